Background: an optimization exercise with open tools, aiming at small area. Do not read the settings as production practice. Where RTL was checked, it was by simulation tests only, not by an equivalence proof against the original. Runs are listed by start time; runs that overlapped did not see each other's results, and the first one shown may already differ from the original design. Some runs may be left out. An edit can pass the tests and still lose a function that they never use. The RTL of run 6 was laid out without a check of its function. Power and IR drop assume default switching activity.

--- design/flow/run.sh ---
#!/bin/bash
# synth_recipe.tcl (not shown) runs the flow's synth.tcl, then flattens the netlist and writes it again
# the make line also repeats each setting of config.mk as NAME=value (left out here)
make -C /OpenROAD-flow-scripts/flow DESIGN_CONFIG=/design/flow/config.mk WORK_HOME=/design/flow/orfs CLKGATE_MAP_FILE= SYNTH_SCRIPT=/design/flow/synth_recipe.tcl finish
--- design/flow/config.mk ---
export PLATFORM = sky130hd
export DESIGN_NAME = Register_File
export DESIGN_NICKNAME = Register_File
export VERILOG_FILES = /design/flow/design.v
export SDC_FILE = /design/flow/constraint.sdc
export NUM_CORES = 4
export LEC_CHECK = 0
export CAP_MARGIN = 20
export CORE_MARGIN = 2
export CORE_UTILIZATION = 40
export SLEW_MARGIN = 20
--- design/flow/constraint.sdc ---
create_clock -name core_clock -period 10.0 [get_ports {clk}]
set_input_delay 2.0000 -clock core_clock [delete_from_list [all_inputs] [get_ports {clk}]]
set_output_delay 2.0000 -clock core_clock [all_outputs]
set_load 0.01 [all_outputs]
--- design/flow/design.v ---
module RegisterUnit
#(
    parameter W = 8
)(
    input                   clk, rst, en, 
    input       [W-1:0]     D,
    output reg  [W-1:0]     Q
);
always @(posedge clk or negedge rst)begin
    if (!rst) Q <= {W{1'b0}};
    else if (en) Q <= D;
    else Q <= Q;
end
endmodule
module MultiplexerUnit
#(
    parameter SEL = 2,
    parameter WORD = 8
)
(
    input   [(2**SEL)*WORD-1:0] DATAin,
    input   [SEL-1:0] Select,
    output  [WORD-1:0] DATAout
);
wire [WORD-1:0] Ddatas [2**SEL-1:0];
genvar i;
generate
    for(i = 0; i < 2**SEL; i = i + 1)begin : Dat
        assign Ddatas[i] = DATAin[(WORD-1+WORD*i):(0+WORD*i)];
    end
endgenerate
assign DATAout = Ddatas[Select];
endmodule
module DecoderUnit
#(
    parameter LEN = 2
)
(
    input   [LEN-1:0]   Dir,
    output  [2**LEN-1:0] Sal
);
localparam [2**LEN-1:0]ONE = 'b1;
assign Sal = ONE << Dir;
endmodule
module Register_File
#(
    parameter N = 32,
    parameter ADDR = 5
)
(
    input               clk,
    input               reset,
    input               Reg_Write_i,
    input   [ADDR-1:0]  Write_Register_i,
    input   [ADDR-1:0]  Read_Register_1_i,
    input   [ADDR-1:0]  Read_Register_2_i,
    input   [N-1:0]     Write_Data_i,
    output  [N-1:0]     Read_Data_1_o,
    output  [N-1:0]     Read_Data_2_o
);
wire [2**ADDR-1:0] DecEnables;
wire [(2**ADDR)*N-1:0] Words;
genvar i;
generate
    for(i = 0; i < 2**ADDR; i = i + 1) begin: REG
        if (i == 0)
            RegisterUnit #(.W(N)) R(.clk(clk), .rst(reset), .en(Reg_Write_i & DecEnables[i]), .D({N{1'b0}}), .Q(Words[(N-1+N*i):(0+N*i)]));
        else
            RegisterUnit #(.W(N)) R(.clk(clk), .rst(reset), .en(Reg_Write_i & DecEnables[i]), .D(Write_Data_i), .Q(Words[(N-1+N*i):(0+N*i)]));
    end
endgenerate
DecoderUnit #(.LEN(ADDR)) Decoder(.Dir(Write_Register_i), .Sal(DecEnables));
MultiplexerUnit #(.SEL(ADDR), .WORD(N)) Mux0(.DATAin(Words),.Select(Read_Register_1_i),.DATAout(Read_Data_1_o));
MultiplexerUnit #(.SEL(ADDR), .WORD(N)) Mux1(.DATAin(Words),.Select(Read_Register_2_i),.DATAout(Read_Data_2_o));
endmodule
==> impl_metrics.ini, run 1 <==
[setup_path]
critical_path.most_common_cell = clkdlybuf4s50_1
end_kind = output pin
rrSetupSlack_ns = 9.15
crit_arrival_ns = 6.75
cp_cell_sequence = clkdlybuf4s50_1 > and3b_2 > and2_2 > buf_4 > a22oi_1 > nand3_1 > or4_1 > clkdlybuf4s50_1
cp_max_fo = 20
r2r-end = REG[10].genblk1.R.Q[30]
cp-start-kind = primary input
rr_worst_depth = 1
path_depth = 8
r2r_start = REG[10].genblk1.R.Q[30]
crit_family = buffers and inverters
crit_slowest_cell = clkdlybuf4s50_1
crit_required_ns = 8.00
criticalPathCategory = in2out
critPathMaxStageDelay_ns = 1.22
cp_num_buf_inv = 3

[yosys]
synth.net_count = 4234
ys.flop_type = dfrtp_1
ys_top_cells_by_count = 997 x mux2_2, 992 x dfrtp_1, 616 x a22oi_1, 372 x and3_1, 310 x clkbuf_1
syn_inst = 4184
yosysWarnings = 2
synth_most_common_cell = mux2_2
avgSynthCellArea_um2 = 12.0
yosysTopAreaCell = dfrtp_1
ys_seq_area_share_pct = 49.4
synth_cell_type_count = 59
yosys-top-cells-area = dfrtp_1 49%, mux2_2 22%, a22oi_1 9.2%, and3_1 4.6%, clkbuf_1 2.3%
ys_seq_elements = 992
async_flop_share_pct = 100
synth_top_area_share_pct = 49.4
synth_edf_count = 0
synth_area_um2 = 50300

[sta]
rsz0062_at_grt = false
relSlewSlack_pct = 9.36
fmaxAchievable_mhz = 114
timing.hold.ws_ns = 0.521
fin_crit_sh_pct = 87.5
tns_ns = 0
fin_crit_ns = 8.75
tightest_slew_ns = 1.36
slew_violations = 0
setup_viol_count_final = 0
skew_ns = 0
hold_viol = 0

[layout]
drive_gt1_share_pct = 35.3
largest_reg_flops = 992
top_register = REG.genblk1.R.Q
largest_registers = REG.genblk1.R.Q (992)
syn2layout_area_growth_pct = 12.8
nFillCells = 11400
nets = 4153

[floorplan]
core_area_um2 = 125000
die_area_um2 = 129000
initial_utilization_pct = 40.2
die_h_um = 358
rows = 130
ios = 114
dieWidth_um = 358

[clock_tree]
cts_root_buffer = clkbuf_16
clk_latency_ns = 0.72
post_cts_buffers = 0
clk_pin_slew_worst_paths_ns = 0.06
postCtsResizedCells = 0
cts_buffers = 106
cts_tree = done
h-tree-depth = 3
clock_path_buffers = 3
clock_sinks = 992
hold_buffers = 0

[hold_path]
holdPathEnd = REG[4].genblk1.R.Q[15]
hold_class = reg2reg
hp-start = REG[4].genblk1.R.Q[15]
min_path_cells = 1

[detailed_routing]
vias = 42700
via_per_inst = 7.30
wl_met1_mm = 85.7
drtAntennaViolNets = 0
drtIter0Drc = 7631
drt_wl_total_mm = 234
met2_length_mm = 94.4
routedWlPerCell_um = 40.0
drc_errors = 0
highest_layer = met5
drtPass1Iterations = 10
route.met3.wl_mm = 35.3

[power_and_ir_drop]
power_frac_comb_pct = 14.5
power_density_nw_per_um2 = 199
p_switching_mw = 3.24
p_clk_share_pct = 36.7
leakage_nw = 25.8
vdd_drop_max_v = 0.000129
p_sw_share_pct = 28.7
seqPwrFrac_pct = 48.8
p_int_mw = 8.05

[global_routing]
gr-total-overflow = 0
grt_pass1_wl_mm = 323
grt_pass1_vias = 40900
grt_max_degree = 168
antenna_found_initial = 13
grt_util_all_layers_pct = 35.8

[place]
gp_congestion = 0.936
portBuffers = 113
dpl.hpwl_mm = 131

[flow_run]
cap_violations = 0

[run_status]
status = timing/DRC/antenna clean
-- through the flow --
| stage | instances | instance area (µm²) | power [mW] | worst slack, ns | utilization, % |
|---|---|---|---|---|---|
| after floorplan | 4184 | 50300 | 6.32 | 4.32 | - |
| after CTS | 5836 | 56700 | 11.2 | 1.65 | 45.3 |
| after global routing | 5839 | 56700 | 11.6 | 1.43 | 45.3 |
| final | 5845 | 56700 | 11.3 | 1.25 | 45.3 |
| after global placement | 5643 | 53100 | 7.10 | 1.68 | 42.5 |
| after detailed placement | 5644 | 53100 | 7.15 | 1.62 | 42.5 |
-- cell type report --
type                       instances  area (µm²)  area share, %
sequential                       992       24800           43.8
inverter                           1        3.75        0.00662
timing repair buffer             263        2310           4.08
clock inverter                    45         527          0.929
multi-input combinational       2739       23900           42.2
antenna                            8        20.0         0.0353
clock buffer                     147        3040           5.35
tap                             1650        2060           3.64
-- power groups by stage --
stage | registers (mW) | clock network [mW] | logic [mW]
after detailed placement | 5.54 | 0 | 1.61
after CTS | 5.48 | 4.14 | 1.61
after global routing | 5.59 | 4.31 | 1.73
final | 5.51 | 4.14 | 1.64
after global placement | 5.53 | 0 | 1.56
after floorplan | 5.27 | 0 | 1.04
-- cell usage in the layout, fill, tap and decap left out, drive strengths merged, types with 18 or more instances in the layout --
| cell | n |
|---|---|
| a2111oi | 123 |
| and3 | 375 |
| a222oi | 49 |
| nor2 | 52 |
| a22oi | 616 |
| dfrtp | 992 |
| clkdlybuf4s50 | 106 |
| clkbuf | 147 |
| or4 | 62 |
| and2 | 38 |
| nand4 | 74 |
| mux2 | 997 |
| nand3 | 176 |
| clkinv | 31 |
| mux2i | 18 |
| nand2 | 50 |
| buf | 157 |
-- worst max path at each step --
| stage | from | to | slack, ns |
|---|---|---|---|
| after floorplan | Read_Register_2_i[2] | Read_Data_2_o[19] | 4.32 |
| after global placement | Read_Register_1_i[0] | Read_Data_1_o[17] | 1.68 |
| after detailed placement | Read_Register_1_i[0] | Read_Data_1_o[17] | 1.62 |
| after CTS | Read_Register_1_i[0] | Read_Data_1_o[17] | 1.65 |
| after global routing | Read_Register_1_i[0] | Read_Data_1_o[17] | 1.43 |
| final | Read_Register_1_i[0] | Read_Data_1_o[17] | 1.25 |
-- per-layer routing --
layer  vias up  track usage [%]
met5         -            0.741
met4        10             21.9
met3      1126             13.5
met2      3822             49.8
met1     21700             46.9
li1      16100                -
-- cells by family (layout without fill, tap and decap cells) --
kind of cell    after synthesis  after routing  share of synthesized area [%]
flops                       992            992                           49.4
compound gates              839            839                           13.5
buf+inv                     453            456                           3.94
simple gates                883            883                           10.4
mux                        1017           1017                           22.8
other cells                   0              8                              0
==> inputs of run 2 (changes only) <==
==> design/flow/design.v (replaced) <==
module RegisterUnit
#(
    parameter W = 8
)(
    input                   clk, rst, en, 
    input       [W-1:0]     D,
    output reg  [W-1:0]     Q
);
always @(posedge clk or negedge rst)begin
    if (!rst) Q <= {W{1'b0}};
    else if (en) Q <= D;
    else Q <= Q;
end
endmodule
module MultiplexerUnit
(
    input   [30:0]  D,
    input   [30:0]  S,
    output          Y
);
wire [10:0] yn;
wire [2:0]  z;
genvar g;
generate
    for (g = 0; g < 10; g = g + 1) begin : AO
        ao222n U(.a(D[3*g]), .b(S[3*g]), .c(D[3*g+1]), .d(S[3*g+1]),
                 .e(D[3*g+2]), .f(S[3*g+2]), .y(yn[g]));
    end
endgenerate
nand2g N0(.a(D[30]), .b(S[30]), .y(yn[10]));
nand4g N1(.a(yn[0]), .b(yn[1]), .c(yn[2]), .d(yn[3]), .y(z[0]));
nand4g N2(.a(yn[4]), .b(yn[5]), .c(yn[6]), .d(yn[7]), .y(z[1]));
nand3g N3(.a(yn[8]), .b(yn[9]), .c(yn[10]), .y(z[2]));
or3g   O0(.a(z[0]), .b(z[1]), .c(z[2]), .y(Y));
endmodule
module ao222n(input a, b, c, d, e, f, output y);
assign y = ~((a & b) | (c & d) | (e & f));
endmodule
module nand2g(input a, b, output y);
assign y = ~(a & b);
endmodule
module nand3g(input a, b, c, output y);
assign y = ~(a & b & c);
endmodule
module nand4g(input a, b, c, d, output y);
assign y = ~(a & b & c & d);
endmodule
module or3g(input a, b, c, output y);
assign y = a | b | c;
endmodule
module DecoderUnit
#(
    parameter LEN = 2
)
(
    input   [LEN-1:0]   Dir,
    output  [2**LEN-1:0] Sal
);
localparam [2**LEN-1:0]ONE = 'b1;
assign Sal = ONE << Dir;
endmodule
module Register_File
#(
    parameter N = 32,
    parameter ADDR = 5
)
(
    input               clk,
    input               reset,
    input               Reg_Write_i,
    input   [ADDR-1:0]  Write_Register_i,
    input   [ADDR-1:0]  Read_Register_1_i,
    input   [ADDR-1:0]  Read_Register_2_i,
    input   [N-1:0]     Write_Data_i,
    output  [N-1:0]     Read_Data_1_o,
    output  [N-1:0]     Read_Data_2_o
);
localparam R = 2**ADDR;
reg  [N-1:0] data [1:R-1];
reg  [R-1:1] valid;
wire [R-1:1] we;
wire [R-1:1] sel1, sel2;
genvar i, b;
generate
    for (i = 1; i < R; i = i + 1) begin : REG
        assign we[i]   = Reg_Write_i & (Write_Register_i == i);
        assign sel1[i] = valid[i] & (Read_Register_1_i == i);
        assign sel2[i] = valid[i] & (Read_Register_2_i == i);
        always @(posedge clk)
            if (we[i]) data[i] <= Write_Data_i;
        always @(posedge clk or negedge reset)
            if (!reset) valid[i] <= 1'b0;
            else if (we[i]) valid[i] <= 1'b1;
    end
    for (b = 0; b < N; b = b + 1) begin : BIT
        wire [R-2:0] col;
        for (i = 1; i < R; i = i + 1) begin : C
            assign col[i-1] = data[i][b];
        end
        MultiplexerUnit M1(.D(col), .S(sel1), .Y(Read_Data_1_o[b]));
        MultiplexerUnit M2(.D(col), .S(sel2), .Y(Read_Data_2_o[b]));
    end
endgenerate
endmodule
--- a/design/flow/config.mk
+++ b/design/flow/config.mk
@@ -11 +11,2 @@
 export SLEW_MARGIN = 20
+export SYNTH_HIERARCHICAL = 1
==> impl_metrics.ini, run 2 <==
[yosys]
synth_fa_ha_area_share_pct = 0
yosysTopAreaCell = edfxtp_1
synth_edf_count = 992
ys_seq_area_share_pct = 76.7
avgSynthCellArea_um2 = 18.4
ys_seq_elements = 1023
yosys.area_share.xor_xnor_pct = 0
syn_inst = 2162
synth_compound_area_share_pct = 16.7
synth_top_family_by_area = compound AO/OA/AOI/OAI gates
yosys-top-cells-area = edfxtp_1 75%, a222oi_1 16%, nand4_1 2.0%, dfrtp_1 1.9%, and3_1 1.0%
synthMuxAreaShare_pct = 0
synth_area_um2 = 39800
synth_top_area_share_pct = 74.8
ys_top_cells_by_count = 992 x edfxtp_1, 640 x a222oi_1, 129 x nand4_1, 65 x nand2_1
ys.flop_type = edfxtp_1
yosys.area_share.simple_pct = 6.41
synth.net_count = 2212
synth_cell_type_count = 25
synth_most_common_cell = edfxtp_1
async_flop_share_pct = 3.03
yosysWarnings = 8

[clock_tree]
hold_buffers = 0
cts_root_buffer = clkbuf_16
clock_sinks = 1023
cts_tree = done
clk_latency_ns = 0.66
post_cts_buffers = 0
cts_buffers = 99
clock_path_buffers = 3
clk_pin_slew_worst_paths_ns = 0.06
postCtsResizedCells = 0
h-tree-depth = 3

[place]
dpl.hpwl_mm = 79.9
dp_slack_ns = 2.32
gp_congestion = 0.897
dpl_cell_area_um2 = 43500
portBuffers = 113

[detailed_routing]
drtAntennaViolNets = 0
vias = 28600
drc_errors = 0
via_per_inst = 7.46
drt_wl_total_mm = 142
drtIter0Drc = 7444
drtPass1Iterations = 14
routedWlPerCell_um = 37.0

[layout]
final_common_cell = edfxtp_1
nets = 2508
nFillCells = 8146
drive_gt1_share_pct = 11.4
final_cell_mix = 992 x edfxtp_1, 640 x a222oi_1, 129 x nand4_1
syn2layout_area_growth_pct = 17.2
final_cell_area_um2 = 46700
largest_reg_flops = 992
top_register = data
largest_registers = data (992), valid (31)

[setup_path]
cp_max_fo = 18
critical_path.most_common_cell = clkdlybuf4s50_1
cp_num_buf_inv = 3
cp_cell_sequence = clkdlybuf4s50_1 > nor3_1 > and3_1 > buf_4 > a222oi_1 > nand4_1 > or3_1 > clkdlybuf4s50_1
path_depth = 8
crit_family = simple AND/OR/NAND/NOR gates
crit_required_ns = 8.00
crit_slowest_cell = and3_1
cp-start-kind = primary input
rr_worst_depth = 1
critPathMaxStageDelay_ns = 1.05
crit_arrival_ns = 5.84
criticalPathCategory = in2out
end_kind = output pin

[sta]
rsz0062_at_grt = false
setup_viol_count_final = 0
setup_slack_ns = 2.16
fmaxAchievable_mhz = 128
tns_ns = 0
timing.hold.ws_ns = 0.495
skew_ns = 0
fin_crit_sh_pct = 78.4
relSlewSlack_pct = 18.9
hold_viol = 0
tightest_slew_ns = 1.22
fin_crit_ns = 7.84
slew_violations = 0

[floorplan]
initial_utilization_pct = 40.4
dieWidth_um = 320
rows = 115
core_area_um2 = 98600
ios = 114
die_h_um = 320
die_area_um2 = 102000

[hold_path]
min_path_cells = 1
hold_class = reg2reg

[power_and_ir_drop]
finalPower_mw = 9.20
vdd_drop_max_v = 0.000177
power_density_nw_per_um2 = 197
leakage_nw = 14.9

[global_routing]
antenna_found_initial = 1
grt_util_all_layers_pct = 26.9
grt_pass1_vias = 28300
grt_max_degree = 33
grt_pass1_wl_mm = 199
gr-total-overflow = 0

[run_status]
status = timing/DRC/antenna clean

[flow_run]
cap_violations = 0
==> run 2: worst paths after layout <==
path / slack, ns / to / start
max in group asynchronous: 7.95 / valid[21] / reset
hold reg to reg: 0.49 / valid[4] / valid[4]
hold / removal: 0.49 / valid[4] / valid[4]
setup / recovery: 2.16 / Read_Data_1_o[17] / Read_Register_1_i[1]
setup reg to reg: 9.27 / valid[2] / valid[2]
min in group asynchronous: 1.73 / valid[5] / reset
==> run 2: stage by stage <==
| step | instances | util (%) |
|---|---|---|
| detailed placement | 3644 | 44.1 |
| finish | 3831 | 47.4 |
| CTS | 3829 | 47.4 |
| global route | 3829 | 47.3 |
| floorplan | 2162 | - |
| global placement | 3644 | 44.1 |
==> run 2: report_power, final <==
group | internal [mW] | switching, mW | leakage (nW)
Combinational | 0.204 | 0.376 | 3.98
Sequential | 4.78 | 0.0436 | 9.29
Clock | 2.20 | 1.60 | 1.60
==> run 2: per-module statistics from Yosys (local to each module, per instance), excerpt <==
module | times used | area, µm²
nand3g | 64 | 5.00
nand2g | 64 | 3.75
ao222n | 640 | 10.0
or3g | 64 | 6.26
nand4g | 128 | 6.26
Register_File | 1 | 31700
==> run 2: cell families (layout without fill, tap and decap cells) <==
family	after synthesis	after routing
other cells	0	2
compound gates	671	671
simple gates	453	453
flops	1023	1023
buf+inv	15	395
==> run 2: final cells by class <==
cell class	count	area [µm²]	area share, %
Tap cell	1287	1610	3.45
Multi-Input combinational cell	1124	9440	20.2
Antenna cell	2	5.00	0.0107
Clock buffer	127	2650	5.67
Timing Repair Buffer	210	1780	3.81
Clock inverter	58	627	1.34
Sequential cell	1023	30600	65.5
==> run 2: per-layer routing <==
metal | global-route usage (%) | wire (µm) | part of all wire, % | vias to the layer above
li1 | - | - | - | 11300
met5 | 0 | 7 | 0.0049 | -
met3 | 7.05 | 22200 | 16 | 347
met4 | 12.7 | 7030 | 5.0 | 2
met1 | 37.1 | 50900 | 36 | 14300
met2 | 39.7 | 61800 | 44 | 2656
==> inputs of run 3 (changes only) <==
--- a/design/flow/config.mk
+++ b/design/flow/config.mk
@@ -7,6 +7,7 @@
 export LEC_CHECK = 0
-export CAP_MARGIN = 20
+export CAP_MARGIN = 0
 export CORE_MARGIN = 2
-export CORE_UTILIZATION = 40
-export SLEW_MARGIN = 20
+export CORE_UTILIZATION = 60
+export CTS_BUF_LIST = sky130_fd_sc_hd__clkbuf_4
+export SLEW_MARGIN = 0
 export SYNTH_HIERARCHICAL = 1
==> impl_metrics.ini, run 3 <==
[detailed_routing]
drtPass1Iterations = 14
routedWlPerCell_um = 38.0
drt_wl_total_mm = 138
drtAntennaViolNets = 0
drtIter0Drc = 7487
vias = 29600
via_per_inst = 8.13
drc_errors = 0

[yosys]
synth_edf_count = 992
ys_seq_elements = 1023
yosysTopAreaCell = edfxtp_1
ys_top_cells_by_count = 992 x edfxtp_1, 640 x a222oi_1, 129 x nand4_1, 65 x nand2_1
synth.net_count = 2212
synth_most_common_cell = edfxtp_1
synth_top_area_share_pct = 74.8
async_flop_share_pct = 3.03
synth_area_um2 = 39800
synth_cell_type_count = 25
syn_inst = 2162
yosys-top-cells-area = edfxtp_1 75%, a222oi_1 16%, nand4_1 2.0%, dfrtp_1 1.9%, and3_1 1.0%
ys.flop_type = edfxtp_1
avgSynthCellArea_um2 = 18.4
ys_seq_area_share_pct = 76.7
yosysWarnings = 8

[global_routing]
top_usage_layer = met2
grt_pass1_wl_mm = 193
grt_util_all_layers_pct = 40.0
grt_max_degree = 33
met3_usage_pct = 13.1
use_met1_pct = 52.3
globalRouteMet2Util_pct = 59.0
grt_pass1_vias = 29400
antenna_found_initial = 5
gr-total-overflow = 0

[floorplan]
core_area_um2 = 65700
dieWidth_um = 262
ios = 114
rows = 94
initial_utilization_pct = 60.6
die_h_um = 262
die_area_um2 = 68500

[layout]
final_cell_area_um2 = 46000
syn2layout_area_growth_pct = 15.4
nFillCells = 4327
nets = 2662
largest_registers = data (992), valid (31)
utilization_pct = 69.9
largest_reg_flops = 992
final_cell_mix = 992 x edfxtp_1, 640 x a222oi_1, 382 x clkbuf_4
drive_gt1_share_pct = 19.1
top_register = data
final_common_cell = edfxtp_1

[sta]
fin_crit_sh_pct = 77.3
fmaxAchievable_mhz = 129
rsz0062_at_grt = false
hold_viol = 0
skew_ns = 0
slew_violations = 0
setup_viol_count_final = 0
tightest_slew_ns = 1.38
fin_crit_ns = 7.73
relSlewSlack_pct = 7.44
timing.hold.ws_ns = 0.485
tns_ns = 0

[setup_path]
path_depth = 7
rr_worst_depth = 1
cp_num_buf_inv = 2
cp_cell_sequence = clkdlybuf4s50_1 > nor3b_1 > and3_2 > a222oi_1 > nand4_1 > or3_1 > clkdlybuf4s50_1
critPathMaxStageDelay_ns = 1.06
crit_slowest_cell = and3_2
cp_max_fo = 32
crit_arrival_ns = 5.73
crit_required_ns = 8.00
cp-start-kind = primary input
crit_family = simple AND/OR/NAND/NOR gates
end_kind = output pin
critical_path.most_common_cell = clkdlybuf4s50_1
criticalPathCategory = in2out

[clock_tree]
cts_root_buffer = clkbuf_4
post_cts_buffers = 0
clock_sinks = 1023
clk_pin_slew_worst_paths_ns = 0.07
postCtsResizedCells = 0
clock_path_buffers = 4
h-tree-depth = 5
cts_tree = done
hold_buffers = 0
clk_latency_ns = 1.07
cts_buffers = 275

[power_and_ir_drop]
power_density_nw_per_um2 = 193
vdd_drop_max_v = 0.000113
leakage_nw = 15.0
finalPower_mw = 8.86

[place]
gp_congestion = 0.974
dpl.hpwl_mm = 74.4
portBuffers = 113
dpl_cell_area_um2 = 42800

[hold_path]
min_path_cells = 1
hold_class = reg2reg

[run_status]
status = timing/DRC/antenna clean

[flow_run]
cap_violations = 0
## run 3: cell types whose count changed in the layout (fill, tap and decap cells not counted), moves of 3 or more
cell,change
clkbuf_16,-101
clkinv_1,+19
clkinv_2,-12
and3_2,+21
inv_2,+5
buf_4,-22
and3_1,-21
clkdlybuf4s50_1,+16
buf_2,-16
clkbuf_1,-24
clkbuf_4,+382
inv_6,-3
bufinv_16,-10
## run 3: logic make-up (layout without fill, tap and decap cells)
logic type	count (synthesis)	count (layout)	share of synthesized area, %
compound gates	671	671	16.7
buf+inv	15	624	0.176
flops	1023	1023	76.7
other cells	0	4	0
simple gates	453	453	6.41
## run 3: report_power, final
part | internal, mW | switching, mW | total [mW]
clock | 1.82 | 1.64 | 3.46
combinational | 0.206 | 0.370 | 0.576
sequential | 4.78 | 0.0414 | 4.83
total | 6.81 | 2.05 | 8.86
## run 3: layer usage
layer | up-vias | part of all wire, %
met4 | 4 | 6.1
met2 | 2950 | 45
met1 | 14500 | 33
li1 | 11700 | -
met5 | - | 0.043
met3 | 453 | 16
## run 3: stage by stage
step,std cells,setup WS [ns]
after detailed placement,3199,2.36
after global placement,3199,2.38
after CTS,3635,2.34
final,3639,2.27
after floorplan,2162,4.47
after global routing,3637,2.16
## run 3: cell type report
| type | count | area (µm²) | share of cell area (%) |
|---|---|---|---|
| flip-flops and latches | 1023 | 30600 | 66.5 |
| multi-input cells | 1124 | 9470 | 20.6 |
| clock buffers | 382 | 2870 | 6.24 |
| repair buffers | 188 | 1690 | 3.68 |
| well taps | 864 | 1080 | 2.35 |
| clock inverters | 54 | 292 | 0.634 |
| diodes | 4 | 10.0 | 0.0218 |
## run 3: per-module statistics from Yosys, one instance, submodules excluded, a selection
| module | cell area [µm²] | cells |
|---|---|---|
| Register_File | 31700 | 1202 |
| nand4g | 6.26 | 1 |
| ao222n | 10.0 | 1 |
| nand2g | 3.75 | 1 |
| or3g | 6.26 | 1 |
| nand3g | 5.00 | 1 |
## run 3: path summary, 6_finish.rpt
path                                     end            startpoint  slack, ns
max                        Read_Data_1_o[28]  Read_Register_1_i[1]       2.27
min                                valid[13]             valid[13]       0.48
max reg2reg                        valid[25]             valid[25]       9.28
min reg2reg                        valid[13]             valid[13]       0.48
max in group asynchronous          valid[31]                 reset       8.33
min in group asynchronous          valid[14]                 reset       1.33
==> inputs of run 4 (changes only) <==
==> design/flow/flow/run.sh (new file) <==
#!/bin/bash
# Standard layout (standard.sh) with two changes: the port buffers
# are buf_1 cells, and clock tree synthesis uses no dummy loads and the
# leaf cluster size below.
export BUFFER_PORTS_ARGS="-buffer_cell sky130_fd_sc_hd__buf_1"
export CTS_ARGS="-sink_clustering_enable -repair_clock_nets -dont_use_dummy_load -buf_list sky130_fd_sc_hd__clkbuf_16 -sink_clustering_size 24 -sink_clustering_max_diameter 80"
bash standard.sh > flow.log 2>&1
==> design/flow/standard.sh (new file) <==
#!/bin/bash
# synth_recipe.tcl (not shown) runs the flow's synth.tcl, then flattens the netlist and writes it again
# the make line also repeats each setting of config.mk as NAME=value (left out here)
make -C /OpenROAD-flow-scripts/flow DESIGN_CONFIG=/design/flow/config.mk WORK_HOME=/design/flow/orfs CLKGATE_MAP_FILE= SYNTH_SCRIPT=/design/flow/synth_recipe.tcl "${@:-finish}"
--- a/design/flow/config.mk
+++ b/design/flow/config.mk
@@ -10,3 +10,3 @@
 export CORE_UTILIZATION = 60
-export CTS_BUF_LIST = sky130_fd_sc_hd__clkbuf_4
+export CTS_BUF_LIST = sky130_fd_sc_hd__clkbuf_16
 export SLEW_MARGIN = 0
removed: design/flow/run.sh
==> impl_metrics.ini, run 4 <==
[detailed_routing]
routedWlPerCell_um = 42.4
vias = 28200
drtIter0Drc = 7578
drtPass1Iterations = 13
via_per_inst = 8.63
drt_wl_total_mm = 139
drc_errors = 0
drtAntennaViolNets = 0

[flow_run]
cap_violations = 0

[sta]
rsz0062_at_grt = false
tns_ns = 0
skew_ns = 0
fin_crit_sh_pct = 72.1
hold_viol = 0
setup_viol_count_final = 0
fin_crit_ns = 7.21
tightest_slew_ns = 1.47
fmaxAchievable_mhz = 139
slew_violations = 0
relSlewSlack_pct = 1.80

[yosys]
ys_top_cells_by_count = 992 x edfxtp_1, 640 x a222oi_1, 129 x nand4_1, 65 x nand2_1
yosys.area_share.xor_xnor_pct = 0
synth.net_count = 2212
synthMuxAreaShare_pct = 0
avgSynthCellArea_um2 = 18.4
yosysWarnings = 8
synth_compound_area_share_pct = 16.7
syn_inst = 2162
synth_fa_ha_area_share_pct = 0
synth_top_area_share_pct = 74.8
synth_cell_type_count = 25
ys.flop_type = edfxtp_1
yosysTopAreaCell = edfxtp_1
async_flop_share_pct = 3.03
ys_seq_elements = 1023
yosys.area_share.simple_pct = 6.41
yosys-top-cells-area = edfxtp_1 75%, a222oi_1 16%, nand4_1 2.0%, dfrtp_1 1.9%, and3_1 1.0%
synth_edf_count = 992
synth_most_common_cell = edfxtp_1
ys_seq_area_share_pct = 76.7
synth_area_um2 = 39800
synth_top_family_by_area = compound AO/OA/AOI/OAI gates

[layout]
top_register = data
final_cell_mix = 992 x edfxtp_1, 640 x a222oi_1, 129 x nand4_1
largest_reg_flops = 992
syn2layout_area_growth_pct = 9.06
nFillCells = 4523
utilization_pct = 66.1
nets = 2450
largest_registers = data (992), valid (31)
stdcell_count = 3265
drive_gt1_share_pct = 8.47
multiInputGateArea_um2 = 9470
final_common_cell = edfxtp_1
regArea_um2 = 30600

[place]
dp.cells = 3213
gp_congestion = 0.941
portBuffers = 113
dpl.hpwl_mm = 75.5

[hold_path]
hold_class = reg2reg

[floorplan]
die_area_um2 = 68500
rows = 94
initial_utilization_pct = 60.6
die_h_um = 262
ios = 114
dieWidth_um = 262
core_area_um2 = 65700

[setup_path]
cp_max_fo = 17
criticalPathCategory = in2out
crit_arrival_ns = 5.21
end_kind = output pin
crit_required_ns = 8.00
cp-start-kind = primary input

[power_and_ir_drop]
finalPower_mw = 7.47
vdd_drop_max_v = 0.000152
power_density_nw_per_um2 = 172
leakage_nw = 13.5

[clock_tree]
cts_buffers = 49
clk_latency_ns = 0.62
clock_sinks = 1023
clock_path_buffers = 3
postCtsResizedCells = 0
cts_root_buffer = clkbuf_16
clk_pin_slew_worst_paths_ns = 0.08
hold_buffers = 0
post_cts_buffers = 0
h-tree-depth = 2
cts_tree = done

[global_routing]
grt_util_all_layers_pct = 40.1
antenna_found_initial = 4
grt_pass1_vias = 27400
grt_pass1_wl_mm = 192
gr-total-overflow = 0
grt_max_degree = 33

[run_status]
status = timing/DRC/antenna clean
-- run 4: cell counts after synthesis --
No cell type changed its count.
-- run 4: per-module statistics from Yosys (local to each module, per instance), a selection --
module         flip-flops and latches  times used
ao222n                              0         640
nand4g                              0         128
nand3g                              0          64
Register_File                    1023           1
nand2g                              0          64
or3g                                0          64
-- run 4: area by class of cell --
| cell class | instances | area share (%) |
|---|---|---|
| Antenna cell | 3 | 0.0173 |
| Clock buffer | 49 | 2.82 |
| Sequential cell | 1023 | 70.4 |
| Timing Repair Buffer | 202 | 2.51 |
| Tap cell | 864 | 2.49 |
| Multi-Input combinational cell | 1124 | 21.8 |
-- run 4: power by group --
| group | switching (mW) | total [mW] | internal, mW |
|---|---|---|---|
| clock network | 1.27 | 2.14 | 0.876 |
| logic | 0.371 | 0.507 | 0.137 |
| registers | 0.0423 | 4.82 | 4.77 |
| total | 1.68 | 7.47 | 5.79 |
-- run 4: final timing paths --
check / startpoint / to / slack, ns / cells after the start
worst max-delay path: Read_Register_1_i[4] / Read_Data_1_o[20] / 2.79 / 8
worst min-delay path: valid[5] / valid[5] / 0.49 / 1
worst max register to register: valid[2] / valid[2] / 9.28 / 1
worst min register to register: valid[5] / valid[5] / 0.49 / 1
max in group asynchronous: reset / valid[20] / 8.31 / 2
min in group asynchronous: reset / valid[6] / 1.37 / 2
-- run 4: cells by family (layout without fill, tap and decap cells) --
logic type | after synthesis | count (layout)
flip-flops | 1023 | 1023
AO/OA/AOI/OAI | 671 | 671
AND/OR/NAND/NOR | 453 | 453
buffers and inverters | 15 | 251
other | 0 | 3
-- run 4: metrics by stage --
stage	setup slack (ns)	hold slack, ns	area, µm²
floorplan	4.47	0.448	39800
global placement	3.17	0.465	42200
detailed placement	3.09	0.470	42200
CTS	3.09	0.492	43400
global route	2.79	0.511	43400
finish	2.79	0.494	43400
-- run 4: layer usage --
metal  GRT usage [%]  part of all wire (%)  vias up
met5           0.347                 0.022        -
met4            23.7                   7.0        4
met3            11.1                    16      423
met2            59.0                    44     2717
met1            54.0                    34    14000
li1                -                     -    11000
-- run 4: worst max-delay path, stage by stage --
cell and delay [ns]:
buf_1 0.22, nor3b_1 0.39, and3_1 1.21, buf_4 0.50, a222oi_1 0.16, nand4_1 0.25, or3_1 0.26, buf_1 0.21
==> inputs of run 5 (changes only) <==
==> design/flow/flow/run.sh (replaced) <==
#!/bin/bash
# Standard layout (standard.sh) with two changes: the port buffers
# are buf_1 cells, and clock tree synthesis uses no dummy loads and the
# leaf cluster size below.
export BUFFER_PORTS_ARGS="-buffer_cell sky130_fd_sc_hd__buf_1"
export CTS_ARGS="-sink_clustering_enable -repair_clock_nets -dont_use_dummy_load -buf_list sky130_fd_sc_hd__clkbuf_8 -sink_clustering_size 16 -sink_clustering_max_diameter 60"
bash standard.sh > flow.log 2>&1
--- a/design/flow/config.mk
+++ b/design/flow/config.mk
@@ -10,3 +10,3 @@
 export CORE_UTILIZATION = 60
-export CTS_BUF_LIST = sky130_fd_sc_hd__clkbuf_16
+export CTS_BUF_LIST = sky130_fd_sc_hd__clkbuf_8
 export SLEW_MARGIN = 0
==> impl_metrics.ini, run 5 <==
[setup_path]
cp_cell_sequence = buf_1 > nor3b_1 > and3_1 > buf_4 > a222oi_1 > nand4_1 > or3_1 > buf_1
end_kind = output pin
rr_worst_depth = 1
cp_num_buf_inv = 3
crit_required_ns = 8.00
cp_max_fo = 17
r2r-end = valid[2]
rrSetupSlack_ns = 9.28
critPathMaxStageDelay_ns = 1.22
critical_path.most_common_cell = buf_1
crit_family = simple AND/OR/NAND/NOR gates
crit_slowest_cell = and3_1
crit_arrival_ns = 5.23
criticalPathCategory = in2out
r2r_start = valid[2]
cp-start-kind = primary input

[floorplan]
dieWidth_um = 262
die_area_um2 = 68500
rows = 94
ios = 114
initial_utilization_pct = 60.6
core_area_um2 = 65700
die_h_um = 262

[yosys]
synth.net_count = 2212
synth_top_area_share_pct = 74.8
ys_seq_area_share_pct = 76.7
yosysTopAreaCell = edfxtp_1
yosys-top-cells-area = edfxtp_1 75%, a222oi_1 16%, nand4_1 2.0%, dfrtp_1 1.9%, and3_1 1.0%
ys_top_cells_by_count = 992 x edfxtp_1, 640 x a222oi_1, 129 x nand4_1, 65 x nand2_1
yosysWarnings = 8
synth_edf_count = 992
synth_area_um2 = 39800
synth_cell_type_count = 25
ys.flop_type = edfxtp_1
synth_most_common_cell = edfxtp_1
avgSynthCellArea_um2 = 18.4
ys_seq_elements = 1023
async_flop_share_pct = 3.03
syn_inst = 2162

[global_routing]
use_met1_pct = 54.7
globalRouteMet2Util_pct = 59.7
grt_pass1_wl_mm = 194
grt_util_all_layers_pct = 40.4
met3_usage_pct = 11.0
grt_max_degree = 33
top_usage_layer = met2
antenna_found_initial = 3
gr-total-overflow = 0
grt_pass1_vias = 27600

[power_and_ir_drop]
power_density_nw_per_um2 = 169
vdd_drop_max_v = 0.000127
finalPower_mw = 7.29
leakage_nw = 13.5

[sta]
fin_crit_ns = 7.23
setup_viol_count_final = 0
slew_violations = 0
hold_viol = 0
skew_ns = 0
tns_ns = 0
timing.hold.ws_ns = 0.497
fmaxAchievable_mhz = 138
rsz0062_at_grt = false
relSlewSlack_pct = 1.37
fin_crit_sh_pct = 72.3
tightest_slew_ns = 1.48

[hold_path]
holdPathEnd = valid[5]
hold_class = reg2reg
min_path_cells = 1
hp-start = valid[5]

[place]
dpl.hpwl_mm = 75.5
portBuffers = 113
dpl_cell_area_um2 = 42200
gp_congestion = 0.941

[clock_tree]
postCtsResizedCells = 0
cts_root_buffer = clkbuf_8
cts_tree = done
hold_buffers = 0
clk_latency_ns = 0.70
clock_sinks = 1023
clock_path_buffers = 3
post_cts_buffers = 0
cts_buffers = 76
clk_pin_slew_worst_paths_ns = 0.09
h-tree-depth = 3

[detailed_routing]
drc_errors = 0
routedWlPerCell_um = 42.4
drt_wl_total_mm = 140
drtPass1Iterations = 14
drtAntennaViolNets = 0
vias = 28500
via_per_inst = 8.66
drtIter0Drc = 7359

[flow_run]
cap_violations = 0

[layout]
final_common_cell = edfxtp_1
nets = 2477
syn2layout_area_growth_pct = 8.61
drive_gt1_share_pct = 9.48
nFillCells = 4574
final_cell_mix = 992 x edfxtp_1, 640 x a222oi_1, 129 x nand4_1
largest_registers = data (992), valid (31)
top_register = data
largest_reg_flops = 992
final_cell_area_um2 = 43300

[run_status]
status = timing/DRC/antenna clean
==> run 5: changes by cell type in the layout (fill, tap and decap cells not counted) <==
cell	change
clkbuf_16	-49
clkbuf_8	+76
diode_2	+1
==> run 5: stage by stage <==
step                      worst slack (ns)  util, %  cells
after floorplan                       4.47        -   2162
after global placement                3.17     64.2   3213
after detailed placement              3.09     64.2   3213
after CTS                             3.09     65.8   3289
after global routing                  2.78     65.8   3290
final                                 2.77     65.8   3293
==> run 5: worst max-delay path by stage <==
stage | from | to | slack (ns) | cells after the start
after floorplan | Read_Register_2_i[2] | Read_Data_2_o[0] | 4.47 | 5
after global placement | Read_Register_1_i[0] | Read_Data_1_o[0] | 3.17 | 7
after detailed placement | Read_Register_1_i[0] | Read_Data_1_o[0] | 3.09 | 7
after CTS | Read_Register_1_i[0] | Read_Data_1_o[0] | 3.09 | 7
after global routing | Read_Register_1_i[4] | Read_Data_1_o[20] | 2.78 | 8
final | Read_Register_1_i[4] | Read_Data_1_o[20] | 2.77 | 8
==> run 5: final cells by class <==
type / instances / area (µm²) / share of cell area, %
Timing Repair Buffer: 202 / 1090 / 2.52
Antenna cell: 4 / 10.0 / 0.0231
Clock buffer: 76 / 1050 / 2.42
Multi-Input combinational cell: 1124 / 9470 / 21.9
Sequential cell: 1023 / 30600 / 70.6
Tap cell: 864 / 1080 / 2.50
==> run 5: per-module statistics from Yosys (local to each module, per instance), excerpt <==
| module | cells | flops+latches |
|---|---|---|
| nand2g | 1 | 0 |
| nand3g | 1 | 0 |
| nand4g | 1 | 0 |
| or3g | 1 | 0 |
| ao222n | 1 | 0 |
| Register_File | 1202 | 1023 |
==> run 5: metal layers <==
layer	up-vias	wire, µm
li1	11100	-
met1	14100	46900
met2	2848	61700
met3	424	21900
met4	2	9190
met5	-	16
==> run 5: report_power, final <==
group	total, mW	leakage, nW	internal [mW]	switching, mW
combinational	0.510	3.62	0.137	0.373
sequential	4.82	9.29	4.77	0.0422
clock	1.97	0.546	0.684	1.28
==> run 5: logic make-up (layout without fill, tap and decap cells) <==
group / Yosys count / in the layout / share of synthesized area [%]
compound gates: 671 / 671 / 16.7
buf+inv: 15 / 278 / 0.176
flops: 1023 / 1023 / 76.7
other cells: 0 / 4 / 0
simple gates: 453 / 453 / 6.41
==> inputs of run 6 (changes only) <==
--- a/design/flow/design.v
+++ b/design/flow/design.v
@@ -51,11 +51,8 @@
 module DecoderUnit
-#(
-    parameter LEN = 2
-)
 (
-    input   [LEN-1:0]   Dir,
-    output  [2**LEN-1:0] Sal
+    input   an,
+    input   bn,
+    output  y
 );
-localparam [2**LEN-1:0]ONE = 'b1;
-assign Sal = ONE << Dir;
+assign y = ~(an | bn);
 endmodule
@@ -78,10 +75,20 @@
 localparam R = 2**ADDR;
+localparam H = N / 2;
 reg  [N-1:0] data [1:R-1];
 reg  [R-1:1] valid;
-wire [R-1:1] we;
+wire [R-1:1] weL, weH;
 wire [R-1:1] sel1, sel2;
+wire [3:0] wln;
+wire [7:0] whn;
 genvar i, b;
 generate
+    for (i = 0; i < 4; i = i + 1) begin : WL
+        assign wln[i] = ~(Reg_Write_i & (Write_Register_i[1:0] == i));
+    end
+    for (i = 0; i < 8; i = i + 1) begin : WH
+        assign whn[i] = ~(Write_Register_i[ADDR-1:2] == i);
+    end
     for (i = 1; i < R; i = i + 1) begin : REG
-        assign we[i]   = Reg_Write_i & (Write_Register_i == i);
+        DecoderUnit DL(.an(wln[i % 4]), .bn(whn[i / 4]), .y(weL[i]));
+        DecoderUnit DH(.an(wln[i % 4]), .bn(whn[i / 4]), .y(weH[i]));
         assign sel1[i] = valid[i] & (Read_Register_1_i == i);
@@ -89,6 +96,8 @@
         always @(posedge clk)
-            if (we[i]) data[i] <= Write_Data_i;
+            if (weL[i]) data[i][H-1:0] <= Write_Data_i[H-1:0];
+        always @(posedge clk)
+            if (weH[i]) data[i][N-1:H] <= Write_Data_i[N-1:H];
         always @(posedge clk or negedge reset)
             if (!reset) valid[i] <= 1'b0;
-            else if (we[i]) valid[i] <= 1'b1;
+            else if (weL[i]) valid[i] <= 1'b1;
     end
==> impl_metrics.ini, run 6 <==
[setup_path]
end_kind = output pin
crit_slowest_cell = and3_1
crit_arrival_ns = 5.11
r2r-end = valid[8]
crit_family = simple AND/OR/NAND/NOR gates
criticalPathCategory = in2out
r2r_start = valid[8]
crit_end = Read_Data_2_o[21]
cp_cell_sequence = buf_1 > nor2b_1 > and3_1 > buf_4 > a222oi_1 > nand4_1 > or3_1 > buf_1
rr_worst_depth = 1
cp-start-kind = primary input
critical_path.most_common_cell = buf_1
cp-startpoint = Read_Register_2_i[0]
rrSetupSlack_ns = 9.18
cp_max_fo = 19
path_depth = 8
cp_num_buf_inv = 3
crit_required_ns = 8.00
critPathMaxStageDelay_ns = 1.10

[sta]
setup_viol_count_final = 0
tightest_slew_ns = 1.35
fin_crit_sh_pct = 71.1
hold_viol = 0
relSlewSlack_pct = 10.1
slew_violations = 0
skew_ns = 0
rsz0062_at_grt = false
fmaxAchievable_mhz = 141
fin_crit_ns = 7.11
tns_ns = 0

[layout]
top_register = data
final_common_cell = edfxtp_1
utilization_pct = 66.0
nets = 2535
largest_reg_flops = 992
final_cell_mix = 992 x edfxtp_1, 640 x a222oi_1, 128 x nand4_1
drive_gt1_share_pct = 11.4
syn2layout_area_growth_pct = 8.91
largest_registers = data (992), valid (31)

[global_routing]
globalRouteMet2Util_pct = 59.3
grt_pass1_vias = 27200
top_usage_layer = met2
gr-total-overflow = 0
met3_usage_pct = 9.14
grt_pass1_wl_mm = 190
grt_util_all_layers_pct = 39.4
antenna_found_initial = 8
use_met1_pct = 53.8
grt_max_degree = 33

[yosys]
ys_top_cells_by_count = 992 x edfxtp_1, 640 x a222oi_1, 128 x nand4_1, 66 x nand3_1, 66 x nor2_1
ys_seq_area_share_pct = 76.7
synth_cell_type_count = 21
avgSynthCellArea_um2 = 18.3
ys_seq_elements = 1023
syn_inst = 2179
yosysTopAreaCell = edfxtp_1
synth_top_area_share_pct = 74.7
async_flop_share_pct = 3.03
ys.flop_type = edfxtp_1
synth_edf_count = 992
synth.net_count = 2229
synth_most_common_cell = edfxtp_1
synth_area_um2 = 39900
yosys-top-cells-area = edfxtp_1 75%, a222oi_1 16%, nand4_1 2.0%, dfrtp_1 1.9%, or3_1 1.0%
yosysWarnings = 8

[clock_tree]
post_cts_buffers = 0
cts_tree = done
cts_buffers = 75
clk_pin_slew_worst_paths_ns = 0.08
hold_buffers = 0
clock_path_buffers = 3
clock_sinks = 1023
cts_root_buffer = clkbuf_8
h-tree-depth = 3
clk_latency_ns = 0.72
postCtsResizedCells = 0

[detailed_routing]
drt_wl_total_mm = 136
drtAntennaViolNets = 0
drc_errors = 0
drtIter0Drc = 7667
drtPass1Iterations = 15
routedWlPerCell_um = 40.7
via_per_inst = 8.49
vias = 28500

[hold_path]
hold_class = reg2reg

[floorplan]
ios = 114
die_area_um2 = 68500
dieWidth_um = 262
rows = 94
core_area_um2 = 65700
die_h_um = 262
initial_utilization_pct = 60.6

[power_and_ir_drop]
power_density_nw_per_um2 = 168
vdd_drop_max_v = 0.000131
leakage_nw = 13.7

[run_status]
status = timing/DRC/antenna clean

[flow_run]
cap_violations = 0

[place]
gp_congestion = 1.03
dpl.hpwl_mm = 77.9
portBuffers = 113
-- run 6: worst min path at each step --
stage                          from        end  cells after the start
after floorplan           valid[10]  valid[10]                      1
after global placement    valid[28]  valid[28]                      1
after detailed placement  valid[28]  valid[28]                      1
after CTS                  valid[4]   valid[4]                      1
after global routing      valid[28]  valid[28]                      1
final                      valid[4]   valid[4]                      1
-- run 6: routing by layer --
metal	vias up	part of all wire, %
li1	11200	-
met1	14000	33
met2	2810	45
met3	428	15
met4	8	6.2
met5	-	0.034
-- run 6: area by class of cell --
| class | count | area, µm² |
|---|---|---|
| Sequential cell | 1023 | 30600 |
| Fill cell | 4519 | 22300 |
| Multi-Input combinational cell | 1156 | 9420 |
| Timing Repair Buffer | 229 | 1300 |
| Tap cell | 864 | 1080 |
| Clock buffer | 75 | 1030 |
| Antenna cell | 6 | 15.0 |
-- run 6: cell families (layout without fill, tap and decap cells) --
group / after synthesis / count (layout) / synth area share [%]
DFF: 1023 / 1023 / 76.7
buffers and inverters: 0 / 304 / 0
and+or+nand+nor: 516 / 516 / 7.24
AOI/OAI and AO/OA: 640 / 640 / 16.1
other: 0 / 6 / 0
-- run 6: stage by stage --
stage / setup slack (ns) / cell area (µm²) / cells / hold slack (ns) / power [mW]
floorplan: 4.47 / 39900 / 2179 / 0.446 / 5.10
global placement: 3.13 / 42400 / 3272 / 0.463 / 5.38
detailed placement: 3.04 / 42400 / 3272 / 0.467 / 5.40
CTS: 3.05 / 43400 / 3347 / 0.483 / 7.25
global route: 2.92 / 43400 / 3348 / 0.494 / 7.43
finish: 2.89 / 43400 / 3353 / 0.489 / 7.27
-- run 6: modules after synthesis (local to each module, per instance), a selection --
| module | times used | cell area (µm²) | flip-flops and latches |
|---|---|---|---|
| nand4g | 128 | 6.26 | 0 |
| nand3g | 64 | 5.00 | 0 |
| nand2g | 64 | 3.75 | 0 |
| Register_File | 1 | 31500 | 1023 |
| ao222n | 640 | 10.0 | 0 |
| DecoderUnit | 62 | 3.75 | 0 |
| or3g | 64 | 6.26 | 0 |
-- run 6: power breakdown --
| group | total, mW | switching, mW | internal, mW |
|---|---|---|---|
| registers | 4.82 | 0.0419 | 4.77 |
| clock network | 1.95 | 1.28 | 0.675 |
| logic | 0.504 | 0.364 | 0.139 |
==> inputs of run 7 (changes only) <==
--- a/design/flow/design.v
+++ b/design/flow/design.v
@@ -51,8 +51,11 @@
 module DecoderUnit
+#(
+    parameter LEN = 2
+)
 (
-    input   an,
-    input   bn,
-    output  y
+    input   [LEN-1:0]   Dir,
+    output  [2**LEN-1:0] Sal
 );
-assign y = ~(an | bn);
+localparam [2**LEN-1:0]ONE = 'b1;
+assign Sal = ONE << Dir;
 endmodule
@@ -75,20 +78,10 @@
 localparam R = 2**ADDR;
-localparam H = N / 2;
 reg  [N-1:0] data [1:R-1];
 reg  [R-1:1] valid;
-wire [R-1:1] weL, weH;
+wire [R-1:1] we;
 wire [R-1:1] sel1, sel2;
-wire [3:0] wln;
-wire [7:0] whn;
 genvar i, b;
 generate
-    for (i = 0; i < 4; i = i + 1) begin : WL
-        assign wln[i] = ~(Reg_Write_i & (Write_Register_i[1:0] == i));
-    end
-    for (i = 0; i < 8; i = i + 1) begin : WH
-        assign whn[i] = ~(Write_Register_i[ADDR-1:2] == i);
-    end
     for (i = 1; i < R; i = i + 1) begin : REG
-        DecoderUnit DL(.an(wln[i % 4]), .bn(whn[i / 4]), .y(weL[i]));
-        DecoderUnit DH(.an(wln[i % 4]), .bn(whn[i / 4]), .y(weH[i]));
+        assign we[i]   = Reg_Write_i & (Write_Register_i == i);
         assign sel1[i] = valid[i] & (Read_Register_1_i == i);
@@ -96,8 +89,6 @@
         always @(posedge clk)
-            if (weL[i]) data[i][H-1:0] <= Write_Data_i[H-1:0];
-        always @(posedge clk)
-            if (weH[i]) data[i][N-1:H] <= Write_Data_i[N-1:H];
+            if (we[i]) data[i] <= Write_Data_i;
         always @(posedge clk or negedge reset)
             if (!reset) valid[i] <= 1'b0;
-            else if (weL[i]) valid[i] <= 1'b1;
+            else if (we[i]) valid[i] <= 1'b1;
     end
==> design/flow/flow/run.sh (replaced) <==
#!/bin/bash
# Standard layout (standard.sh) with two changes: the port buffers
# are buf_1 cells, and clock tree synthesis uses no dummy loads and the
# leaf cluster size below.
export BUFFER_PORTS_ARGS="-buffer_cell sky130_fd_sc_hd__buf_1"
export CTS_ARGS="-sink_clustering_enable -repair_clock_nets -dont_use_dummy_load -buf_list sky130_fd_sc_hd__clkbuf_8 -sink_clustering_size 18 -sink_clustering_max_diameter 70"
bash standard.sh > flow.log 2>&1
==> impl_metrics.ini, run 7 <==
[sta]
tns_ns = 0
hold_viol = 0
fin_crit_ns = 7.18
slew_violations = 0
relSlewSlack_pct = 3.45
tightest_slew_ns = 1.45
fmaxAchievable_mhz = 139
setup_viol_count_final = 0
fin_crit_sh_pct = 71.8
rsz0062_at_grt = false
skew_ns = 0
setup_slack_ns = 2.82

[clock_tree]
cts_root_buffer = clkbuf_8
cts_tree = done
clk_latency_ns = 0.71
postCtsResizedCells = 0
cts_buffers = 67
h-tree-depth = 3
clk_pin_slew_worst_paths_ns = 0.08
clock_path_buffers = 3
hold_buffers = 0
clock_sinks = 1023
post_cts_buffers = 0

[layout]
nFillCells = 4580
largest_reg_flops = 992
multiInputGateArea_um2 = 9470
final_common_cell = edfxtp_1
syn2layout_area_growth_pct = 8.30
final_cell_mix = 992 x edfxtp_1, 640 x a222oi_1, 129 x nand4_1
top_register = data
drive_gt1_share_pct = 9.15
largest_registers = data (992), valid (31)
regArea_um2 = 30600
nets = 2468

[detailed_routing]
drtIter0Drc = 7582
drtPass1Iterations = 13
vias = 28400
routedWlPerCell_um = 42.4
via_per_inst = 8.66
drt_wl_total_mm = 139
drtAntennaViolNets = 0
drc_errors = 0

[setup_path]
critical_path.most_common_cell = buf_1
cp-start-kind = primary input
crit_slowest_cell = and3_1
rr_worst_depth = 1
cp_max_fo = 17
r2r_start = valid[2]
crit_arrival_ns = 5.18
cp_cell_sequence = buf_1 > nor3b_1 > and3_1 > buf_4 > a222oi_1 > nand4_1 > or3_1 > buf_1
end_kind = output pin
r2r-end = valid[2]
criticalPathCategory = in2out
critPathMaxStageDelay_ns = 1.20
rrSetupSlack_ns = 9.27
crit_required_ns = 8.00

[place]
gp_congestion = 0.941
dp_slack_ns = 3.09
dpl.hpwl_mm = 75.5
portBuffers = 113

[hold_path]
min_path_cells = 1
hold_class = reg2reg
holdPathEnd = valid[8]
hp-start = valid[8]

[yosys]
ys_seq_elements = 1023
yosysWarnings = 8
yosysTopAreaCell = edfxtp_1
avgSynthCellArea_um2 = 18.4
synth_area_um2 = 39800
synth_top_area_share_pct = 74.8
synth_cell_type_count = 25
ys_top_cells_by_count = 992 x edfxtp_1, 640 x a222oi_1, 129 x nand4_1, 65 x nand2_1
async_flop_share_pct = 3.03
syn_inst = 2162
ys_seq_area_share_pct = 76.7
yosys-top-cells-area = edfxtp_1 75%, a222oi_1 16%, nand4_1 2.0%, dfrtp_1 1.9%, and3_1 1.0%
synth_edf_count = 992
ys.flop_type = edfxtp_1
synth.net_count = 2212
synth_most_common_cell = edfxtp_1

[flow_run]
cap_violations = 0

[power_and_ir_drop]
leakage_nw = 13.4
vdd_drop_max_v = 0.000123
power_density_nw_per_um2 = 167
finalPower_mw = 7.18

[global_routing]
grt_util_all_layers_pct = 40.3
grt_pass1_wl_mm = 193
grt_max_degree = 33
antenna_found_initial = 4
grt_pass1_vias = 27500
gr-total-overflow = 0

[floorplan]
rows = 94
core_area_um2 = 65700
die_area_um2 = 68500
dieWidth_um = 262
initial_utilization_pct = 60.6
ios = 114
die_h_um = 262

[run_status]
status = timing/DRC/antenna clean
-- run 7: changes by cell type after synthesis, sizes merged, moves of 2 or more --
cell	change
buf	+6
clkbuf	+9
nand2b	+2
nand3	-2
nand3b	-5
nand4b	+3
nand4bb	+3
nor2	-32
o21bai	+31
or2	-30
or3b	-3
-- run 7: layout make-up --
type | count | area share [%]
Sequential cell | 1023 | 70.8
Clock buffer | 67 | 2.14
Multi-Input combinational cell | 1124 | 22.0
Antenna cell | 4 | 0.0232
Tap cell | 864 | 2.51
Timing Repair Buffer | 202 | 2.53
-- run 7: where the power goes --
part           total [mW]  internal (mW)  switching [mW]
Sequential           4.82           4.77          0.0425
Clock                1.86          0.608            1.25
Combinational       0.509          0.137           0.372
Total                7.18           5.52            1.67
-- run 7: cells by family after synthesis --
kind of cell           share of synthesized area (%)
flip-flops                                      76.7
AO/OA/AOI/OAI                                   16.7
AND/OR/NAND/NOR                                 6.41
buffers and inverters                          0.176
-- run 7: worst max-delay path, delay by kind of cell --
family          cells  cell delay, ns
simple gates        4            2.09
buf+inv             3            0.91
compound gates      1            0.16
-- run 7: layer usage --
layer	global-route usage, %	wire (µm)	vias up	part of all wire, %
li1	-	-	11100	-
met1	54.4	46500	14100	33
met2	60.1	61800	2770	44
met3	11.3	22100	445	16
met4	22.1	8880	6	6.4
met5	0.347	45	-	0.032
-- run 7: worst max path at each step --
stage | start | to | slack (ns) | cells past startpoint
after floorplan | Read_Register_2_i[2] | Read_Data_2_o[0] | 4.47 | 5
after global placement | Read_Register_1_i[0] | Read_Data_1_o[0] | 3.17 | 7
after detailed placement | Read_Register_1_i[0] | Read_Data_1_o[0] | 3.09 | 7
after CTS | Read_Register_1_i[0] | Read_Data_1_o[0] | 3.09 | 7
after global routing | Read_Register_1_i[4] | Read_Data_1_o[20] | 2.80 | 8
final | Read_Register_1_i[4] | Read_Data_1_o[20] | 2.82 | 8
-- run 7: stage by stage --
stage / utilization, % / instances / hold slack, ns / cell area (µm²)
after floorplan: - / 2162 / 0.448 / 39800
after global placement: 64.2 / 3213 / 0.465 / 42200
after detailed placement: 64.2 / 3213 / 0.470 / 42200
after CTS: 65.6 / 3280 / 0.494 / 43100
after global routing: 65.6 / 3281 / 0.520 / 43100
final: 65.6 / 3284 / 0.496 / 43100
-- run 7: Yosys stat by module, one instance, submodules excluded, a selection --
module | copies in the design | flip-flops and latches
ao222n | 640 | 0
nand4g | 128 | 0
Register_File | 1 | 1023
nand3g | 64 | 0
or3g | 64 | 0
nand2g | 64 | 0
==> inputs of run 8 (changes only) <==
==> design/flow/flow/run.sh (replaced) <==
#!/bin/bash
# Standard layout (standard.sh) with two changes: the port buffers
# are buf_1 cells, and clock tree synthesis uses no dummy loads and the
# leaf cluster size below.
export BUFFER_PORTS_ARGS="-buffer_cell sky130_fd_sc_hd__buf_1"
export CTS_ARGS="-sink_clustering_enable -repair_clock_nets -dont_use_dummy_load -buf_list sky130_fd_sc_hd__clkbuf_4 -sink_clustering_size 10 -sink_clustering_max_diameter 50"
bash standard.sh > flow.log 2>&1
--- a/design/flow/config.mk
+++ b/design/flow/config.mk
@@ -10,3 +10,3 @@
 export CORE_UTILIZATION = 60
-export CTS_BUF_LIST = sky130_fd_sc_hd__clkbuf_8
+export CTS_BUF_LIST = sky130_fd_sc_hd__clkbuf_4
 export SLEW_MARGIN = 0
==> impl_metrics.ini, run 8 <==
[run_status]
status = timing/DRC/antenna clean

[place]
gp_congestion = 0.941
portBuffers = 113
dpl.hpwl_mm = 75.5

[sta]
timing.hold.ws_ns = 0.502
tightest_slew_ns = 1.49
fin_crit_ns = 7.18
relSlewSlack_pct = 0.778
slew_violations = 0
setup_viol_count_final = 0
fmaxAchievable_mhz = 139
skew_ns = 0
tns_ns = 0
hold_viol = 0
rsz0062_at_grt = false
fin_crit_sh_pct = 71.8

[global_routing]
gr-total-overflow = 0
grt_max_degree = 33
grt_pass1_wl_mm = 194
grt_pass1_vias = 28000
antenna_found_initial = 5
grt_util_all_layers_pct = 40.6

[layout]
nets = 2517
syn2layout_area_growth_pct = 8.18
largest_reg_flops = 992
largest_registers = data (992), valid (31)
final_cell_mix = 992 x edfxtp_1, 640 x a222oi_1, 129 x nand4_1
drive_gt1_share_pct = 11.0
top_register = data
regArea_um2 = 30600
nFillCells = 4601
final_common_cell = edfxtp_1
multiInputGateArea_um2 = 9470

[detailed_routing]
routedWlPerCell_um = 42.1
drc_errors = 0
drtPass1Iterations = 15
drtAntennaViolNets = 0
vias = 28800
drt_wl_total_mm = 140
drtIter0Drc = 7546
via_per_inst = 8.62

[setup_path]
crit_family = simple AND/OR/NAND/NOR gates
crit_required_ns = 8.00
criticalPathCategory = in2out
cp_max_fo = 17
cp_cell_sequence = buf_1 > nor3b_1 > and3_1 > buf_4 > a222oi_1 > nand4_1 > or3_1 > buf_1
critPathMaxStageDelay_ns = 1.22
critical_path.most_common_cell = buf_1
crit_arrival_ns = 5.18
cp-start-kind = primary input
cp_num_buf_inv = 3
crit_slowest_cell = and3_1
end_kind = output pin

[clock_tree]
clock_sinks = 1023
hold_buffers = 0
clock_path_buffers = 3
cts_tree = done
postCtsResizedCells = 0
cts_root_buffer = clkbuf_4
clk_latency_ns = 0.88
cts_buffers = 116
h-tree-depth = 3
clk_pin_slew_worst_paths_ns = 0.11
post_cts_buffers = 0

[floorplan]
rows = 94
dieWidth_um = 262
die_area_um2 = 68500
ios = 114
initial_utilization_pct = 60.6
core_area_um2 = 65700
die_h_um = 262

[flow_run]
cap_violations = 0

[yosys]
avgSynthCellArea_um2 = 18.4
synth_top_area_share_pct = 74.8
synth_edf_count = 992
yosysTopAreaCell = edfxtp_1
ys_seq_area_share_pct = 76.7
synth_most_common_cell = edfxtp_1
ys_top_cells_by_count = 992 x edfxtp_1, 640 x a222oi_1, 129 x nand4_1, 65 x nand2_1
synth_area_um2 = 39800
yosysWarnings = 8
synth.net_count = 2212
syn_inst = 2162
synth_cell_type_count = 25
ys_seq_elements = 1023
ys.flop_type = edfxtp_1
async_flop_share_pct = 3.03
yosys-top-cells-area = edfxtp_1 75%, a222oi_1 16%, nand4_1 2.0%, dfrtp_1 1.9%, and3_1 1.0%

[hold_path]
hold_class = reg2reg

[power_and_ir_drop]
p_int_mw = 5.44
p_sw_share_pct = 23.8
p_clk_share_pct = 25.4
p_switching_mw = 1.70
vdd_drop_max_v = 0.000101
power_density_nw_per_um2 = 166
seqPwrFrac_pct = 67.5
power_frac_comb_pct = 7.1
leakage_nw = 13.4
## run 8: changes by cell type in the layout (fill, tap and decap cells not counted)
cell      delta
clkbuf_4   +116
clkbuf_8    -67
diode_2      +1
## run 8: Yosys stat by module (local to each module, per instance), excerpt
module         cell area, µm²  flops+latches  cells inside
Register_File           31700           1023          1202
nand2g                   3.75              0             1
nand3g                   5.00              0             1
or3g                     6.26              0             1
nand4g                   6.26              0             1
ao222n                   10.0              0             1
## run 8: routing by layer
| layer | vias up | global-route usage [%] | share of wire (%) |
|---|---|---|---|
| li1 | 11200 | - | - |
| met1 | 14200 | 54.6 | 33 |
| met2 | 2911 | 59.5 | 44 |
| met3 | 451 | 12.0 | 16 |
| met4 | 0 | 24.0 | 6.7 |
| met5 | - | 0.347 | 0 |
## run 8: power groups by stage
stage	clock [mW]	sequential [mW]	combinational, mW
2_1_floorplan	0	4.90	0.207
3_3_place_gp	0	4.91	0.479
3_5_place_dp	0	4.91	0.487
4_1_cts	1.81	4.81	0.489
5_1_grt	1.96	4.82	0.523
6_report	1.81	4.82	0.508
## run 8: final timing paths
kind                                 startpoint                 to  slack, ns  depth (start not counted)
max                        Read_Register_1_i[4]  Read_Data_1_o[29]       2.82                          8
max reg2reg                            valid[2]           valid[2]       9.27                          1
min                                    valid[9]           valid[9]       0.50                          1
min in group asynchronous                 reset          valid[13]       1.06                          2
min reg2reg                            valid[9]           valid[9]       0.50                          1
max in group asynchronous                 reset          valid[19]       8.56                          2
## run 8: area by class of cell
cell class / instances / area share [%]
clock buffers: 116 / 2.02
diodes: 5 / 0.0290
flip-flops and latches: 1023 / 70.9
multi-input cells: 1124 / 22.0
repair buffers: 202 / 2.53
well taps: 864 / 2.51
## run 8: cell families after synthesis
logic type / Yosys count / synth area share, %
and+or+nand+nor: 453 / 6.41
AOI/OAI and AO/OA: 671 / 16.7
buffers and inverters: 15 / 0.176
DFF: 1023 / 76.7
## run 8: stage by stage
stage | setup WS, ns | area (µm²) | power, mW | instances | util [%]
4_1_cts | 3.09 | 43100 | 7.11 | 3329 | 65.5
6_report | 2.82 | 43100 | 7.14 | 3334 | 65.5
5_1_grt | 2.77 | 43100 | 7.30 | 3331 | 65.5
3_3_place_gp | 3.17 | 42200 | 5.39 | 3213 | 64.2
3_5_place_dp | 3.09 | 42200 | 5.40 | 3213 | 64.2
2_1_floorplan | 4.47 | 39800 | 5.11 | 2162 | -
==> inputs of run 9 (changes only) <==
==> design/flow/flow/run.sh (replaced) <==
#!/bin/bash
# Standard layout (standard.sh) with two changes: the port buffers
# are buf_1 cells, and clock tree synthesis uses no dummy loads and the
# leaf cluster size below.
export BUFFER_PORTS_ARGS="-buffer_cell sky130_fd_sc_hd__buf_1"
export CTS_ARGS="-sink_clustering_enable -repair_clock_nets -dont_use_dummy_load -buf_list sky130_fd_sc_hd__clkbuf_4 -sink_clustering_size 9 -sink_clustering_max_diameter 45"
bash standard.sh > flow.log 2>&1
==> impl_metrics.ini, run 9 <==
[global_routing]
grt_max_degree = 33
grt_util_all_layers_pct = 41.0
gr-total-overflow = 0
grt_pass1_wl_mm = 195
antenna_found_initial = 8
grt_pass1_vias = 28300

[detailed_routing]
drt_wl_total_mm = 141
met2_length_mm = 61.7
drc_errors = 0
vias = 29000
wl_met1_mm = 47.3
via_per_inst = 8.64
route.met3.wl_mm = 22.3
drtPass1Iterations = 14
drtIter0Drc = 7424
highest_layer = met5
drtAntennaViolNets = 0
routedWlPerCell_um = 42.0

[yosys]
ys.flop_type = edfxtp_1
yosys-top-cells-area = edfxtp_1 75%, a222oi_1 16%, nand4_1 2.0%, dfrtp_1 1.9%, and3_1 1.0%
synth.net_count = 2212
yosysTopAreaCell = edfxtp_1
avgSynthCellArea_um2 = 18.4
synth_fa_ha_area_share_pct = 0
synth_cell_type_count = 25
synth_edf_count = 992
yosysWarnings = 8
ys_seq_area_share_pct = 76.7
synth_compound_area_share_pct = 16.7
synth_top_area_share_pct = 74.8
ys_top_cells_by_count = 992 x edfxtp_1, 640 x a222oi_1, 129 x nand4_1, 65 x nand2_1
synthMuxAreaShare_pct = 0
yosys.area_share.xor_xnor_pct = 0
async_flop_share_pct = 3.03
synth_top_family_by_area = compound AO/OA/AOI/OAI gates
yosys.area_share.simple_pct = 6.41
synth_most_common_cell = edfxtp_1
syn_inst = 2162
ys_seq_elements = 1023
synth_area_um2 = 39800

[sta]
tightest_slew_ns = 1.43
slew_violations = 0
fmaxAchievable_mhz = 140
rsz0062_at_grt = false
fin_crit_sh_pct = 71.6
skew_ns = 0
relSlewSlack_pct = 4.57
fin_crit_ns = 7.16
tns_ns = 0
hold_viol = 0
setup_viol_count_final = 0

[setup_path]
criticalPathCategory = in2out
crit_arrival_ns = 5.16
crit_slowest_cell = and3_1
r2r_start = valid[2]
cp_num_buf_inv = 3
cp-start-kind = primary input
cp_cell_sequence = buf_1 > nor3b_1 > and3_1 > buf_4 > a222oi_1 > nand4_1 > or3_1 > buf_1
end_kind = output pin
critical_path.most_common_cell = buf_1
cp-startpoint = Read_Register_1_i[4]
cp_max_fo = 17
crit_family = simple AND/OR/NAND/NOR gates
critPathMaxStageDelay_ns = 1.18
crit_required_ns = 8.00

[layout]
nets = 2539
top_register = data
syn2layout_area_growth_pct = 8.58
final_cell_mix = 992 x edfxtp_1, 640 x a222oi_1, 138 x clkbuf_4
drive_gt1_share_pct = 11.7
largest_reg_flops = 992
final_common_cell = edfxtp_1
final_cell_area_um2 = 43300
largest_registers = data (992), valid (31)

[clock_tree]
cts_tree = done
h-tree-depth = 4
clk_latency_ns = 0.95
hold_buffers = 0
postCtsResizedCells = 0
clock_path_buffers = 3
clk_pin_slew_worst_paths_ns = 0.07
clock_sinks = 1023
cts_buffers = 138
cts_root_buffer = clkbuf_4
post_cts_buffers = 0

[power_and_ir_drop]
leakage_nw = 13.5
seqPwrFrac_pct = 66.1
vdd_drop_max_v = 0.000113
p_switching_mw = 1.74
power_density_nw_per_um2 = 169
finalPower_mw = 7.29
p_sw_share_pct = 23.9
p_clk_share_pct = 26.9
p_int_mw = 5.55
power_frac_comb_pct = 7.0

[floorplan]
die_h_um = 262
rows = 94
initial_utilization_pct = 60.6
dieWidth_um = 262
die_area_um2 = 68500
core_area_um2 = 65700
ios = 114

[place]
dpl.hpwl_mm = 75.5
gp_congestion = 0.941
portBuffers = 113
dpl_cell_area_um2 = 42200

[hold_path]
hp-start = valid[8]
hold_class = reg2reg

[run_status]
status = timing/DRC/antenna clean

[flow_run]
cap_violations = 0
[run 9: cell counts after synthesis]
Identical to the previous run, type by type.
[run 9: cells by family after synthesis]
group                  after synthesis
AO/OA/AOI/OAI                      671
flip-flops                        1023
buffers and inverters               15
AND/OR/NAND/NOR                    453
[run 9: layer usage]
layer  GRT usage (%)  up-vias
met1            54.4    14300
met2            59.4     2887
li1                -    11300
met3            13.4      483
met4            25.2        6
met5           0.347        -
[run 9: layout make-up]
| type | count | area (µm²) |
|---|---|---|
| diodes | 3 | 7.51 |
| clock buffers | 138 | 1040 |
| fillers | 4607 | 22500 |
| multi-input cells | 1124 | 9470 |
| flip-flops and latches | 1023 | 30600 |
| well taps | 864 | 1080 |
| repair buffers | 202 | 1090 |
[run 9: stage by stage]
step	std cells	util [%]	hold slack, ns	setup WS, ns
6_report	3354	65.8	0.496	2.84
5_1_grt	3353	65.8	0.511	2.77
4_1_cts	3351	65.8	0.490	3.09
3_5_place_dp	3213	64.2	0.470	3.09
3_3_place_gp	3213	64.2	0.465	3.17
2_1_floorplan	2162	-	0.448	4.47
[run 9: per-module statistics from Yosys, one instance, submodules excluded, excerpt]
module	copies in the design	cell area [µm²]	cells inside	flip-flops and latches
Register_File	1	31700	1202	1023
nand3g	64	5.00	1	0
or3g	64	6.26	1	0
nand2g	64	3.75	1	0
ao222n	640	10.0	1	0
nand4g	128	6.26	1	0
[run 9: worst paths after layout]
check,endpoint,slack (ns),cells after the start
setup reg to reg,valid[2],9.27,1
hold reg to reg,valid[8],0.50,1
min in group asynchronous,valid[3],1.04,2
setup / recovery,Read_Data_1_o[20],2.84,8
hold / removal,valid[8],0.50,1
max in group asynchronous,valid[4],8.62,2
[run 9: power by group through the flow]
stage / Clock [mW] / Sequential, mW / Combinational [mW]
after detailed placement: 0 / 4.91 / 0.487
after global routing: 2.11 / 4.82 / 0.524
final: 1.96 / 4.82 / 0.511
after CTS: 1.95 / 4.81 / 0.489
after floorplan: 0 / 4.90 / 0.207
after global placement: 0 / 4.91 / 0.479

==> static timing again, ports no longer ideal <==
The flow's constraints put no driver on any port. The routed layouts listed below were extracted and timed again, unchanged, in two steps.
Step 1, drivers: a clkbuf_16 drives clk and a buf_2 each remaining input, both assumed.
Step 2 times the ports against the registers' clock, not the clock port: input delays grow and output delays shrink by t, the midpoint of the rising clock arrivals with the driver on.
Three values: ideal ports, drivers, drivers and shift; two values: the first two.
run | t (ns) | slack for setup (ns) | latest minus earliest clock arrival (ns) | cell pins on the clock port's net
run 1 | 0.776 | 1.253 / 1.216 / 1.216 | 0.047 / 0.047 | 1
run 2 | 0.736 | 2.160 / 2.132 / 2.132 | 0.027 / 0.027 | 1
run 3 | 1.128 | 2.269 / 2.244 / 2.244 | 0.112 / 0.112 | 1
run 4 | 0.694 | 2.790 / 2.755 / 2.755 | 0.025 / 0.024 | 1
run 5 | 0.768 | 2.767 / 2.733 / 2.733 | 0.055 / 0.056 | 1
run 6 | 0.779 | 2.893 / 2.865 / 2.865 | 0.050 / 0.050 | 1
run 7 | 0.762 | 2.822 / 2.787 / 2.787 | 0.056 / 0.056 | 1
run 8 | 0.993 | 2.820 / 2.785 / 2.785 | 0.110 / 0.110 | 1
run 9 | 1.035 | 2.835 / 2.801 / 2.801 | 0.076 / 0.075 | 1
After both steps setup and hold are still met in every run listed. For run 1, which loses most, drivers alone change the setup slack by -0.037 ns; drivers and shift together by -0.037 ns.
